From an optimization exercise on the open Yosys and OpenROAD flow, aimed at small area; shortcuts taken in it are not production practice. Function was checked by simulation only, so behaviour that the tests miss may differ from the original. The runs stand in the order in which they began. Some may have run side by side, so a run need not build on the results above it, and the first need not be the original design. Not every run is shown, and edits may drop behaviour that the tests do not exercise.

### run.sh
#!/bin/bash
# synth_recipe.tcl (not shown) runs the flow's synth.tcl, then flattens the netlist and writes it again
# the make line also repeats each setting of config.mk as NAME=value (left out here)
make -C /OpenROAD-flow-scripts/flow DESIGN_CONFIG=/design/flow/config.mk WORK_HOME=/design/flow/orfs CLKGATE_MAP_FILE= SYNTH_SCRIPT=/design/flow/synth_recipe.tcl finish
### design.v
module Cache #(
    parameter CACHE_SIZE    = 8,
    parameter BLOCK_SIZE    = 4,
    parameter ADDRESS_WIDTH = 6,
    parameter DATA_WIDTH    = 32,
    parameter INDEX_WIDTH   = 3,
    parameter TAG_WIDTH     = ADDRESS_WIDTH - INDEX_WIDTH - $clog2(BLOCK_SIZE)
) (
    input  logic clk, reset,
    input  logic core_req_valid,
    input  logic core_req_type,  
    input  logic [ADDRESS_WIDTH-1:0] core_req_addr,
    input  logic [DATA_WIDTH-1:0] core_req_data,
    input  logic bus_snoop_valid,
    input  logic [1:0] bus_snoop_type,  
    input  logic [ADDRESS_WIDTH-1:0] bus_snoop_addr,
    input  logic [DATA_WIDTH-1:0] bus_data_in,
    input  logic bus_data_in_valid_from_bus,
    output logic core_resp_valid,
    output logic [DATA_WIDTH-1:0] core_resp_data,
    output logic bus_req_valid,
    output logic [1:0] bus_req_type,  
    output logic [ADDRESS_WIDTH-1:0] bus_req_addr,
    output logic [DATA_WIDTH-1:0] bus_data_out,
    output logic snoop_resp_valid,
    output logic [DATA_WIDTH-1:0] snoop_resp_data,
    output logic snoop_resp_hit,
    output logic [1:0] snoop_resp_state
);
    reg [DATA_WIDTH-1:0] cache_data [CACHE_SIZE-1:0];
    reg [TAG_WIDTH-1:0]  cache_tag  [CACHE_SIZE-1:0];
    reg [1:0]            cache_state[CACHE_SIZE-1:0];  
    reg                  cache_valid[CACHE_SIZE-1:0];
    reg core_req_pending;
    reg core_req_type_r;
    reg [ADDRESS_WIDTH-1:0] core_req_addr_r;
    reg [DATA_WIDTH-1:0] core_req_data_r;
    reg [INDEX_WIDTH-1:0] core_index;
    reg [TAG_WIDTH-1:0] core_tag;
    reg bus_req_valid_r;
    reg [1:0] bus_req_type_r;
    reg [ADDRESS_WIDTH-1:0] bus_req_addr_r;
    reg core_resp_valid_r;
    reg [DATA_WIDTH-1:0] core_resp_data_r;
    reg snoop_resp_valid_r;
    reg [DATA_WIDTH-1:0] snoop_resp_data_r;
    reg snoop_resp_hit_r;
    reg [1:0] snoop_resp_state_r;
    function automatic [INDEX_WIDTH-1:0] get_index(input [ADDRESS_WIDTH-1:0] addr);
        get_index = addr[$clog2(BLOCK_SIZE) +: INDEX_WIDTH];
    endfunction
    function automatic [TAG_WIDTH-1:0] get_tag(input [ADDRESS_WIDTH-1:0] addr);
        get_tag = addr[$clog2(BLOCK_SIZE) + INDEX_WIDTH +: TAG_WIDTH];
    endfunction
    wire [INDEX_WIDTH-1:0] req_index   = get_index(core_req_addr);
    wire [TAG_WIDTH-1:0]   req_tag     = get_tag(core_req_addr);
    wire [INDEX_WIDTH-1:0] snoop_index = get_index(bus_snoop_addr);
    wire [TAG_WIDTH-1:0]   snoop_tag   = get_tag(bus_snoop_addr);
    always @(posedge clk or posedge reset) begin
        if (reset) begin
            for (int i = 0; i < CACHE_SIZE; i++) begin
                cache_valid[i] <= 0;
                cache_state[i] <= 2'b00;
            end
            core_req_pending <= 0;
            core_resp_valid_r <= 0;
            bus_req_valid_r <= 0;
            snoop_resp_valid_r <= 0;
            snoop_resp_hit_r <= 0;
        end else begin
            core_resp_valid_r <= 0;
            bus_req_valid_r <= 0;
            snoop_resp_valid_r <= 0;
            if (core_req_valid && !core_req_pending) begin
                core_req_pending <= 1;
                core_req_type_r <= core_req_type;
                core_req_addr_r <= core_req_addr;
                core_req_data_r <= core_req_data;
                core_index <= get_index(core_req_addr);
                core_tag <= get_tag(core_req_addr);
                if (cache_valid[req_index] && cache_tag[req_index] == req_tag) begin
                    if (core_req_type == 1'b0) begin  
                        core_resp_valid_r <= 1;
                        core_resp_data_r <= cache_data[req_index];
                    end else begin  
                        cache_data[req_index] <= core_req_data;
                        cache_state[req_index] <= 2'b11;  
                        core_resp_valid_r <= 1;
                    end
                    core_req_pending <= 0;
                end else begin
                    bus_req_valid_r <= 1;
                    bus_req_addr_r <= core_req_addr;
                    bus_req_type_r <= (core_req_type == 1'b0) ? 2'b01 : 2'b10;
                end
            end
            if (bus_data_in_valid_from_bus && core_req_pending) begin
                cache_data[core_index] <= bus_data_in;
                cache_tag[core_index] <= core_tag;
                cache_valid[core_index] <= 1;
                cache_state[core_index] <= (core_req_type_r == 1'b0) ? 2'b10 : 2'b11;
                core_resp_valid_r <= 1;
                core_resp_data_r <= bus_data_in;
                core_req_pending <= 0;
            end
            if (bus_snoop_valid) begin
                if (cache_valid[snoop_index] && cache_tag[snoop_index] == snoop_tag) begin
                    snoop_resp_hit_r <= 1;
                    snoop_resp_state_r <= cache_state[snoop_index];
                    snoop_resp_valid_r <= 1;
                    snoop_resp_data_r <= cache_data[snoop_index];
                    if (bus_snoop_type == 2'b01) begin  
                        if (cache_state[snoop_index] == 2'b11 || cache_state[snoop_index] == 2'b10)
                            cache_state[snoop_index] <= 2'b01;  
                    end else if (bus_snoop_type == 2'b10) begin  
                        cache_state[snoop_index] <= 2'b00;  
                    end
                end else begin
                    snoop_resp_hit_r <= 0;
                    snoop_resp_state_r <= 2'b00;
                end
            end
        end
    end
    assign core_resp_valid  = core_resp_valid_r;
    assign core_resp_data   = core_resp_data_r;
    assign bus_req_valid    = bus_req_valid_r;
    assign bus_req_type     = bus_req_type_r;
    assign bus_req_addr     = bus_req_addr_r;
    assign bus_data_out     = core_req_data_r;
    assign snoop_resp_valid = snoop_resp_valid_r;
    assign snoop_resp_data  = snoop_resp_data_r;
    assign snoop_resp_hit   = snoop_resp_hit_r;
    assign snoop_resp_state = snoop_resp_state_r;
endmodule
module Bus #(
    parameter ADDRESS_WIDTH = 6,
    parameter DATA_WIDTH    = 32,
    parameter NUM_CORES     = 2
) (
    input  logic clk, reset,
    input  logic [NUM_CORES-1:0] cache_req_valid,
    input  logic [NUM_CORES-1:0] cache_req_type,  
    input  logic [NUM_CORES-1:0][ADDRESS_WIDTH-1:0] cache_req_addr,
    input  logic [NUM_CORES-1:0][DATA_WIDTH-1:0] cache_data_out,
    input  logic mem_resp_valid,
    input  logic [DATA_WIDTH-1:0] mem_resp_data,
    output logic [NUM_CORES-1:0] cache_snoop_valid,
    output logic [NUM_CORES-1:0] cache_snoop_type,
    output logic [NUM_CORES-1:0][ADDRESS_WIDTH-1:0] cache_snoop_addr,
    output logic [NUM_CORES-1:0][DATA_WIDTH-1:0] bus_data_in_to_cache,
    output logic [NUM_CORES-1:0] bus_data_in_valid_to_cache,
    input  logic [NUM_CORES-1:0] snoop_resp_valid_from_cache,
    input  logic [NUM_CORES-1:0][DATA_WIDTH-1:0] snoop_resp_data_from_cache,
    input  logic [NUM_CORES-1:0] snoop_resp_hit_from_cache,
    input  logic [NUM_CORES-1:0] snoop_resp_state_from_cache,
    output logic mem_req_valid,
    output logic mem_req_write,
    output logic [ADDRESS_WIDTH-1:0] mem_req_addr,
    output logic [DATA_WIDTH-1:0] mem_req_data
);
    reg [NUM_CORES-1:0] arb_grant;
    reg [NUM_CORES-1:0] snoop_valid;
    reg [NUM_CORES-1:0] snoop_type;
    reg [ADDRESS_WIDTH-1:0] snoop_addr [NUM_CORES];
    reg [DATA_WIDTH-1:0] bus_data_r;
    reg bus_data_valid;
    reg [NUM_CORES-1:0] bus_data_in_valid_to_cache_r;
    reg mem_req_valid_r;
    reg mem_req_write_r;
    reg [ADDRESS_WIDTH-1:0] mem_req_addr_r;
    reg [DATA_WIDTH-1:0] mem_req_data_r;
    integer i;
    always @(posedge clk or posedge reset) begin
        if (reset) begin
            for (i = 0; i < NUM_CORES; i++) begin
                arb_grant[i] <= 0;
                snoop_valid[i] <= 0;
            end
            bus_data_valid <= 0;
            mem_req_valid_r <= 0;
            bus_data_in_valid_to_cache_r <= '0;
        end else begin
            mem_req_valid_r <= 0;
            bus_data_in_valid_to_cache_r <= '0;
            arb_grant <= '0;
            if (cache_req_valid[0]) arb_grant[0] <= 1;
            else if (cache_req_valid[1]) arb_grant[1] <= 1;
            for (i = 0; i < NUM_CORES; i++) begin
                snoop_valid[i] <= cache_req_valid[NUM_CORES-1-i];
                snoop_addr[i] <= cache_req_addr[NUM_CORES-1-i];
                snoop_type[i] <= cache_req_type[NUM_CORES-1-i];
            end
            bus_data_valid <= 0;
            if (arb_grant[0]) begin
                if (cache_req_type[0] == 1'b0) begin  
                    if (snoop_resp_hit_from_cache[1]) begin
                        bus_data_r <= snoop_resp_data_from_cache[1];
                        bus_data_valid <= 1;
                        bus_data_in_valid_to_cache_r[0] <= 1;
                    end else begin
                        mem_req_valid_r <= 1;
                        mem_req_write_r <= 0;
                        mem_req_addr_r <= cache_req_addr[0];
                    end
                end else begin  
                    bus_data_r <= cache_data_out[0];
                    bus_data_valid <= 1;
                    bus_data_in_valid_to_cache_r[0] <= 1;
                    mem_req_valid_r <= 1;
                    mem_req_write_r <= 1;
                    mem_req_addr_r <= cache_req_addr[0];
                    mem_req_data_r <= cache_data_out[0];
                end
            end
            else if (arb_grant[1]) begin
                if (cache_req_type[1] == 1'b0) begin  
                    if (snoop_resp_hit_from_cache[0]) begin
                        bus_data_r <= snoop_resp_data_from_cache[0];
                        bus_data_valid <= 1;
                        bus_data_in_valid_to_cache_r[1] <= 1;
                    end else begin
                        mem_req_valid_r <= 1;
                        mem_req_write_r <= 0;
                        mem_req_addr_r <= cache_req_addr[1];
                    end
                end else begin  
                    bus_data_r <= cache_data_out[1];
                    bus_data_valid <= 1;
                    bus_data_in_valid_to_cache_r[1] <= 1;
                    mem_req_valid_r <= 1;
                    mem_req_write_r <= 1;
                    mem_req_addr_r <= cache_req_addr[1];
                    mem_req_data_r <= cache_data_out[1];
                end
            end
            if (mem_resp_valid) begin
                bus_data_r <= mem_resp_data;
                bus_data_valid <= 1;
                for (i = 0; i < NUM_CORES; i++) begin
                    bus_data_in_valid_to_cache_r[i] <= 1;
                end
            end
        end
    end
    genvar gi;
    generate
        for (gi = 0; gi < NUM_CORES; gi++) begin
            assign cache_snoop_type[gi]            = snoop_type[gi];
            assign cache_snoop_addr[gi]            = snoop_addr[gi];
            assign bus_data_in_to_cache[gi]        = bus_data_r;
            assign bus_data_in_valid_to_cache[gi]  = bus_data_in_valid_to_cache_r[gi];
        end
    endgenerate
    assign cache_snoop_valid = snoop_valid;
    assign mem_req_valid     = mem_req_valid_r;
    assign mem_req_write     = mem_req_write_r;
    assign mem_req_addr      = mem_req_addr_r;
    assign mem_req_data      = mem_req_data_r;
endmodule
module Memory #(
    parameter ADDRESS_WIDTH = 6,
    parameter DATA_WIDTH    = 32,
    parameter MEMORY_SIZE   = 1 << ADDRESS_WIDTH
) (
    input  logic clk,
    input  logic reset,
    input  logic mem_req_valid,
    input  logic [ADDRESS_WIDTH-1:0] mem_req_addr,
    input  logic mem_req_write,
    input  logic [DATA_WIDTH-1:0] mem_req_data,
    output logic mem_resp_valid,
    output logic [DATA_WIDTH-1:0] mem_resp_data
);
    reg [DATA_WIDTH-1:0] memory [0:MEMORY_SIZE-1];
    reg [DATA_WIDTH-1:0] mem_resp_data_r;
    reg mem_resp_valid_r;
    reg [3:0] delay_count;
    localparam DELAY_CYCLES = 4;
    reg busy;
    reg [ADDRESS_WIDTH-1:0] read_addr_r;
    always @(posedge clk or posedge reset) begin
        if (reset) begin
            mem_resp_valid_r <= 0;
            delay_count <= 0;
            busy <= 0;
            for (int i = 0; i < MEMORY_SIZE; i++)
                memory[i] <= i * 10;
        end else begin
            mem_resp_valid_r <= 0;
            if (mem_req_valid && mem_req_write) begin
                memory[mem_req_addr] <= mem_req_data;
            end
            if (!busy) begin
                if (mem_req_valid && !mem_req_write) begin
                    busy <= 1;
                    read_addr_r <= mem_req_addr;
                    delay_count <= 1;
                end
            end else begin
                if (delay_count == DELAY_CYCLES - 1) begin
                    mem_resp_data_r <= memory[read_addr_r];
                    mem_resp_valid_r <= 1;
                    delay_count <= 0;
                    busy <= 0;
                end else begin
                    delay_count <= delay_count + 1;
                end
            end
        end
    end
    assign mem_resp_data  = mem_resp_data_r;
    assign mem_resp_valid = mem_resp_valid_r;
endmodule
module TopLevel #(
    parameter CACHE_SIZE     = 8,
    parameter BLOCK_SIZE     = 4,
    parameter ADDRESS_WIDTH  = 6,
    parameter DATA_WIDTH     = 32,
    parameter INDEX_WIDTH    = 3,
    parameter TAG_WIDTH      = ADDRESS_WIDTH - INDEX_WIDTH - $clog2(BLOCK_SIZE),
    parameter NUM_CORES      = 2
) (
    input  logic clk,
    input  logic reset,
    input  logic [NUM_CORES-1:0] core_req_valid,
    input  logic [NUM_CORES-1:0] core_req_type,
    input  logic [NUM_CORES*ADDRESS_WIDTH-1:0] core_req_addr,
    input  logic [NUM_CORES*DATA_WIDTH-1:0] core_req_data,
    output logic [NUM_CORES-1:0] cache_resp_valid,
    output logic [NUM_CORES*DATA_WIDTH-1:0] cache_resp_data
);
    logic [NUM_CORES-1:0] bus_req_valid;
    logic [NUM_CORES*2-1:0] bus_req_type2;
    logic [NUM_CORES-1:0] bus_req_type;
    logic [NUM_CORES-1:0][ADDRESS_WIDTH-1:0] bus_req_addr;
    logic [NUM_CORES-1:0][DATA_WIDTH-1:0] bus_data_out;
    logic [NUM_CORES-1:0] bus_snoop_valid;
    logic [NUM_CORES-1:0] bus_snoop_type;
    logic [NUM_CORES-1:0][ADDRESS_WIDTH-1:0] bus_snoop_addr;
    logic [NUM_CORES-1:0][DATA_WIDTH-1:0] bus_data_in;
    logic [NUM_CORES-1:0] bus_data_in_valid_to_cache;
    logic [NUM_CORES-1:0] snoop_resp_valid;
    logic [NUM_CORES-1:0][DATA_WIDTH-1:0] snoop_resp_data;
    logic [NUM_CORES-1:0] snoop_resp_hit;
    logic [NUM_CORES*2-1:0] snoop_resp_state;  
    logic mem_req_valid;
    logic mem_req_write;
    logic [ADDRESS_WIDTH-1:0] mem_req_addr;
    logic [DATA_WIDTH-1:0] mem_req_data;
    logic mem_resp_valid;
    logic [DATA_WIDTH-1:0] mem_resp_data;
    genvar i;
    generate
        for (i = 0; i < NUM_CORES; i++) begin : gen_cache
            assign bus_req_type[i] = bus_req_type2[i*2+1];
            Cache #(
                .CACHE_SIZE(CACHE_SIZE),
                .BLOCK_SIZE(BLOCK_SIZE),
                .ADDRESS_WIDTH(ADDRESS_WIDTH),
                .DATA_WIDTH(DATA_WIDTH),
                .INDEX_WIDTH(INDEX_WIDTH),
                .TAG_WIDTH(TAG_WIDTH)
            ) cache_inst (
                .clk(clk),
                .reset(reset),
                .core_req_valid(core_req_valid[i]),
                .core_req_type(core_req_type[i]),
                .core_req_addr(core_req_addr[i*ADDRESS_WIDTH +: ADDRESS_WIDTH]),
                .core_req_data(core_req_data[i*DATA_WIDTH +: DATA_WIDTH]),
                .bus_snoop_valid(bus_snoop_valid[i]),
                .bus_snoop_type({1'b0, bus_snoop_type[i]}),
                .bus_snoop_addr(bus_snoop_addr[i]),
                .bus_data_in(bus_data_in[i]),
                .bus_data_in_valid_from_bus(bus_data_in_valid_to_cache[i]),
                .core_resp_valid(cache_resp_valid[i]),
                .core_resp_data(cache_resp_data[i*DATA_WIDTH +: DATA_WIDTH]),
                .bus_req_valid(bus_req_valid[i]),
                .bus_req_type(bus_req_type2[i*2 +: 2]),
                .bus_req_addr(bus_req_addr[i]),
                .bus_data_out(bus_data_out[i]),
                .snoop_resp_valid(snoop_resp_valid[i]),
                .snoop_resp_data(snoop_resp_data[i]),
                .snoop_resp_hit(snoop_resp_hit[i]),
                .snoop_resp_state(snoop_resp_state[i*2 +: 2])
            );
        end
    endgenerate
    Bus #(
        .ADDRESS_WIDTH(ADDRESS_WIDTH),
        .DATA_WIDTH(DATA_WIDTH),
        .NUM_CORES(NUM_CORES)
    ) bus_inst (
        .clk(clk),
        .reset(reset),
        .cache_req_valid(bus_req_valid),
        .cache_req_type(bus_req_type),
        .cache_req_addr(bus_req_addr),
        .cache_data_out(bus_data_out),
        .mem_resp_valid(mem_resp_valid),
        .mem_resp_data(mem_resp_data),
        .cache_snoop_valid(bus_snoop_valid),
        .cache_snoop_type(bus_snoop_type),
        .cache_snoop_addr(bus_snoop_addr),
        .bus_data_in_to_cache(bus_data_in),
        .bus_data_in_valid_to_cache(bus_data_in_valid_to_cache),
        .snoop_resp_valid_from_cache(snoop_resp_valid),
        .snoop_resp_data_from_cache(snoop_resp_data),
        .snoop_resp_hit_from_cache(snoop_resp_hit),
        .snoop_resp_state_from_cache(snoop_resp_state[NUM_CORES-1:0]),
        .mem_req_valid(mem_req_valid),
        .mem_req_write(mem_req_write),
        .mem_req_addr(mem_req_addr),
        .mem_req_data(mem_req_data)
    );
    Memory #(
        .ADDRESS_WIDTH(ADDRESS_WIDTH),
        .DATA_WIDTH(DATA_WIDTH),
        .MEMORY_SIZE(1 << ADDRESS_WIDTH)
    ) memory_inst (
        .clk(clk),
        .reset(reset),
        .mem_req_valid(mem_req_valid),
        .mem_req_addr(mem_req_addr),
        .mem_req_write(mem_req_write),
        .mem_req_data(mem_req_data),
        .mem_resp_valid(mem_resp_valid),
        .mem_resp_data(mem_resp_data)
    );
endmodule
### config.mk
export PLATFORM = sky130hd
export DESIGN_NAME = TopLevel
export DESIGN_NICKNAME = TopLevel
export VERILOG_FILES = /design/flow/design.v
export SDC_FILE = /design/flow/constraint.sdc
export NUM_CORES = 4
export LEC_CHECK = 0
export CAP_MARGIN = 20
export CORE_MARGIN = 2
export CORE_UTILIZATION = 45
export PLACE_DENSITY = 0.6
export SLEW_MARGIN = 20
### constraint.sdc
create_clock -name core_clock -period 5.0 [get_ports {clk}]
set_input_delay 1.0000 -clock core_clock [delete_from_list [all_inputs] [get_ports {clk}]]
set_output_delay 1.0000 -clock core_clock [all_outputs]
set_load 0.01 [all_outputs]
==> results.txt, run 1 <==
num ports=approximately 150; worst reg2reg setup slack=between 500 and 600 ps; Area Overhead vs Synth=13.1%; worst flop-to-flop path endpoint=memory_inst.mem_resp_data_r[0]; Die Y=approximately 560 um; clk slew on worst S/H paths=~60 ps; Met2 Wirelength=250 mm; Worst-Margin Slew=approximately 1300 ps; GR Overflow Total=0; Peak Freq=between 200 and 250 MHz; part of the Yosys area used for sequential elements=between 50% and 60%; die footprint=about 310000 um^2; Wirelength per Cell=38.2 um; Root Driver=clkbuf_16; final WL=about 590 mm; Post-synth top flop=dfrtp_1; Syn Area/Cell=approximately 12 um^2; DR iter-0 viols=approximately 17000; largest cells by area after synthesis=dfrtp_1, edfxtp_1, mux2_2, a22oi_1, dfstp_2; most instantiated cells after synthesis=mux2_2, dfrtp_1, nand2_1; Pre-antenna DRT Iters=8; Syn. warnings=9; Post-layout nets=about 11000; RSZ-0062 raised after global routing=no; FILL cells=roughly 26000; GPL Wtd Cong=about 0.9; required time of the critical path=5630 ps; Via density=6.82; worst reg-to-reg path cell count=8; Worst Path Arrival=a little over 5000 ps; asr flop ratio synth=between 70% and 80%; Die W=roughly 560 um; status=complete, no violations; CTS buffer count=321; Final setup viols=0; classification of the worst setup path=flop to flop; H-tree Lvls=5; WL met3=76.8 mm; crit-path max FO=20; core area=around 310000 um^2; count leader, synth=mux2_2; Fin. Hold Viols=0; post-synthesis cell count=approximately 11000; layout cells sized above 1=32.5%; clock latency on the worst-skew pair=between 900 and 1000 ps; Yosys reg bits=slightly below 3000; HP Class=flop to flop; initial core utilization=approximately 45%; vias in the first global route=101000; Critical Path Source Type=flop; antenna-violating nets left=0; Slew Limit Fails=0; DR DRC count=0; Max-Cap Viols=0; Hold Buf Count CTS=0; FF-to-FF Start=memory_inst.read_addr_r[0]; Fin Setup TNS=0 ps; Clock Path Buffers=4; Worst Setup End Kind=flop; Yosys top cell area share=33.2%; Top Layer Used=met5; Crit. Startpoint=memory_inst.read_addr_r[0]; crit path time final=~4400 ps; fin crit share=approximately nine tenths; post-CTS sizing=0; global-route wire length before repair=between 800 and 900 mm; Synthesized Nets=11400; initial antenna violation count=65; Routed met1 length=214 mm; CTS tree=done; Post-Syn Area=138000 um^2; CTS Sinks=around 2900; largest net degree at the start of global routing=~180; worst clock skew=between 70 and 80 ps; setup ws final=slightly below 600 ps; Max-slew headroom=between 10% and 20%; synth unique cells=73; IO Port Bufs=roughly 150; HPWL Detailed=about 350 mm; total track usage=about 37%; Yosys top cell by area=dfrtp_1; FP Rows=203; number of setup buffers added after CTS=0; Placement Setup Slack=~700 ps; via count=between 100k and 150k; worst setup path endpoint=memory_inst.mem_resp_data_r[0]; number of flops mapped to enable cells by yosys=~860; hold path cells=0
-- how the worst min path moves through the flow --
stage	start	endpoint	slack (ps)
after floorplan	gen_cache[1].cache_inst.bus_req_valid_r	bus_inst.snoop_valid[0]	350
after global placement	gen_cache[0].cache_inst.bus_req_valid_r	bus_inst.arb_grant[0]	370
after detailed placement	gen_cache[0].cache_inst.bus_req_valid_r	bus_inst.arb_grant[0]	380
after CTS	gen_cache[0].cache_inst.bus_req_valid_r	bus_inst.arb_grant[0]	380
after global routing	gen_cache[1].cache_inst.bus_req_valid_r	bus_inst.snoop_valid[0]	380
final	gen_cache[1].cache_inst.bus_req_valid_r	bus_inst.snoop_valid[0]	390
-- critical path: stages, from the launching register on --
cell and delay (ps):
edfxtp_1 660, or4b_2 930, nor2_4 1010, buf_4 420, a22oi_1 160, nand2_1 140, or3_1 120, nor3_1 60
a31oi_1 580
-- metrics by stage --
stage / hold WS, ps / instance area, um^2 / util, % / instances
2_1_floorplan: 347 / 138000 / - / 11300
3_3_place_gp: 369 / 145000 / 47.5 / 14800
3_5_place_dp: 381 / 145000 / 47.6 / 14800
4_1_cts: 385 / 156000 / 51.0 / 15400
5_1_grt: 382 / 156000 / 51.0 / 15400
6_report: 389 / 156000 / 51.0 / 15500
-- layout by cell type (no fill, tap or decap), types with 75 or more instances in the layout --
cell type / count
a21oi_1: 293
a221oi_1: 95
a22o_1: 75
a22oi_1: 908
a31oi_1: 375
buf_12: 76
buf_4: 373
clkbuf_1: 99
clkbuf_16: 326
clkdlybuf4s50_1: 140
dfrtp_1: 1826
dfstp_2: 256
edfxtp_1: 859
mux2_2: 2176
mux2i_1: 277
mux4_2: 117
nand2_1: 1066
nand3_1: 91
nand4_1: 108
nor2_1: 757
o21ai_0: 217
-- kinds of logic (layout without fill, tap and decap cells) --
family	count (synthesis)	in the layout	share of synthesized area, %
flops	2943	2943	56.8
mux	2570	2570	21.7
simple gates	2441	2441	7.52
compound gates	2122	2122	10.5
buf+inv	1215	1252	3.43
fa+ha+maj	1	1	0.00908
xor+xnor	1	1	0.00636
other cells	0	22	0
-- sequential cells by signal, summed over array words and instances (netlist names), 2 cells and up --
signal                                  count
bus_inst.arb_grant                          2
bus_inst.bus_data_in_valid_to_cache_r       2
bus_inst.bus_data_r                        32
bus_inst.mem_req_addr_r                     6
bus_inst.mem_req_data_r                    32
bus_inst.snoop_addr                         8
gen_cache.cache_inst.bus_req_addr_r        12
gen_cache.cache_inst.bus_req_type_r         2
gen_cache.cache_inst.bus_req_valid_r        2
gen_cache.cache_inst.cache_data           512
gen_cache.cache_inst.cache_tag             16
gen_cache.cache_inst.cache_valid           16
gen_cache.cache_inst.core_index             6
gen_cache.cache_inst.core_req_data_r       64
gen_cache.cache_inst.core_req_pending       2
gen_cache.cache_inst.core_resp_data_r      64
gen_cache.cache_inst.core_resp_valid_r      2
gen_cache.cache_inst.core_tag               2
gen_cache.cache_inst.snoop_resp_data_r     64
gen_cache.cache_inst.snoop_resp_hit_r       2
memory_inst.delay_count                     4
memory_inst.mem_resp_data_r                32
memory_inst.memory                       2048
memory_inst.read_addr_r                     6
-- area by class of cell --
type | instances | area, um^2 | area share [%]
Antenna cell | 22 | 55.1 | 0.0353
Clock buffer | 484 | 9340 | 5.99
Clock inverter | 107 | 1030 | 0.659
Inverter | 62 | 236 | 0.152
Multi-Input combinational cell | 7135 | 55900 | 35.8
Sequential cell | 2943 | 78300 | 50.2
Tap cell | 4100 | 5130 | 3.29
Timing Repair Buffer | 599 | 5920 | 3.80
-- metal layers --
metal  GRT usage [%]  vias to the layer above
met5               0                        -
met4            25.6                       74
met3            10.9                     2223
met2            54.0                     8008
met1            48.2                    53900
li1                -                    41200
Power of run 1 is not shown: the default activity estimate is doubtful for this run.
==> run 2, diff against run 1 <==
==> design.v (replaced) <==
module TopLevel #(
    parameter CACHE_SIZE     = 8,
    parameter BLOCK_SIZE     = 4,
    parameter ADDRESS_WIDTH  = 6,
    parameter DATA_WIDTH     = 32,
    parameter INDEX_WIDTH    = 3,
    parameter TAG_WIDTH      = ADDRESS_WIDTH - INDEX_WIDTH - $clog2(BLOCK_SIZE),
    parameter NUM_CORES      = 2
) (
    input  logic clk,
    input  logic reset,
    input  logic [NUM_CORES-1:0] core_req_valid,
    input  logic [NUM_CORES-1:0] core_req_type,
    input  logic [NUM_CORES*ADDRESS_WIDTH-1:0] core_req_addr,
    input  logic [NUM_CORES*DATA_WIDTH-1:0] core_req_data,
    output logic [NUM_CORES-1:0] cache_resp_valid,
    output logic [NUM_CORES*DATA_WIDTH-1:0] cache_resp_data
);
    localparam MEM_WORDS = 1 << ADDRESS_WIDTH;
    reg [DATA_WIDTH-1:0] c0_data [CACHE_SIZE-1:0];
    reg [DATA_WIDTH-1:0] c1_data [CACHE_SIZE-1:0];
    reg [CACHE_SIZE-1:0] c0_tag, c1_tag;
    reg [CACHE_SIZE-1:0] c0_vld, c1_vld;
    reg [1:0] pend;                        
    reg [1:0] resp_v;                      
    reg [1:0] breq;                        
    reg [1:0] shit;                        
    reg [ADDRESS_WIDTH-1:0] baddr [1:0];   
    reg [1:0] btype;                       
    reg [DATA_WIDTH-1:0] wdat [1:0];       
    reg [DATA_WIDTH-1:0] rdat [1:0];       
    reg [DATA_WIDTH-1:0] sdat [1:0];       
    reg g0;                                
    reg q1;                                
    reg [1:0] bv;                          
    reg [DATA_WIDTH-1:0] bdat;             
    reg [DATA_WIDTH-1:0] mem [MEM_WORDS-1:0];
    reg [MEM_WORDS-1:0] written;
    reg [2:0] mst;                         
    reg mresp_v;
    reg [ADDRESS_WIDTH-1:0] raddr;
    reg [DATA_WIDTH-1:0] mresp_d;
    wire g1 = q1 & ~g0;
    wire [DATA_WIDTH-1:0] c0_wd = core_req_data[0 +: DATA_WIDTH];
    wire [DATA_WIDTH-1:0] c1_wd = core_req_data[DATA_WIDTH +: DATA_WIDTH];
    wire [ADDRESS_WIDTH-1:0] c0_a = core_req_addr[0 +: ADDRESS_WIDTH];
    wire [ADDRESS_WIDTH-1:0] c1_a = core_req_addr[ADDRESS_WIDTH +: ADDRESS_WIDTH];
    wire gsel_type = g0 ? btype[0] : btype[1];
    wire gsel_shit = g0 ? shit[1]  : shit[0];
    wire gany      = g0 | q1;
    wire [ADDRESS_WIDTH-1:0] gaddr = g0 ? baddr[0] : baddr[1];
    wire [DATA_WIDTH-1:0]    gwdat = g0 ? wdat[0]  : wdat[1];
    wire [DATA_WIDTH-1:0]    gsdat = g0 ? sdat[1]  : sdat[0];
    wire mem_wr = gany & gsel_type;
    wire mem_rq = gany & ~gsel_type & ~gsel_shit;
    wire bus_xfer = gany & (gsel_type | gsel_shit);
    always @(posedge clk or posedge reset) begin
        if (reset) begin
            g0 <= 1'b0;
            q1 <= 1'b0;
            bv <= 2'b00;
        end else begin
            g0 <= breq[0];
            q1 <= breq[1];
            bv <= mresp_v ? 2'b11 : {bus_xfer & ~g0, bus_xfer & g0};
        end
    end
    always @(posedge clk) begin
        if (mresp_v)
            bdat <= mresp_d;
        else if (bus_xfer)
            bdat <= gsel_type ? gwdat : gsdat;
    end
    wire [31:0] rdef = {{(32-ADDRESS_WIDTH){1'b0}}, raddr} * 32'd10;
    reg [DATA_WIDTH-1:0] mrd_w;
    reg mrd_wr;
    integer wi;
    always @* begin
        mrd_w = '0;
        mrd_wr = 1'b0;
        for (wi = 0; wi < MEM_WORDS; wi = wi + 1) begin
            mrd_w = mrd_w | (mem[wi] & {DATA_WIDTH{raddr == wi[ADDRESS_WIDTH-1:0]}});
            mrd_wr = mrd_wr | (written[wi] & (raddr == wi[ADDRESS_WIDTH-1:0]));
        end
    end
    wire [DATA_WIDTH-1:0] mrd = mrd_wr ? mrd_w : rdef[DATA_WIDTH-1:0];
    wire midle = (mst == 3'd0) | (mst == 3'd4);
    always @(posedge clk) begin
        if (mem_wr) mem[gaddr] <= gwdat;
    end
    always @(posedge clk) begin
        if (midle & mem_rq) raddr <= gaddr;
        if (mst == 3'd3) mresp_d <= mrd;
    end
    always @(posedge clk or posedge reset) begin
        if (reset) begin
            written <= '0;
            mst <= 3'd0;
            mresp_v <= 1'b0;
        end else begin
            if (mem_wr) written[gaddr] <= 1'b1;
            mresp_v <= (mst == 3'd4);
            case (mst)
                3'd1: mst <= 3'd2;
                3'd2: mst <= 3'd3;
                3'd3: mst <= 3'd4;
                default: mst <= mem_rq ? 3'd1 : 3'd0;
            endcase
        end
    end
    wire [INDEX_WIDTH-1:0] c0_idx = c0_a[4:2];
    wire [INDEX_WIDTH-1:0] c1_idx = c1_a[4:2];
    wire c0_hit = c0_vld[c0_idx] & (c0_tag[c0_idx] == c0_a[5]);
    wire c1_hit = c1_vld[c1_idx] & (c1_tag[c1_idx] == c1_a[5]);
    wire [1:0] acc = core_req_valid & ~pend;
    wire [1:0] fill = bv & pend;
    wire [INDEX_WIDTH-1:0] c0_sidx = baddr[1][4:2];
    wire [INDEX_WIDTH-1:0] c1_sidx = baddr[0][4:2];
    wire c0_shit = c0_vld[c0_sidx] & (c0_tag[c0_sidx] == baddr[1][5]);
    wire c1_shit = c1_vld[c1_sidx] & (c1_tag[c1_sidx] == baddr[0][5]);
    always @(posedge clk or posedge reset) begin
        if (reset) begin
            pend   <= 2'b00;
            resp_v <= 2'b00;
            breq   <= 2'b00;
            shit   <= 2'b00;
            c0_vld <= '0;
            c1_vld <= '0;
        end else begin
            resp_v[0] <= (acc[0] & c0_hit) | fill[0];
            resp_v[1] <= (acc[1] & c1_hit) | fill[1];
            breq[0] <= acc[0] & ~c0_hit;
            breq[1] <= acc[1] & ~c1_hit;
            pend[0] <= (pend[0] & ~bv[0]) | (acc[0] & ~c0_hit);
            pend[1] <= (pend[1] & ~bv[1]) | (acc[1] & ~c1_hit);
            if (fill[0]) c0_vld[baddr[0][4:2]] <= 1'b1;
            if (fill[1]) c1_vld[baddr[1][4:2]] <= 1'b1;
            if (q1) shit[0] <= c0_shit;
            if (g0) shit[1] <= c1_shit;
        end
    end
    always @(posedge clk) begin
        if (acc[0] & ~c0_hit) begin
            baddr[0] <= c0_a;
            btype[0] <= core_req_type[0];
            wdat[0]  <= c0_wd;
        end
        if (acc[0] & c0_hit & ~core_req_type[0]) rdat[0] <= c0_data[c0_idx];
        if (fill[0]) rdat[0] <= bdat;
        if (acc[0] & c0_hit & core_req_type[0]) c0_data[c0_idx] <= c0_wd;
        if (fill[0]) begin
            c0_data[baddr[0][4:2]] <= bdat;
            c0_tag[baddr[0][4:2]] <= baddr[0][5];
        end
        if (q1 & c0_shit) sdat[0] <= c0_data[c0_sidx];
        if (acc[1] & ~c1_hit) begin
            baddr[1] <= c1_a;
            btype[1] <= core_req_type[1];
            wdat[1]  <= c1_wd;
        end
        if (acc[1] & c1_hit & ~core_req_type[1]) rdat[1] <= c1_data[c1_idx];
        if (fill[1]) rdat[1] <= bdat;
        if (acc[1] & c1_hit & core_req_type[1]) c1_data[c1_idx] <= c1_wd;
        if (fill[1]) begin
            c1_data[baddr[1][4:2]] <= bdat;
            c1_tag[baddr[1][4:2]] <= baddr[1][5];
        end
        if (g0 & c1_shit) sdat[1] <= c1_data[c1_sidx];
    end
    assign cache_resp_valid = resp_v;
    assign cache_resp_data  = {rdat[1], rdat[0]};
endmodule
==> results.txt, run 2 <==
Root Driver=clkbuf_16; Worst Setup End Kind=flop; Hold Buf Count CTS=0; Top reg by flops=mem; DR iter-0 viols=between 15000 and 20000; GR Overflow Total=0; HP Class=flop to flop; Fin Setup TNS=0 ps; Worst Path Arrival=roughly 5400 ps; number of setup buffers added after CTS=0; asr flop ratio synth=between 3 and 4%; crit-path max FO=26; Via density=about 7; Yosys top cell by area=edfxtp_1; number of flops mapped to enable cells by yosys=2852; most instantiated cells after synthesis=edfxtp_1, nand3_1, a22oi_1; clock latency on the worst-skew pair=980 ps; crit path time final=roughly 4700 ps; num ports=148; Post-synth top flop=edfxtp_1; commonest non-fill, non-tap cell in the layout=edfxtp_1; CTS tree=done; worst clock skew=about 87 ps; post-synthesis cell count=between 6000 and 7000; Final setup viols=0; CP max stage cell=edfxtp_1; Wirelength per Cell=roughly 45 um; core area=about 260000 um^2; crit-path most repeated cell=buf_4; most frequent cells in the layout=edfxtp_1, nand3_1, a22oi_1; GPL Wtd Cong=around 0.96; Die W=~510 um; Slew Limit Fails=0; FP Rows=186; Syn Area/Cell=about 17 um^2; fin crit share=between 90% and 100%; DR DRC count=0; Post-layout nets=roughly 7400; Post-Syn Area=around 120000 um^2; Max-slew headroom=9.34%; HPWL Detailed=about 290 mm; status=complete, no violations; Die Y=between 500 and 600 um; required time of the critical path=approximately 5600 ps; worst path cell trace=buf_4, nor4bb_4, buf_4, buf_4, and3_1, a2111oi_2, buf_4, nand3_1, nor4_1, a21boi_0; FILL cells=about 20000; Clock Path Buffers=4; clk slew on worst S/H paths=about 60 ps; post-CTS sizing=0; Syn. warnings=5; layout cells sized above 1=18.9%; IO Port Bufs=147; Peak Freq=211 MHz; synth unique cells=roughly 70; RSZ-0062 raised after global routing=no; die footprint=about 260000 um^2; Max-Cap Viols=0; Yosys reg bits=approximately 2900; antenna-violating nets left=0; Pre-antenna DRT Iters=8; CTS buffer count=roughly 320; Yosys top cell area share=73.6%; H-tree Lvls=5; Fin. Hold Viols=0; largest net degree at the start of global routing=around 120; largest cells by area after synthesis=edfxtp_1, mux4_2, a22oi_1, nand3_1, and3_1; classification of the worst setup path=flop to flop; count leader, synth=edfxtp_1; Worst-Margin Slew=1360 ps; max reg flops=between 2000 and 2500; via count=just under 80000; global-route wire length before repair=642 mm; CTS Sinks=between 2000 and 3000; Regs by FF count=mem x2048, c0_data x256, c1_data x256; final WL=486 mm; Area Overhead vs Synth=16.1%; initial core utilization=a little under half; vias in the first global route=72900; part of the Yosys area used for sequential elements=around 76%; slowest stage delay, CP=about 1100 ps; initial antenna violation count=between 50 and 60; Synthesized Nets=6960; total track usage=a little over a third; Critical Path Source Type=flop
-- run 2: cell count changes after synthesis, sizes merged, moves of 283 or more --
| cell | delta |
|---|---|
| a31oi | -364 |
| dfrtp | -1732 |
| a22oi | -401 |
| a21oi | -283 |
| nand3 | +461 |
| mux2 | -2052 |
| edfxtp | +1993 |
| clkbuf | -463 |
| nand2 | -772 |
| nor2 | -687 |
| and3 | +393 |
-- run 2: kinds of logic (layout without fill, tap and decap cells) --
| family | after synthesis | count (layout) | synth area share (%) |
|---|---|---|---|
| other cells | 0 | 21 | 0 |
| mux | 529 | 529 | 7.63 |
| fa+ha+maj | 18 | 18 | 0.200 |
| flops | 2948 | 2948 | 75.7 |
| compound gates | 974 | 974 | 6.13 |
| simple gates | 1874 | 1874 | 8.54 |
| xor+xnor | 16 | 16 | 0.120 |
| buf+inv | 501 | 1145 | 1.69 |
-- run 2: cell type report --
cell class | count | area [um^2] | share of cell area [%]
clock buffers | 403 | 8480 | 6.28
clock inverters | 137 | 1170 | 0.868
repair buffers | 582 | 5620 | 4.16
diodes | 21 | 52.6 | 0.0389
multi-input cells | 3411 | 27400 | 20.3
flip-flops and latches | 2948 | 88000 | 65.2
inverters | 23 | 88.8 | 0.0658
well taps | 3384 | 4230 | 3.14
-- run 2: stage by stage --
step / hold slack, ps / instances / setup slack [ps] / utilization, % / area [um^2]
after floorplan: 331 / 6860 / 352 / - / 116000
after global placement: 333 / 10300 / 99.6 / 48.8 / 125000
after CTS: 329 / 10900 / 446 / 52.5 / 135000
after global routing: 356 / 10900 / 357 / 52.5 / 135000
after detailed placement: 336 / 10300 / 456 / 48.8 / 125000
final: 348 / 10900 / 251 / 52.6 / 135000
-- run 2: worst paths after layout --
check | start | endpoint | slack [ps] | cells past startpoint
max | raddr[3] | mresp_d[23] | 250 | 10
min | breq[0] | g0 | 350 | 0
max reg2reg | raddr[3] | mresp_d[23] | 250 | 10
min reg2reg | breq[0] | g0 | 350 | 0
max in group asynchronous | reset | written[23] | 3230 | 3
min in group asynchronous | reset | written[12] | 690 | 2
-- run 2: metal layers --
layer / track usage [%] / wire length, um
met5: 1.11 / 452
met4: 23.2 / 40500
met3: 11.8 / 74500
met2: 53.0 / 209000
met1: 46.6 / 162000
-- run 2: critical path: cells and delay by family (launching register included) --
kind,cells,cell delay [ps]
flip-flops,1,1110
AND/OR/NAND/NOR,4,930
buffers and inverters,4,1040
AO/OA/AOI/OAI,2,1340
Power of run 2 is not shown: the default activity estimate is doubtful for this run.
==> run 3, diff against run 2 <==
--- a/design.v
+++ b/design.v
@@ -35,3 +35,2 @@
     reg [1:0] bv;                          
-    reg [DATA_WIDTH-1:0] bdat;             
     reg [DATA_WIDTH-1:0] mem [MEM_WORDS-1:0];
@@ -64,11 +63,7 @@
             q1 <= breq[1];
-            bv <= mresp_v ? 2'b11 : {bus_xfer & ~g0, bus_xfer & g0};
+            bv <= bv_n;
         end
     end
-    always @(posedge clk) begin
-        if (mresp_v)
-            bdat <= mresp_d;
-        else if (bus_xfer)
-            bdat <= gsel_type ? gwdat : gsdat;
-    end
+    wire [DATA_WIDTH-1:0] bus_src = mresp_v ? mresp_d : (gsel_type ? gwdat : gsdat);
+    wire [1:0] bv_n = mresp_v ? 2'b11 : {bus_xfer & ~g0, bus_xfer & g0};
     wire [31:0] rdef = {{(32-ADDRESS_WIDTH){1'b0}}, raddr} * 32'd10;
@@ -116,2 +111,20 @@
     wire [1:0] fill = bv & pend;
+    wire [1:0] pend_n = (pend & ~bv) | (acc & ~{c1_hit, c0_hit});
+    wire [1:0] take = bv_n & pend_n;       
+    function automatic [DATA_WIDTH-1:0] rd8(input [CACHE_SIZE*DATA_WIDTH-1:0] lines, input [INDEX_WIDTH-1:0] idx);
+        integer k;
+        begin
+            rd8 = '0;
+            for (k = 0; k < CACHE_SIZE; k = k + 1)
+                rd8 = rd8 | (lines[k*DATA_WIDTH +: DATA_WIDTH] & {DATA_WIDTH{idx == k[INDEX_WIDTH-1:0]}});
+        end
+    endfunction
+    wire [CACHE_SIZE*DATA_WIDTH-1:0] c0_flat, c1_flat;
+    genvar gl;
+    generate
+        for (gl = 0; gl < CACHE_SIZE; gl = gl + 1) begin : g_flat
+            assign c0_flat[gl*DATA_WIDTH +: DATA_WIDTH] = c0_data[gl];
+            assign c1_flat[gl*DATA_WIDTH +: DATA_WIDTH] = c1_data[gl];
+        end
+    endgenerate
     wire [INDEX_WIDTH-1:0] c0_sidx = baddr[1][4:2];
@@ -133,4 +146,3 @@
             breq[1] <= acc[1] & ~c1_hit;
-            pend[0] <= (pend[0] & ~bv[0]) | (acc[0] & ~c0_hit);
-            pend[1] <= (pend[1] & ~bv[1]) | (acc[1] & ~c1_hit);
+            pend <= pend_n;
             if (fill[0]) c0_vld[baddr[0][4:2]] <= 1'b1;
@@ -147,10 +159,10 @@
         end
-        if (acc[0] & c0_hit & ~core_req_type[0]) rdat[0] <= c0_data[c0_idx];
-        if (fill[0]) rdat[0] <= bdat;
+        if (acc[0] & c0_hit & ~core_req_type[0]) rdat[0] <= rd8(c0_flat, c0_idx);
+        if (take[0]) rdat[0] <= bus_src;
         if (acc[0] & c0_hit & core_req_type[0]) c0_data[c0_idx] <= c0_wd;
         if (fill[0]) begin
-            c0_data[baddr[0][4:2]] <= bdat;
+            c0_data[baddr[0][4:2]] <= rdat[0];
             c0_tag[baddr[0][4:2]] <= baddr[0][5];
         end
-        if (q1 & c0_shit) sdat[0] <= c0_data[c0_sidx];
+        if (q1 & c0_shit) sdat[0] <= rd8(c0_flat, c0_sidx);
         if (acc[1] & ~c1_hit) begin
@@ -160,10 +172,10 @@
         end
-        if (acc[1] & c1_hit & ~core_req_type[1]) rdat[1] <= c1_data[c1_idx];
-        if (fill[1]) rdat[1] <= bdat;
+        if (acc[1] & c1_hit & ~core_req_type[1]) rdat[1] <= rd8(c1_flat, c1_idx);
+        if (take[1]) rdat[1] <= bus_src;
         if (acc[1] & c1_hit & core_req_type[1]) c1_data[c1_idx] <= c1_wd;
         if (fill[1]) begin
-            c1_data[baddr[1][4:2]] <= bdat;
+            c1_data[baddr[1][4:2]] <= rdat[1];
             c1_tag[baddr[1][4:2]] <= baddr[1][5];
         end
-        if (g0 & c1_shit) sdat[1] <= c1_data[c1_sidx];
+        if (g0 & c1_shit) sdat[1] <= rd8(c1_flat, c1_sidx);
     end
--- a/config.mk
+++ b/config.mk
@@ -7,6 +7,10 @@
 export LEC_CHECK = 0
-export CAP_MARGIN = 20
+export CAP_MARGIN = 0
 export CORE_MARGIN = 2
-export CORE_UTILIZATION = 45
-export PLACE_DENSITY = 0.6
-export SLEW_MARGIN = 20
+export CORE_UTILIZATION = 55
+export CTS_BUF_LIST = sky130_fd_sc_hd__clkbuf_4 sky130_fd_sc_hd__clkbuf_8 sky130_fd_sc_hd__clkbuf_16
+export CTS_CLUSTER_DIAMETER = 50
+export CTS_CLUSTER_SIZE = 25
+export GPL_TIMING_DRIVEN = 0
+export PLACE_DENSITY = 0.65
+export SLEW_MARGIN = 0
==> results.txt, run 3 <==
Worst Path Arrival=about 6200 ps; Hold Buf Count CTS=0; Worst Setup End Kind=flop; part of the Yosys area used for sequential elements=about four fifths; number of flops mapped to enable cells by yosys=2820; count leader, synth=edfxtp_1; crit path time final=between 5000 and 6000 ps; Top reg by flops=mem; final WL=505 mm; initial antenna violation count=59; clk slew on worst S/H paths=about 80 ps; number of setup buffers added after CTS=0; CP max stage cell=buf_1; Wirelength per Cell=a little over 50 um; DR iter-0 viols=approximately 19000; Syn Area/Cell=roughly 17 um^2; Slew Limit Fails=approximately 220; Max-slew headroom=-4.95%; largest net degree at the start of global routing=approximately 70; IO Port Bufs=about 150; dpl cells=~9500; FP Rows=approximately 160; worst path cell trace=buf_2, nand4b_1, nor2_1, buf_1, clkbuf_2, a22oi_1, nand4_1, nor3_1, nand4_1, nor2b_1; crit-path max FO=10; Root Driver=clkbuf_16; global-route wire length before repair=roughly 650 mm; Area Overhead vs Synth=16.2%; max reg flops=between 2000 and 2500; Synthesized Nets=about 6700; synth unique cells=60; total track usage=about half; Regs by FF count=mem x2048, c0_data x256, c1_data x256; Peak Freq=183 MHz; slowest stage delay, CP=approximately 1100 ps; RSZ-0062 raised after global routing=yes; HPWL Detailed=between 300 and 400 mm; antenna-violating nets left=0; Clock Path Buffers=3; most instantiated cells after synthesis=edfxtp_1, a22oi_1, nand2_1; post-synthesis cell count=approximately 6600; clock latency on the worst-skew pair=~960 ps; GR Overflow Total=0; WP buf/inv=3; largest cells by area after synthesis=edfxtp_1, a22oi_1, dfrtp_1, a221oi_1, nand2_1; Via density=8.01; crit-path leading delay family=simple AND/OR/NAND/NOR gates; GPL Wtd Cong=a little over 1; status=complete, but fails checks; most frequent cells in the layout=edfxtp_1, a22oi_1, nand2_1; DR DRC count=0; Finished Layout Cells=between 10000 and 15000; classification of the worst setup path=flop to flop; die footprint=206000 um^2; required time of the critical path=about 5800 ps; num ports=roughly 150; Pre-antenna DRT Iters=10; fin crit share=109%; SO Viols=capacitance limit, slew limit, setup timing; Critical Path Source Type=flop; via count=80400; Die Y=453 um; initial core utilization=roughly 55%; Final setup viols=20; H-tree Lvls=4; Syn. warnings=5; FILL cells=approximately 14000; layout cells sized above 1=14.2%; CTS buffer count=about 230; worst clock skew=48.9 ps; setup ws final=-457 ps; asr flop ratio synth=under 10%; Yosys top cell by area=edfxtp_1; Post-Syn Area=roughly 110000 um^2; vias in the first global route=roughly 71000; commonest non-fill, non-tap cell in the layout=edfxtp_1; Worst-Margin Slew=between 1500 and 2000 ps; Post-layout nets=a little over 7000; core area=about 200000 um^2; Fin. Hold Viols=0; HP Class=flop to flop; crit-path most repeated cell=nand4_1; CTS Sinks=2916; Yosys reg bits=2916; CTS tree=done; Post-synth top flop=edfxtp_1; Die W=around 450 um; Max-Cap Viols=7; Yosys top cell area share=between 70% and 80%
==> run 3: cell count changes after synthesis, sizes merged, moves of 119 or more <==
| cell | previous run | this run |
|---|---|---|
| clkbuf | 369 | 220 |
| nand3 | 559 | 32 |
| nor2 | 134 | 253 |
| a2111oi | 139 | 0 |
| a22o | 18 | 182 |
| and3 | 417 | 22 |
| mux4 | 272 | 16 |
| a221oi | 1 | 226 |
| nand2 | 343 | 523 |
| a22oi | 507 | 913 |
==> run 3: worst paths after layout <==
kind                            slack (ps)     endpoint      from  depth (start not counted)
worst min-delay path                   350           g0   breq[0]                          0
worst max-delay path                  -460  mresp_d[16]  raddr[3]                         10
worst min register to register         350           g0   breq[0]                          0
max in group asynchronous             3770  written[57]     reset                          3
worst max register to register        -460  mresp_d[16]  raddr[3]                         10
min in group asynchronous              480           g0     reset                          2
==> run 3: worst register-to-register path, stage by stage (launching register included) <==
cell      delay, ps
edfxtp_1        520
buf_2           240
nand4b_1        310
nor2_1          730
buf_1          1120
clkbuf_2        940
a22oi_1         180
nand4_1         580
nor3_1          140
nand4_1         340
nor2b_1         210
==> run 3: logic make-up (layout without fill, tap and decap cells) <==
group,count (synthesis),count (layout),synth area share (%)
other,0,70,0
DFF,2916,2916,78.4
muxes,249,249,2.53
xor gates and xnor gates,17,17,0.134
AOI/OAI and AO/OA,1758,1758,12.3
and+or+nand+nor,1168,1168,4.83
adders and majority gates,23,23,0.266
buffers and inverters,421,1178,1.56
==> run 3: metrics by stage <==
| step | hold WS, ps | util (%) | setup WS, ps | TNS, ps | area [um^2] |
|---|---|---|---|---|---|
| 2_1_floorplan | 331 | - | 74.9 | 0 | 111000 |
| 3_3_place_gp | 333 | 57.9 | -3490 | -7000560 | 116000 |
| 3_5_place_dp | 336 | 60.0 | -711 | -52470 | 120000 |
| 4_1_cts | 353 | 64.3 | -25.8 | -25.8 | 129000 |
| 5_1_grt | 368 | 64.4 | -18.4 | -29.3 | 129000 |
| 6_report | 353 | 64.5 | -457 | -4740 | 129000 |
==> run 3: cell type report <==
class / count / area [um^2] / area share (%)
Inverter: 29 / 111 / 0.0863
Antenna cell: 70 / 175 / 0.136
Clock buffer: 236 / 5800 / 4.49
Tap cell: 2656 / 3320 / 2.57
Timing Repair Buffer: 321 / 5100 / 3.95
Clock inverter: 202 / 2590 / 2.01
Buffer: 390 / 1780 / 1.38
Multi-Input combinational cell: 3215 / 23100 / 17.9
Sequential cell: 2916 / 87100 / 67.5
==> run 3: timing repair <==
item                       CTS  global route
pin swaps                    0             2
setup endpoints to repair   25            31
gates resized for setup     32            52
==> run 3: layer usage <==
metal	vias up	track usage, %	part of all wire [%]	routed length, um
met1	39300	58.7	30	151000
met3	2656	23.7	19	95600
li1	28300	-	-	-
met5	-	0.373	0.13	679
met4	59	38.7	11	53900
met2	10100	66.1	40	203000
Power of run 3 is not shown: the default activity estimate is doubtful for this run.
==> run 4, diff against run 3 <==
==> flow/run.sh (new file) <==
#!/bin/bash
# Own layout flow: the standard synthesis unchanged, then the standard layout from
# floorplan to finish with the largest plain buffers set don't-use, so that the resizer
# buffers the memory's high-fanout nets with small buffers instead of buf_12/buf_16 trees
# (and buffers the ports with small buffers too).
set -euo pipefail
W=$(pwd)
R=$W/orfs/results/${FLOW_PLATFORM}/TopLevel/base

bash standard.sh synth > $W/std_synth.log 2>&1

cp $W/config.mk $W/config.mk.std
echo 'export DONT_USE_CELLS = sky130_fd_sc_hd__buf_6 sky130_fd_sc_hd__buf_8 sky130_fd_sc_hd__buf_12 sky130_fd_sc_hd__buf_16 sky130_fd_sc_hd__bufbuf_8 sky130_fd_sc_hd__bufbuf_16' >> $W/config.mk
# keep the synthesis results up to date with respect to the edited config
for f in 1_1_yosys_canonicalize.rtlil 1_2_yosys.v 1_2_yosys.sdc 1_synth.odb 1_synth.sdc; do
  [[ -f $R/$f ]] && touch $R/$f
  sleep 1
done

bash standard.sh finish > $W/std_layout.log 2>&1
==> standard.sh (new file) <==
#!/bin/bash
# synth_recipe.tcl (not shown) runs the flow's synth.tcl, then flattens the netlist and writes it again
# the make line also repeats each setting of config.mk as NAME=value (left out here)
make -C /OpenROAD-flow-scripts/flow DESIGN_CONFIG=/design/flow/config.mk WORK_HOME=/design/flow/orfs CLKGATE_MAP_FILE= SYNTH_SCRIPT=/design/flow/synth_recipe.tcl "${@:-finish}"
--- a/config.mk
+++ b/config.mk
@@ -7,5 +7,5 @@
 export LEC_CHECK = 0
-export CAP_MARGIN = 0
+export CAP_MARGIN = 20
 export CORE_MARGIN = 2
-export CORE_UTILIZATION = 55
+export CORE_UTILIZATION = 50
 export CTS_BUF_LIST = sky130_fd_sc_hd__clkbuf_4 sky130_fd_sc_hd__clkbuf_8 sky130_fd_sc_hd__clkbuf_16
@@ -13,4 +13,4 @@
 export CTS_CLUSTER_SIZE = 25
-export GPL_TIMING_DRIVEN = 0
 export PLACE_DENSITY = 0.65
-export SLEW_MARGIN = 0
+export SLEW_MARGIN = 20
+export DONT_USE_CELLS = sky130_fd_sc_hd__buf_6 sky130_fd_sc_hd__buf_8 sky130_fd_sc_hd__buf_12 sky130_fd_sc_hd__buf_16 sky130_fd_sc_hd__bufbuf_8 sky130_fd_sc_hd__bufbuf_16
removed: run.sh
==> results.txt, run 4 <==
Fin Setup TNS=-16.8 ps; Finished Layout Cells=between 10000 and 15000; Clock Path Buffers=3; DR DRC count=0; Wirelength per Cell=approximately 45 um; post-synthesis cell count=~6600; crit-path max FO=18; worst reg2reg setup slack=-20 ps; met2 Track Usage GR=between 50 and 60%; initial core utilization=around half; CP max stage cell=nor2_4; GPL Wtd Cong=roughly 1; most instantiated cells after synthesis=edfxtp_1, a22oi_1, nand2_1; DR iter-0 viols=approximately 17000; most frequent cells in the layout=edfxtp_1, a22oi_1, nand2_1; FILL cells=around 17000; Slew Limit Fails=0; worst path cell trace=or4b_1, nor2_4, buf_4, buf_1, a22oi_1, nand2_1, nor3_1, nand4_1, nor2b_1; Worst Path Arrival=5800 ps; number of setup buffers added after CTS=0; clk slew on worst S/H paths=around 80 ps; Fin. Hold Viols=0; post-CTS sizing=0; clock latency on the worst-skew pair=940 ps; CTS buffer count=220; Final setup viols=1; final WL=455 mm; M1 GR Usage=between 40 and 50%; HP Class=input pin to asynchronous set/reset pin; SO Viols=setup timing; Peak Freq=about 200 MHz; Pre-antenna DRT Iters=12; Hold Buf Count CTS=0; Max-Cap Viols=0; grt peak-use layer=met2; number of flops mapped to enable cells by yosys=about 2800; IO Port Bufs=around 150; Critical Path Source Type=flop; FP Rows=roughly 170; die footprint=226000 um^2; total track usage=between 30% and 40%; initial antenna violation count=43; core area=around 220000 um^2; Syn Area/Cell=17.0 um^2; largest net degree at the start of global routing=67; fin crit share=100%; num ports=~150; Worst-Margin Slew=1310 ps; routing usage on met3=16.5%; Yosys reg bits=approximately 2900; Root Driver=clkbuf_16; CTS Sinks=between 2000 and 3000; via count=around 77000; CTS tree=done; largest cells by area after synthesis=edfxtp_1, a22oi_1, dfrtp_1, a221oi_1, nand2_1; worst clock skew=about 90 ps; Regs by FF count=mem x2048, c0_data x256, c1_data x256; status=complete, but fails checks; Area Overhead vs Synth=13.3%; crit path time final=5020 ps; HPWL Detailed=about 290 mm; Placement Setup Slack=~410 ps; GR Overflow Total=0; antenna-violating nets left=0; Max-slew headroom=between 10 and 15%; classification of the worst setup path=flop to flop; Post-Syn Area=around 110000 um^2; Core Util, Final=a little under three fifths; Die Y=about 480 um; slowest stage delay, CP=~1000 ps; Top reg by flops=mem; global-route wire length before repair=roughly 600 mm; commonest non-fill, non-tap cell in the layout=edfxtp_1; part of the Yosys area used for sequential elements=about four fifths; layout cells sized above 1=15.1%; dpl cells=~9800; Post-synth top flop=edfxtp_1; Synthesized Nets=between 6000 and 7000; count leader, synth=edfxtp_1; RSZ-0062 raised after global routing=no; Via density=approximately 7.5; synth unique cells=60; vias in the first global route=69500; Yosys top cell by area=edfxtp_1; setup ws final=-16.8 ps; Post-layout nets=~7100; H-tree Lvls=4; Yosys top cell area share=76.2%; max reg flops=2048; Worst Setup End Kind=flop; Syn. warnings=5; asr flop ratio synth=between 3 and 4%; required time of the critical path=about 5800 ps; Die W=about 480 um
## run 4: worst max-delay path: cells and delay by family (launching register included)
kind	cells	cell delay [ps]
AOI/OAI and AO/OA	1	230
buffers and inverters	2	1250
DFF	1	660
and+or+nand+nor	6	2720
## run 4: kinds of logic (layout without fill, tap and decap cells)
kind of cell               after synthesis  in the layout  synth area share (%)
muxes                                  249            249                  2.53
adders and majority gates               23             23                 0.266
xor gates and xnor gates                17             17                 0.134
DFF                                   2916           2916                  78.4
and+or+nand+nor                       1168           1168                  4.83
buffers and inverters                  421           1067                  1.56
other                                    0             38                     0
AOI/OAI and AO/OA                     1758           1758                  12.3
## run 4: metal layers
metal | wire, um | part of all wire, % | up-vias
met5 | 281 | 0.062 | -
met4 | 39000 | 8.6 | 36
met3 | 82400 | 18 | 2015
met2 | 189000 | 41 | 8586
met1 | 145000 | 32 | 37900
li1 | - | - | 28100
## run 4: final timing paths
kind,startpoint,end,depth (start not counted)
setup reg to reg,raddr[3],mresp_d[22],9
hold / removal,reset,breq[0],2
hold reg to reg,breq[1],q1,0
max in group asynchronous,reset,written[34],3
min in group core_clock,core_req_addr[1],baddr[0][1],1
setup / recovery,raddr[3],mresp_d[22],9
## run 4: area by class of cell
class                      instances  area, um^2  share of cell area (%)
clock inverter                   191        2500                    1.99
clock buffer                     228        5580                    4.44
multi-input combinational       3215       23500                    18.7
sequential                      2916       87100                    69.2
tap                             2975        3720                    2.96
antenna                           38        95.1                  0.0756
inverter                          29         111                  0.0885
timing repair buffer             619        3250                    2.58
## run 4: per-stage QoR
stage | area [um^2] | hold slack, ps
final | 126000 | 184
after global routing | 126000 | 223
after CTS | 126000 | 200
after detailed placement | 118000 | 336
after global placement | 118000 | 335
after floorplan | 111000 | 331
Power of run 4 is not shown: the default activity estimate is doubtful for this run.
==> run 5, diff against run 4 <==
==> run.sh (new file) <==
#!/bin/bash
# synth_recipe.tcl (not shown) runs the flow's synth.tcl, then flattens the netlist and writes it again
# the make line also repeats each setting of config.mk as NAME=value (left out here)
make -C /OpenROAD-flow-scripts/flow DESIGN_CONFIG=/design/flow/config.mk WORK_HOME=/design/flow/orfs CLKGATE_MAP_FILE= SYNTH_SCRIPT=/design/flow/synth_recipe.tcl finish
==> config.mk (replaced) <==
export PLATFORM = sky130hd
export DESIGN_NAME = TopLevel
export DESIGN_NICKNAME = TopLevel
export VERILOG_FILES = /design/flow/design.v
export SDC_FILE = /design/flow/constraint.sdc
export NUM_CORES = 4
export LEC_CHECK = 0
export CAP_MARGIN = 20
export CORE_MARGIN = 2
export CORE_UTILIZATION = 45
export PLACE_DENSITY = 0.6
export SLEW_MARGIN = 20
removed: flow/run.sh
removed: standard.sh
==> results.txt, run 5 <==
final WL=between 400 and 500 mm; initial core utilization=a little under half; FF-to-FF Start=raddr[0]; worst reg-to-reg path cell count=9; required time of the critical path=roughly 5700 ps; RSZ-0062 raised after global routing=no; slowest stage delay, CP=roughly 900 ps; Synthesized Nets=roughly 6700; num ports=between 100 and 150; clock latency on the worst-skew pair=~980 ps; number of flops mapped to enable cells by yosys=~2800; GPL Wtd Cong=roughly 0.95; Max-slew headroom=between 10% and 20%; layout cells sized above 1=15.8%; post-CTS sizing=0; Top reg by flops=mem; commonest non-fill, non-tap cell in the layout=edfxtp_1; Syn Area/Cell=17.0 um^2; HP Class=flop to flop; Post-synth top flop=edfxtp_1; Post-Syn Area=between 100000 and 150000 um^2; part of the Yosys area used for sequential elements=between 70% and 80%; FP Rows=182; Peak Freq=approximately 230 MHz; max reg flops=approximately 2000; Yosys top cell area share=between 70 and 80%; classification of the worst setup path=flop to flop; worst flop-to-flop path endpoint=mresp_d[19]; Yosys top cell by area=edfxtp_1; Area Overhead vs Synth=17.1%; Slew Limit Fails=0; worst path cell trace=or2_2, nor2_4, buf_12, buf_4, a22oi_1, nand2_1, nor4_1, nand4_1, nor2b_1; worst clock skew=around 76 ps; dpl cells=9950; clk slew on worst S/H paths=~60 ps; Worst Setup End Kind=flop; IO Port Bufs=~150; synth unique cells=60; Post-layout nets=about 7200; global-route wire length before repair=between 600 and 700 mm; Max-Cap Viols=0; Clock Path Buffers=4; total track usage=35.8%; Via density=7.15; largest net degree at the start of global routing=just over 70; H-tree Lvls=5; number of setup buffers added after CTS=0; Root Driver=clkbuf_16; WP buf/inv=2; Critical Path Source Type=flop; asr flop ratio synth=between 3 and 4%; crit-path leading delay family=simple AND/OR/NAND/NOR gates; largest cells by area after synthesis=edfxtp_1, a22oi_1, dfrtp_1, a221oi_1, nand2_1; FILL cells=roughly 19000; CTS Sinks=roughly 2900; area of the multi-input gates=approximately 23000 um^2; GR Overflow Total=0; die footprint=between 200000 and 300000 um^2; Pre-antenna DRT Iters=9; via count=roughly 75000; hold path cells=0; post-synthesis cell count=roughly 6600; Fin. Hold Viols=0; Hold Buf Count CTS=0; Finished Layout Cells=10500; initial antenna violation count=34; most instantiated cells after synthesis=edfxtp_1, a22oi_1, nand2_1; core area=~250000 um^2; worst reg2reg setup slack=between 600 and 700 ps; DR iter-0 viols=roughly 15000; crit-path max FO=16; HPWL Detailed=275 mm; Yosys reg bits=~2900; status=complete, no violations; Regs by FF count=mem x2048, c0_data x256, c1_data x256; fin crit share=between 80% and 90%; most frequent cells in the layout=edfxtp_1, a22oi_1, nand2_1; Syn. warnings=5; CP max stage cell=nor4_1; Die Y=between 500 and 600 um; crit path time final=about 4300 ps; HP Start=breq[0]; Wirelength per Cell=43.6 um; count leader, synth=edfxtp_1; FF+latch area=about 87000 um^2; CTS buffer count=around 320; antenna-violating nets left=0; Die W=501 um; Min-Delay Endpoint=g0; DR DRC count=0; Worst-Margin Slew=between 1000 and 1500 ps; CTS tree=done; Worst Path Arrival=~5000 ps; vias in the first global route=68900; Final setup viols=0
run 5: cell counts after synthesis:
Identical to the previous run, type by type.
run 5: worst register-to-register path: cells and delay by family, from the launching register on:
family | cells | cell delay, ps
and+or+nand+nor | 6 | 2760
buffers and inverters | 2 | 570
DFF | 1 | 510
AOI/OAI and AO/OA | 1 | 280
run 5: final cells by class:
class / count / area share, %
flip-flops and latches: 2916 / 67.0
multi-input cells: 3215 / 18.1
clock buffers: 382 / 6.38
repair buffers: 571 / 4.33
well taps: 3220 / 3.10
clock inverters: 160 / 1.03
inverters: 29 / 0.0876
diodes: 17 / 0.0327
run 5: how the worst max path moves through the flow:
stage / slack [ps] / start / cells past startpoint / endpoint
floorplan: 70 / core_req_addr[8] / 7 / rdat[1][0]
global route: 740 / core_req_addr[2] / 9 / c0_data[5][0]
finish: 670 / raddr[0] / 9 / mresp_d[19]
global placement: -40 / core_req_addr[2] / 9 / c0_data[5][13]
detailed placement: -20 / core_req_addr[2] / 9 / c0_data[5][13]
CTS: 950 / raddr[3] / 7 / mresp_d[2]
run 5: metrics by stage:
step / hold slack, ps / utilization (%) / worst slack (ps) / setup TNS [ps] / area (um^2)
3_5_place_dp: 340 / 49.0 / -18.7 / -293 / 120000
5_1_grt: 366 / 52.9 / 745 / 0 / 130000
3_3_place_gp: 332 / 48.9 / -44.9 / -1260 / 120000
4_1_cts: 354 / 52.9 / 946 / 0 / 130000
2_1_floorplan: 331 / - / 74.9 / 0 / 111000
6_report: 352 / 52.9 / 670 / 0 / 130000
run 5: cell families after synthesis:
family	Yosys count	synth area share (%)
muxes	249	2.53
DFF	2916	78.4
xor gates and xnor gates	17	0.134
AOI/OAI and AO/OA	1758	12.3
and+or+nand+nor	1168	4.83
adders and majority gates	23	0.266
buffers and inverters	421	1.56
run 5: per-layer routing:
layer	track usage [%]	share of wire, %
met4	21.2	7.4
met2	52.8	43
met1	46.2	34
met5	0.0579	0.055
met3	11.8	16
Power of run 5 is not shown: the default activity estimate is doubtful for this run.
==> run 6, diff against run 5 <==
==> flow/run.sh (new file) <==
#!/bin/bash
# Own layout flow: the standard synthesis unchanged, then the standard layout from
# floorplan to finish with the two largest plain buffers set don't-use, so that the resizer
# buffers the memory's high-fanout nets with smaller buffers instead of buf_12/buf_16 trees,
# and a clock tree built without dummy loads.
set -euo pipefail
W=$(pwd)
R=$W/orfs/results/${FLOW_PLATFORM}/TopLevel/base

bash standard.sh synth > $W/std_synth.log 2>&1

cp $W/config.mk $W/config.mk.std
echo 'export DONT_USE_CELLS = sky130_fd_sc_hd__buf_12 sky130_fd_sc_hd__buf_16 sky130_fd_sc_hd__bufbuf_16' >> $W/config.mk
# Clock tree: clustered clkbuf_8/clkbuf_16 sink buffers, without ORFS's dummy balancing loads.
echo 'export CTS_ARGS = -sink_clustering_enable -repair_clock_nets -dont_use_dummy_load -buf_list {sky130_fd_sc_hd__clkbuf_8 sky130_fd_sc_hd__clkbuf_16} -sink_clustering_size 20 -sink_clustering_max_diameter 50' >> $W/config.mk
# keep the synthesis results up to date with respect to the edited config
for f in 1_1_yosys_canonicalize.rtlil 1_2_yosys.v 1_2_yosys.sdc 1_synth.odb 1_synth.sdc; do
  [[ -f $R/$f ]] && touch $R/$f
  sleep 1
done

bash standard.sh finish > $W/std_layout.log 2>&1
==> standard.sh (new file) <==
#!/bin/bash
# synth_recipe.tcl (not shown) runs the flow's synth.tcl, then flattens the netlist and writes it again
# the make line also repeats each setting of config.mk as NAME=value (left out here)
make -C /OpenROAD-flow-scripts/flow DESIGN_CONFIG=/design/flow/config.mk WORK_HOME=/design/flow/orfs CLKGATE_MAP_FILE= SYNTH_SCRIPT=/design/flow/synth_recipe.tcl "${@:-finish}"
--- a/config.mk
+++ b/config.mk
@@ -11,2 +11,5 @@
 export PLACE_DENSITY = 0.6
+export SETUP_SLACK_MARGIN = 0.1
 export SLEW_MARGIN = 20
+export DONT_USE_CELLS = sky130_fd_sc_hd__buf_12 sky130_fd_sc_hd__buf_16 sky130_fd_sc_hd__bufbuf_16
+export CTS_ARGS = -sink_clustering_enable -repair_clock_nets -dont_use_dummy_load -buf_list {sky130_fd_sc_hd__clkbuf_8 sky130_fd_sc_hd__clkbuf_16} -sink_clustering_size 20 -sink_clustering_max_diameter 50
removed: run.sh
==> results.txt, run 6 <==
status=complete, no violations; synth unique cells=60; CTS Sinks=about 3000; initial core utilization=45.2%; Max-Cap Viols=0; classification of the worst setup path=flop to flop; worst path cell trace=mux2i_1, inv_1, nor2_1, nand2_1, nor2_4, buf_4; Clock Path Buffers=4; GPL Wtd Cong=~0.96; Area Overhead vs Synth=14.2%; number of setup buffers added after CTS=0; largest cells by area after synthesis=edfxtp_1, a22oi_1, dfrtp_1, a221oi_1, nand2_1; Post-synth top flop=edfxtp_1; CTS buffer count=between 200 and 300; Fin. Hold Viols=0; GR Overflow Total=0; Post-layout nets=7234; crit-path max FO=18; slowest stage delay, CP=approximately 1000 ps; layout cells sized above 1=roughly 16%; DR DRC count=0; part of the Yosys area used for sequential elements=about four fifths; fin crit share=95.2%; Worst Setup End Kind=flop; vias in the first global route=69000; clock latency on the worst-skew pair=1000 ps; Slew Limit Fails=0; global-route wire length before repair=roughly 610 mm; Syn. warnings=5; Final setup viols=0; HPWL Detailed=295 mm; DR iter-0 viols=15300; via count=around 75000; final instance area=between 100000 and 150000 um^2; Max-slew headroom=around 14%; Yosys top cell area share=about 76%; largest net degree at the start of global routing=67; final WL=about 460 mm; asr flop ratio synth=around 3.3%; Worst-Margin Slew=1290 ps; RSZ-0062 raised after global routing=no; CP max stage cell=nor2_4; max reg flops=about 2000; Wirelength per Cell=44.6 um; Die W=501 um; FILL cells=between 15000 and 20000; Critical Path Source Type=flop; crit path time final=approximately 4800 ps; area of the multi-input gates=between 20000 and 25000 um^2; IO Port Bufs=approximately 150; FF+latch area=about 87000 um^2; WP buf/inv=2; Yosys reg bits=2916; Syn Area/Cell=between 15 and 20 um^2; initial antenna violation count=31; Die Y=around 500 um; Pre-antenna DRT Iters=10; Fin Setup TNS=0 ps; Area after DPL=119000 um^2; core area=~250000 um^2; clk slew on worst S/H paths=70 ps; Worst Path Arrival=5370 ps; FP Rows=182; commonest non-fill, non-tap cell in the layout=edfxtp_1; Yosys top cell by area=edfxtp_1; crit-path leading delay family=simple AND/OR/NAND/NOR gates; Peak Freq=roughly 210 MHz; Root Driver=clkbuf_16; num ports=148; Via density=7.26; Hold Buf Count CTS=0; post-synthesis cell count=6552; H-tree Lvls=5; CTS tree=done; total track usage=a little over a third; Post-Syn Area=111000 um^2; required time of the critical path=about 5600 ps; Top reg by flops=mem; most frequent cells in the layout=edfxtp_1, a22oi_1, nand2_1; worst clock skew=115 ps; Regs by FF count=mem x2048, c0_data x256, c1_data x256; die footprint=between 200000 and 300000 um^2; post-CTS sizing=0; HP Class=flop to flop; count leader, synth=edfxtp_1; most instantiated cells after synthesis=edfxtp_1, a22oi_1, nand2_1; number of flops mapped to enable cells by yosys=approximately 2800; antenna-violating nets left=0; Synthesized Nets=approximately 6700
run 6: changes by cell type in the layout (fill, tap and decap cells not counted), moves of 21 or more:
cell | previous run | this run
buf_12 | 76 | 0
buf_2 | 2 | 295
buf_4 | 346 | 225
bufinv_16 | 21 | 0
clkbuf_1 | 57 | 0
clkbuf_16 | 321 | 297
clkdlybuf4s25_1 | 0 | 145
clkdlybuf4s50_1 | 145 | 0
clkinv_1 | 65 | 2
clkinv_2 | 47 | 0
run 6: cell families after synthesis:
family                   synth area share, %
AO/OA/AOI/OAI                           12.3
XOR/XNOR                               0.134
adder cells (fa/ha/maj)                0.266
buffers and inverters                   1.56
flip-flops                              78.4
multiplexers                            2.53
AND/OR/NAND/NOR                         4.83
run 6: path summary, 6_finish.rpt:
kind                            startpoint  slack, ps          end  cells past startpoint
worst max register to register          g0        240   mem[46][3]                      6
min in group asynchronous            reset        420           g0                      2
worst min register to register     breq[0]        350           g0                      0
worst max-delay path                    g0        240   mem[46][3]                      6
worst min-delay path               breq[0]        350           g0                      0
max in group asynchronous            reset       3420  written[60]                      3
run 6: area by class of cell:
cell class              count  area share [%]
well taps                3220            3.17
flip-flops and latches   2916            68.6
multi-input cells        3215            18.5
repair buffers            673            3.75
clock buffers             294            5.80
inverters                  29          0.0878
diodes                     22          0.0434
run 6: through the flow:
step           utilization (%)  setup WS [ps]  cells  hold slack (ps)
2_1_floorplan                -            698   6552              331
3_3_place_gp              48.6            301  10000              332
3_5_place_dp              48.6            300  10000              343
4_1_cts                   51.6            530  10300              345
5_1_grt                   51.6            396  10400              348
6_report                  51.6            242  10400              348
run 6: worst reg2reg max path, stage by stage (launching register included):
cell     delay (ps)
dfrtp_4         730
mux2i_1         980
inv_1           290
nor2_1          220
nand2_1         570
nor2_4         1030
buf_4           560
run 6: layer usage:
metal	share of wire, %	global-route usage [%]	up-vias
met2	43	53.0	7311
met1	34	47.3	38300
met5	0.034	0	-
met4	7.3	21.1	20
li1	-	-	28100
met3	16	11.4	1608
Power of run 6 is not shown: the default activity estimate is doubtful for this run.
==> run 7, diff against run 6 <==
--- a/flow/run.sh
+++ b/flow/run.sh
@@ -13,4 +13,4 @@
 echo 'export DONT_USE_CELLS = sky130_fd_sc_hd__buf_12 sky130_fd_sc_hd__buf_16 sky130_fd_sc_hd__bufbuf_16' >> $W/config.mk
-# Clock tree: clustered clkbuf_8/clkbuf_16 sink buffers, without ORFS's dummy balancing loads.
-echo 'export CTS_ARGS = -sink_clustering_enable -repair_clock_nets -dont_use_dummy_load -buf_list {sky130_fd_sc_hd__clkbuf_8 sky130_fd_sc_hd__clkbuf_16} -sink_clustering_size 20 -sink_clustering_max_diameter 50' >> $W/config.mk
+# Clock tree: clustered clkbuf_8 sink buffers, without ORFS's dummy balancing loads.
+echo 'export CTS_ARGS = -sink_clustering_enable -repair_clock_nets -dont_use_dummy_load -buf_list {sky130_fd_sc_hd__clkbuf_8} -sink_clustering_size 20 -sink_clustering_max_diameter 40' >> $W/config.mk
 # keep the synthesis results up to date with respect to the edited config
--- a/config.mk
+++ b/config.mk
@@ -14,2 +14,2 @@
 export DONT_USE_CELLS = sky130_fd_sc_hd__buf_12 sky130_fd_sc_hd__buf_16 sky130_fd_sc_hd__bufbuf_16
-export CTS_ARGS = -sink_clustering_enable -repair_clock_nets -dont_use_dummy_load -buf_list {sky130_fd_sc_hd__clkbuf_8 sky130_fd_sc_hd__clkbuf_16} -sink_clustering_size 20 -sink_clustering_max_diameter 50
+export CTS_ARGS = -sink_clustering_enable -repair_clock_nets -dont_use_dummy_load -buf_list {sky130_fd_sc_hd__clkbuf_8} -sink_clustering_size 20 -sink_clustering_max_diameter 40
==> results.txt, run 7 <==
GPL Wtd Cong=roughly 0.96; Syn Area/Cell=between 15 and 20 um^2; Area after DPL=between 100000 and 150000 um^2; asr flop ratio synth=3.29%; Root Driver=clkbuf_8; Hold Buf Count CTS=0; CP max stage cell=nor2_4; CTS buffer count=about 400; worst path cell trace=mux2i_1, inv_1, nor2_1, nand2_1, nor2_4, buf_4; worst flop-to-flop path endpoint=mem[46][11]; Peak Freq=212 MHz; DR iter-0 viols=around 15000; final WL=463 mm; final instance area=between 100000 and 150000 um^2; IO Port Bufs=between 100 and 150; Yosys reg bits=slightly below 3000; DR DRC count=0; HP Class=input pin to asynchronous set/reset pin; Fin. Hold Viols=0; CTS Sinks=about 2900; crit path time final=about 4700 ps; Die W=approximately 500 um; Final setup viols=0; Syn. warnings=5; Worst Setup End Kind=flop; CTS tree=done; core area=~250000 um^2; Min Hold Slack=approximately 260 ps; Fin Setup TNS=0 ps; Max-slew headroom=7.44%; max reg flops=between 2000 and 2500; Post-synth top flop=edfxtp_1; Area Overhead vs Synth=12.7%; H-tree Lvls=5; Die Y=approximately 500 um; largest net degree at the start of global routing=67; Max-Cap Viols=0; num ports=approximately 150; most frequent cells in the layout=edfxtp_1, a22oi_1, nand2_1; clock latency on the worst-skew pair=~1200 ps; GR Overflow Total=0; commonest non-fill, non-tap cell in the layout=edfxtp_1; via count=between 70000 and 80000; most instantiated cells after synthesis=edfxtp_1, a22oi_1, nand2_1; HPWL Detailed=slightly below 300 mm; clk slew on worst S/H paths=roughly 60 ps; initial antenna violation count=45; total track usage=around 36%; status=complete, no violations; antenna-violating nets left=0; Worst Path Arrival=~5400 ps; layout cells sized above 1=~17%; worst reg2reg setup slack=270 ps; crit-path max FO=18; post-CTS sizing=0; Synthesized Nets=~6700; largest cells by area after synthesis=edfxtp_1, a22oi_1, dfrtp_1, a221oi_1, nand2_1; Pre-antenna DRT Iters=15; Regs by FF count=mem x2048, c0_data x256, c1_data x256; Critical Path Source Type=flop; fin crit share=a little over nine tenths; Wirelength per Cell=44.1 um; Yosys top cell by area=edfxtp_1; synth unique cells=60; Via density=about 7.2; initial core utilization=a little under half; Clock Path Buffers=4; post-synthesis cell count=approximately 6600; Post-layout nets=7348; Top reg by flops=mem; required time of the critical path=5710 ps; count leader, synth=edfxtp_1; FP Rows=approximately 180; Worst-Margin Slew=between 1000 and 1500 ps; number of flops mapped to enable cells by yosys=roughly 2800; Yosys top cell area share=76.2%; RSZ-0062 raised after global routing=no; classification of the worst setup path=flop to flop; Post-Syn Area=around 110000 um^2; number of setup buffers added after CTS=0; worst reg-to-reg path cell count=6; Slew Limit Fails=0; slowest stage delay, CP=~1000 ps; worst clock skew=around 180 ps; die footprint=approximately 250000 um^2; global-route wire length before repair=612 mm; FF-to-FF Start=g0; FILL cells=between 15000 and 20000; vias in the first global route=roughly 70000; part of the Yosys area used for sequential elements=about 78%
[run 7: layout make-up]
cell class,instances,area (um^2),area share (%)
sequential,2916,87100,69.6
multi-input combinational,3215,23500,18.8
clock buffer,409,5630,4.50
timing repair buffer,672,4740,3.79
tap,3220,4030,3.22
inverter,29,111,0.0890
antenna,36,90.1,0.0720
[run 7: through the flow]
step | util, % | cells | setup slack (ps)
finish | 50.9 | 10500 | 274
floorplan | - | 6552 | 698
CTS | 50.9 | 10500 | 607
global placement | 48.6 | 10000 | 301
detailed placement | 48.6 | 10000 | 300
global route | 50.9 | 10500 | 382
[run 7: routing by layer]
layer / GRT usage, % / part of all wire, % / wire (um)
met3: 12.2 / 16 / 74300
met4: 20.4 / 7.2 / 33300
met2: 53.3 / 43 / 199000
met1: 46.8 / 34 / 156000
met5: 0.772 / 0.12 / 541
[run 7: worst max-delay path, delay by kind of cell, from the launching register on]
| kind | cells | cell delay [ps] |
|---|---|---|
| AND/OR/NAND/NOR | 3 | 1820 |
| multiplexers | 1 | 960 |
| buffers and inverters | 2 | 820 |
| flip-flops | 1 | 710 |
[run 7: cells by family after synthesis]
family	Yosys count	synth area share (%)
fa+ha+maj	23	0.266
mux	249	2.53
xor+xnor	17	0.134
compound gates	1758	12.3
simple gates	1168	4.83
buf+inv	421	1.56
flops	2916	78.4
[run 7: worst max path at each step]
stage,cells after the start,slack [ps],endpoint,start
finish,6,270,mem[46][11],g0
CTS,6,610,mem[46][11],g0
detailed placement,9,300,c0_data[2][4],core_req_addr[2]
floorplan,5,700,sdat[1][0],baddr[0][2]
global placement,9,300,c0_data[2][13],core_req_addr[2]
global route,6,380,mem[46][11],g0
Power of run 7 is not shown: the default activity estimate is doubtful for this run.

[separate check: timing with driven ports]
Ports are ideal in the flow. The routed layouts listed here were re-timed in OpenROAD. Step 1 assumes that a clkbuf_16 drives the clock port and a buf_2 every other input. Step 2, shift: input delay + t, output delay - t, t = (earliest + latest rising clock arrival at the registers) / 2. This alone moves slack from input paths to output paths. Slacks: no drivers / after step 1 / after step 2; pairs: no drivers / after step 1.
| run | t, ns | slack for setup (ns) | worst setup path after step 2 | latest minus earliest clock arrival (ns) |
|---|---|---|---|---|
| run 1 | 1.054 | 0.594 / 0.594 / 0.570 | input to register | 0.073 / 0.072 |
| run 2 | 1.043 | 0.251 / 0.251 / 0.251 | register to register | 0.090 / 0.090 |
| run 3 | 1.032 | -0.457 / -0.457 / -0.894 | input to register | 0.053 / 0.053 |
| run 4 | 1.003 | -0.017 / -0.017 / -0.017 | register to register | 0.103 / 0.103 |
| run 5 | 1.035 | 0.670 / 0.670 / -0.112 | input to register | 0.076 / 0.076 |
| run 6 | 1.043 | 0.242 / 0.242 / 0.172 | input to register | 0.147 / 0.147 |
| run 7 | 1.188 | 0.274 / 0.274 / 0.150 | input to register | 0.183 / 0.183 |
Met with ideal ports but missed after step 2: setup timing in run 5. For run 5, which loses most, drivers alone change the setup slack by 0.000 ns; drivers and shift together by -0.782 ns.
